This design comes from an exercise in tuning for small area and a short achievable clock period on the open sky130 flow, not from production work. In this exercise RTL edits were held to simulation tests only and were not proved equivalent to the original. Runs are listed by start time; runs that overlapped did not see each other's results, and the first one shown may already differ from the original design. Some runs may be left out. An edit can pass the tests and still lose a function that they never use.

$ cat flow/run.sh
#!/bin/bash
# synth_recipe.tcl (not shown) runs the flow's synth.tcl, then flattens the netlist and writes it again
# the make line also repeats each setting of config.mk as NAME=value (left out here)
make -C /OpenROAD-flow-scripts/flow DESIGN_CONFIG=/design/flow/config.mk WORK_HOME=/design/flow/orfs CLKGATE_MAP_FILE= SYNTH_SCRIPT=/design/flow/synth_recipe.tcl finish
$ cat flow/design.v
module signed_vector_division(in_vector_1, in_vector_2, clk, out_vector);
  parameter LEFT_SHIFT_RESOLUTION = 10;  
  input clk;
  input  [56:0] in_vector_1, in_vector_2;
  output [56:0] out_vector;
  reg [18:0] reg_x1, reg_x2;
  reg [18:0] reg_y1, reg_y2;   
  reg [18:0] reg_z1, reg_z2;
  reg [27:0] x1_left_shift, y1_left_shift, z1_left_shift;   
  reg x_sign_bit, y_sign_bit, z_sign_bit;
  reg [27:0] reg_x, reg_y, reg_z;      
  reg [56:0] reg_out_vector;           
  always @(posedge clk)
    begin : SIGNED_VECTOR_DIVISION
      reg_x1[18:0] = in_vector_1[56:38];             
      reg_x2[18:0] = in_vector_2[56:38];
      reg_y1[18:0] = in_vector_1[37:19];             
      reg_y2[18:0] = in_vector_2[37:19];
      reg_z1[18:0] = in_vector_1[18:0];              
      reg_z2[18:0] = in_vector_2[18:0];
      x1_left_shift[27:0] = reg_x1[17:0] << LEFT_SHIFT_RESOLUTION;  
      y1_left_shift[27:0] = reg_y1[17:0] << LEFT_SHIFT_RESOLUTION;   
      z1_left_shift[27:0] = reg_z1[17:0] << LEFT_SHIFT_RESOLUTION;  
      reg_x[27:0] <= x1_left_shift[27:0] / reg_x2[17:0]; 
      reg_y[27:0] <= y1_left_shift[27:0] / reg_y2[17:0];   
      reg_z[27:0] <= z1_left_shift[27:0] / reg_z2[17:0];
      x_sign_bit <= reg_x1[18] ^ reg_x2[18];
      y_sign_bit <= reg_y1[18] ^ reg_y2[18];
      z_sign_bit <= reg_z1[18] ^ reg_z2[18];
      reg_out_vector[56:0] <= { {x_sign_bit, reg_x[17:0]}, {y_sign_bit, reg_y[17:0]}, {z_sign_bit, reg_z[17:0]} };
    end
  assign out_vector[56:0] = reg_out_vector[56:0];
endmodule
$ cat flow/constraint.sdc
create_clock -name core_clock -period 80.0 [get_ports {clk}]
set_input_delay 16.0000 -clock core_clock [delete_from_list [all_inputs] [get_ports {clk}]]
set_output_delay 16.0000 -clock core_clock [all_outputs]
set_load 0.01 [all_outputs]
$ cat flow/config.mk
export PLATFORM = sky130hd
export DESIGN_NAME = signed_vector_division
export DESIGN_NICKNAME = signed_vector_division
export VERILOG_FILES = /design/flow/design.v
export SDC_FILE = /design/flow/constraint.sdc
export NUM_CORES = 4
export LEC_CHECK = 0
export CAP_MARGIN = 20
export CORE_MARGIN = 2
export CORE_UTILIZATION = 40
export SLEW_MARGIN = 20
==> results of run 1 <==
cell type report:
cell class | count | area (µm²)
clock buffer | 17 | 425
clock inverter | 15 | 146
fill | 15000 | 76800
inverter | 353 | 1360
multi-input combinational | 7864 | 60000
sequential | 114 | 2280
tap | 2030 | 2540
timing repair buffer | 976 | 8260
timing repair inverter | 3 | 17.5
through the flow:
step	instance area, µm²	hold WS [ps]	util (%)
2_1_floorplan	61500	310	-
3_3_place_gp	69200	310	45.6
3_5_place_dp	69200	312	45.6
4_1_cts	70100	317	46.2
5_1_grt	75100	333	49.4
6_report	75100	318	49.4
final timing paths:
path                                      start                  to  slack [ps]  cells past startpoint
worst min register to register        reg_y[17]  reg_out_vector[36]         320                      0
worst min-delay path                  reg_y[17]  reg_out_vector[36]         320                      0
worst max register to register        reg_x[14]  reg_out_vector[52]       79490                      0
worst max-delay path            in_vector_2[11]            reg_z[0]        2540                    312
timing repair:
action	4_1_cts	5_1_grt
resized for setup	56	707
buffers inserted	15	197
setup endpoints to repair	3	6
hold endpoints to repair	0	0
pin swaps	12	244
gates cloned	2	12
cell families (layout without fill, tap and decap cells):
logic type                 after synthesis  in the layout  synth area share, %
adders and majority gates             1029           1029                 21.1
DFF                                    114            114                 3.73
buffers and inverters                  588           1364                 3.71
xor gates and xnor gates               618            618                 8.86
muxes                                  383            383                 6.94
and+or+nand+nor                       2837           2838                 22.8
AOI/OAI and AO/OA                     2996           2996                 32.8
cell usage after synthesis, types with 123 or more instances:
cell type | number | area (µm²)
ha_1 | 1026 | 12800
nor2_1 | 790 | 2970
a21oi_1 | 706 | 3530
nand2_1 | 694 | 2610
o21ai_0 | 527 | 2640
xnor2_1 | 420 | 3680
a21o_1 | 417 | 3130
o21a_1 | 336 | 2520
inv_1 | 333 | 1250
nor3_1 | 314 | 1570
mux2_2 | 282 | 3180
xor2_1 | 198 | 1730
clkbuf_1 | 175 | 657
nand3_1 | 166 | 831
o31ai_1 | 123 | 923
registers in the layout, summed over array words and instances, names as in the netlist:
signal and count:
reg_z 18, y_sign_bit 1, reg_out_vector 57, reg_x 18
x_sign_bit 1, reg_y 18, z_sign_bit 1
per-layer routing:
metal	GRT usage [%]	up-vias
met5	0	-
met3	2.40	403
met4	8.53	0
met2	45.7	1777
met1	34.8	32300
li1	-	33900
==> impl_metrics.py, run 1 <==
metrics = {
    "clocking": {
        "cts_made_buffers": 17,
        "cts-root-buf": "clkbuf_16",
        "clockBufferDepth": 2,
        "clkSlewWorstSetupHoldPaths_ps": 80,
        "clock_latency_ps": 600,
        "cts_tree": "yes",
        "cts_hold_buf": 0,
        "clock-sinks": 114,
        "h-tree-depth": 4,
    },
    "worst_setup_path": {
        "path_buf_inv": 26,
        "worstSetupStartpointType": "input port",
        "critical_path_arrival_ps": 77930,
        "critPathTopFamily": "compound AO/OA/AOI/OAI gates",
        "cp_slowest_stage_delay_ps": 560,
        "crit_path_end_kind": "register",
        "crit_type": "input port to register",
        "worst_ep_required_time_ps": 80470,
        "critPathMaxFanout": 11,
        "cp_slowest_cell": "or4_4",
        "critPathMostFrequentCell": "o21a_1",
    },
    "timing": {
        "timing.final.crit_share_pct": 96.8,
        "max_slew_margin_pct": 29.9,
        "setup_viol_count_final": 0,
        "worstMarginPinSlew_ps": 1050,
        "drv_slew": 0,
        "min_period_ps": 77460,
        "fin_setup_tns_ps": 0,
        "hold_viol": 0,
        "skew_ps": 24.3,
        "fin_ws_ps": 2540,
        "max_freq_mhz": 12.9,
    },
    "yosys": {
        "syn_avg_cell_area_um2": 7.14,
        "yosys_register_bits": 114,
        "syn_area_um2": 61100,
        "ys_seq_area_share_pct": 3.73,
        "synth_fp_nets": 9709,
        "async_flop_share_pct": 0,
        "synthCells": 8565,
        "yosys_warnings": 1,
        "ys_types": 123,
        "synth_edf_count": 0,
        "ys.flop_type": "dfxtp_1",
    },
    "floorplan": {
        "ios": 172,
        "rows": 143,
        "initial_core_util_pct": 40.2,
        "die_area_um2": 156000,
        "core_area_um2": 152000,
        "fp.dieH_um": 395,
        "die_x_um": 395,
    },
    "global_routing": {
        "grt_pass1_vias": 63600,
        "grt_antenna_before_repair": 4,
        "grt_first_pass_wirelength_um": 340000,
        "gr-total-overflow": 0,
        "grt_use_total_pct": 26.6,
        "grt_start_max_net_pins": 36,
    },
    "place": {
        "post-place-ws_ps": -2020,
        "port_buffers": 171,
        "place_inst": 11100,
        "dp.final_hpwl_um": 171000,
        "gp_congestion": 0.956,
    },
    "routing": {
        "final_antenna_net_count": 0,
        "drt-initial-drc-count": 4274,
        "highest_layer": "met4",
        "wl_met3_um": 9860,
        "drcViolationCount": 0,
        "wl_met2_um": 105000,
        "wl_um": 222000,
        "routed_via_density": 6.01,
        "vias": 68400,
        "routedWlPerCell_um": 19.6,
        "met1_length_um": 101000,
        "firstDrtPassIters": 6,
    },
    "cells_and_area": {
        "final_common_cell": "ha_1",
        "final_nets": 10500,
        "final_cell_mix": "ha_1 (960), nor2_1 (760), buf_4 (744), nand2_1 (683), a21oi_1 (610)",
        "fin_cells": 11400,
        "drive_above_1_share_pct": 19.7,
        "area_growth_pct": 22.8,
        "n_antenna_cell": 0,
    },
    "job": {
        "maxCapViolations": 0,
    },
    "min_path": {
        "hp-class": "register to register",
    },
    "run_status": {
        "status": "complete, no violations",
    },
}
Power of run 1 is left out: the tool's default activity adds up to more than one toggle a clock period on the data nets, which glitch-free logic cannot reach.
==> inputs of run 2 (changes only) <==
==> flow/design.v (replaced) <==
module vd_front (
  input  [17:0] m1,
  input  [17:0] m2,
  output [16:0] dn,      
  output [17:0] r0,      
  output [7:0]  feed     
);
  wire [9:0] a = m1[17:8];
  wire [9:0] r [0:10];
  assign r[0] = 10'd0;
  genvar j;
  generate
    for (j = 1; j <= 10; j = j + 1) begin : rs
      wire [j-1:0] t;
      if (j == 1) begin : t1
        assign t = a[9];
      end else begin : tn
        assign t = {r[j-1][j-2:0], a[10-j]};
      end
      wire hi_zero = ~|m2[17:j];
      wire ge = hi_zero & (t >= m2[j-1:0]);
      wire [j-1:0] d = t - m2[j-1:0];
      wire [j-1:0] n = ge ? d : t;
      if (j < 10) begin : pad
        assign r[j] = {{(10-j){1'b0}}, n};
      end else begin : nopad
        assign r[j] = n;
      end
    end
  endgenerate
  wire c4 = ~|m2[17:2];
  wire [17:0] u1 = c4 ? {m2[1:0], 16'd0} : m2;
  wire c3 = ~|u1[17:10];
  wire [17:0] u2 = c3 ? {u1[9:0], 8'd0} : u1;
  wire c2 = ~|u2[17:14];
  wire [17:0] u3 = c2 ? {u2[13:0], 4'd0} : u2;
  wire c1 = ~|u3[17:16];
  wire [17:0] u4 = c1 ? {u3[15:0], 2'd0} : u3;
  wire c0 = ~u4[17];
  wire [17:0] u5 = c0 ? {u4[16:0], 1'b0} : u4;
  assign dn = u5[16:0];
  wire [34:0] y0 = {17'd0, r[10], m1[7:0]};
  wire [34:0] y1 = c4 ? {y0[18:0], 16'd0} : y0;
  wire [34:0] y2 = c3 ? {y1[26:0], 8'd0} : y1;
  wire [34:0] y3 = c2 ? {y2[30:0], 4'd0} : y2;
  wire [34:0] y4 = c1 ? {y3[32:0], 2'd0} : y3;
  wire [34:0] y5 = c0 ? {y4[33:0], 1'b0} : y4;
  assign r0 = y5[25:8];
  assign feed = y5[7:0];
endmodule
module vd_back (
  input  [16:0] dn,
  input  [17:0] r0,
  input  [7:0]  feed,
  output [17:0] q
);
  wire [19:0] dp = {3'b001, dn};     
  wire [19:0] ws [0:18];
  wire [19:0] wc [0:18];
  wire [17:0] pd, nd;
  assign ws[0] = {2'b00, r0};
  assign wc[0] = 20'd0;
  genvar k;
  generate
    for (k = 0; k < 18; k = k + 1) begin : st
      wire b = (k < 8) ? feed[7-k] : 1'b0;
      wire [19:0] vs = {ws[k][18:0], b};
      wire [19:0] vc = {wc[k][18:0], 1'b0};
      wire [3:0] est = ws[k][19:16] + wc[k][19:16];
      wire pos = ~est[3];
      wire zer = &est;
      wire neg = est[3] & ~zer;
      wire [19:0] op = ({20{pos}} & ~dp) | ({20{neg}} & dp);
      wire [19:0] sm = vs ^ vc ^ op;
      wire [19:0] cy = (vs & vc) | (vs & op) | (vc & op);
      assign ws[k+1] = sm;
      assign wc[k+1] = {cy[18:0], pos};
      assign pd[17-k] = pos;
      assign nd[17-k] = neg;
    end
  endgenerate
  wire [19:0] rf = ws[18] + wc[18];
  assign q = pd - nd - {17'd0, rf[19]};
endmodule
module signed_vector_division(in_vector_1, in_vector_2, clk, out_vector);
  input clk;
  input  [56:0] in_vector_1, in_vector_2;
  output [56:0] out_vector;
  reg [2:0]  s_r;
  reg [16:0] dn_r [0:2];
  reg [17:0] r0_r [0:2];
  reg [7:0]  fd_r [0:2];
  reg [56:0] out_r;
  wire [16:0] dn [0:2];
  wire [17:0] r0 [0:2];
  wire [7:0]  fd [0:2];
  wire [17:0] q  [0:2];
  genvar i;
  generate
    for (i = 0; i < 3; i = i + 1) begin : c
      vd_front f (.m1(in_vector_1[19*i+17:19*i]), .m2(in_vector_2[19*i+17:19*i]),
                  .dn(dn[i]), .r0(r0[i]), .feed(fd[i]));
      vd_back b (.dn(dn_r[i]), .r0(r0_r[i]), .feed(fd_r[i]), .q(q[i]));
      always @(posedge clk) begin
        s_r[i]  <= in_vector_1[19*i+18] ^ in_vector_2[19*i+18];
        dn_r[i] <= dn[i];
        r0_r[i] <= r0[i];
        fd_r[i] <= fd[i];
        out_r[19*i+18:19*i] <= {s_r[i], q[i]};
      end
    end
  endgenerate
  assign out_vector = out_r;
endmodule
==> run 2 against run 1 <==
Net effect: count of clock-buffer cells in the layout unchanged; worst setup slack improved by 22000 ps; die area decreased by 1.9%; non-clock buffer count decreased by 669; synthesized cell count decreased by 12%; clock skew decreased by 4.1 ps; critical path depth decreased by 103; utilization decreased by 6.4 points; global-route usage decreased by 1.4 points; worst hold slack improved by 17 ps; sequential cell count increased by 75; final cell count decreased by 17%.
==> impl_metrics.py, run 2 <==
metrics = {
    "worst_setup_path": {
        "critPathMaxFanout": 24,
        "crit_path_end_kind": "register",
        "worst_ep_required_time_ps": 80480,
        "r2r-start": "dn_r[1][16]",
        "critPathMostFrequentCell": "a21oi_1",
        "crit_type": "register to register",
        "critical_path_arrival_ps": 56340,
        "worstSetupStartpointType": "register",
        "cp_slowest_cell": "nor2_1",
        "cp_slowest_stage_delay_ps": 870,
        "critPathTopFamily": "adder cells",
        "startpoint": "dn_r[1][16]",
        "path_buf_inv": 44,
    },
    "timing": {
        "fin_setup_tns_ps": 0,
        "hold_viol": 0,
        "worstMarginPinSlew_ps": 1140,
        "max_slew_margin_pct": 24.0,
        "min_period_ps": 55860,
        "timing.final.crit_share_pct": 69.8,
        "drv_slew": 0,
        "max_freq_mhz": 17.9,
        "rsz0062_at_grt": "false",
        "skew_ps": 20.2,
        "setup_viol_count_final": 0,
    },
    "global_routing": {
        "grt_pass1_vias": 53000,
        "grt_antenna_before_repair": 4,
        "gr-total-overflow": 0,
        "grt_use_total_pct": 25.1,
        "grt_start_max_net_pins": 57,
        "grt_first_pass_wirelength_um": 304000,
    },
    "yosys": {
        "synthCells": 7572,
        "syn_area_um2": 60000,
        "ys_types": 101,
        "syn_avg_cell_area_um2": 7.92,
        "yosys_warnings": 9,
        "synth.area.top_cells": "fa_1 (32%), ha_1 (11%), dfxtp_1 (6.3%)",
        "async_flop_share_pct": 0,
        "synth_common_cells": "fa_1 (944), inv_1 (933), nand2_1 (836)",
        "yosys_register_bits": 189,
        "yosysTopAreaCellShare_pct": 31.5,
        "ys.flop_type": "dfxtp_1",
        "ys_seq_area_share_pct": 6.31,
        "yosys.cell_count.top_type": "fa_1",
        "synth_edf_count": 0,
        "synth_area_leader_cell": "fa_1",
        "synth_fp_nets": 9144,
    },
    "clocking": {
        "cts_made_buffers": 17,
        "clock-sinks": 189,
        "h-tree-depth": 4,
        "cts_hold_buf": 0,
        "cts_resized": 0,
        "cts_tree": "yes",
        "clock_latency_ps": 560,
        "cts-root-buf": "clkbuf_16",
        "postCtsSetupBuffers": 0,
        "clockBufferDepth": 2,
        "clkSlewWorstSetupHoldPaths_ps": 90,
    },
    "cells_and_area": {
        "final_common_cell": "fa_1",
        "largest_reg_flops": 57,
        "top_register": "out_r",
        "area_growth_pct": 7.13,
        "final_cell_mix": "fa_1 (944), inv_1 (933), nand2_1 (836), o21ai_0 (704), a21oi_1 (690)",
        "final_nets": 9024,
        "drive_above_1_share_pct": 3.79,
        "reg_top3": "out_r x57, r0_r x54, dn_r x51",
        "n_fill_cell": 15000,
    },
    "min_path": {
        "hold_path_startpoint": "s_r[0]",
        "hp-class": "register to register",
    },
    "floorplan": {
        "initial_core_util_pct": 40.1,
        "die_area_um2": 153000,
        "ios": 172,
        "rows": 142,
        "core_area_um2": 149000,
        "die_x_um": 391,
        "fp.dieH_um": 391,
    },
    "job": {
        "maxCapViolations": 0,
    },
    "place": {
        "gp_congestion": 0.944,
        "dp.final_hpwl_um": 154000,
        "port_buffers": 171,
    },
    "routing": {
        "routedWlPerCell_um": 20.1,
        "drt-initial-drc-count": 4101,
        "vias": 52600,
        "routed_via_density": 5.54,
        "firstDrtPassIters": 6,
        "drcViolationCount": 0,
        "final_antenna_net_count": 0,
        "wl_um": 191000,
    },
    "run_status": {
        "status": "complete, no violations",
    },
}
==> run 2: final cells by class <==
cell class | instances | area [µm²] | area share (%)
Multi-Input combinational cell | 5978 | 50900 | 79.3
Clock inverter | 15 | 220 | 0.343
Sequential cell | 189 | 3790 | 5.89
Timing Repair Buffer | 307 | 2750 | 4.29
Tap cell | 2016 | 2520 | 3.93
Antenna cell | 1 | 2.50 | 0.00390
Inverter | 959 | 3600 | 5.61
Clock buffer | 17 | 425 | 0.662
==> run 2: metrics by stage <==
stage | worst slack, ps | std cells | util [%] | hold WS (ps) | instance area (µm²)
2_1_floorplan | 29960 | 7572 | - | 310 | 60000
3_3_place_gp | 23890 | 9447 | 42.5 | 310 | 63500
3_5_place_dp | 23900 | 9447 | 42.5 | 312 | 63500
4_1_cts | 23780 | 9479 | 43.0 | 335 | 64200
5_1_grt | 19220 | 9481 | 43.0 | 351 | 64200
6_report | 24140 | 9482 | 43.0 | 334 | 64200
==> run 2: cell families (layout without fill, tap and decap cells) <==
group,count (synthesis),count (layout),synth area share (%)
fa+ha+maj,1457,1457,42.2
other cells,0,1,0
xor+xnor,365,365,5.95
mux,115,115,2.13
simple gates,1999,1999,14.5
buf+inv,1405,1298,8.88
compound gates,2042,2042,20.0
flops,189,189,6.31
==> run 2: worst paths after layout <==
check	slack [ps]	cells past startpoint	to
setup / recovery	24140	209	out_r[36]
hold / removal	330	0	out_r[18]
setup reg to reg	24140	209	out_r[36]
hold reg to reg	330	0	out_r[18]
==> run 2: per-layer routing <==
metal	vias to the layer above	GRT usage [%]	part of all wire, %	wire (µm)
met5	-	0	0.013	24
met4	4	7.02	2.7	5180
met3	276	3.06	6.5	12400
met2	1787	42.2	47	90200
met1	25600	34.0	44	83100
li1	24900	-	-	-
Power of run 2 is left out for the same reason.
==> inputs of run 3 (changes only) <==
==> flow/design.v (replaced) <==
module vd_step1 (
  input  [0:0] t,
  input  [17:0] m2,
  output [0:0] r,
  output        ge
);
  wire [0:0] m = m2[0:0];
  wire hz = ~|m2[17:1];
  wire [0:0] p = ~(t ^ m);
  wire [0:0] g = t & ~m;
  wire G_0_0 = t[0] | ~m[0];
  wire [1:0] c = {G_0_0, 1'b1};
  wire [0:0] d = p ^ c[0:0];
  assign ge = hz & c[1];
  assign r = ge ? d : t;
endmodule
module vd_step2 (
  input  [1:0] t,
  input  [17:0] m2,
  output [1:0] r,
  output        ge
);
  wire [1:0] m = m2[1:0];
  wire hz = ~|m2[17:2];
  wire [1:0] p = ~(t ^ m);
  wire [1:0] g = t & ~m;
  wire G_0_0 = t[0] | ~m[0];
  wire G_1_1 = g[1];
  wire P_1_1 = p[1];
  wire G_1_0 = G_1_1 | (P_1_1 & G_0_0);
  wire [2:0] c = {G_1_0, G_0_0, 1'b1};
  wire [1:0] d = p ^ c[1:0];
  assign ge = hz & c[2];
  assign r = ge ? d : t;
endmodule
module vd_step3 (
  input  [2:0] t,
  input  [17:0] m2,
  output [2:0] r,
  output        ge
);
  wire [2:0] m = m2[2:0];
  wire hz = ~|m2[17:3];
  wire [2:0] p = ~(t ^ m);
  wire [2:0] g = t & ~m;
  wire G_0_0 = t[0] | ~m[0];
  wire G_1_1 = g[1];
  wire P_1_1 = p[1];
  wire G_2_2 = g[2];
  wire P_2_2 = p[2];
  wire G_1_0 = G_1_1 | (P_1_1 & G_0_0);
  wire G_2_0 = G_2_2 | (P_2_2 & G_1_0);
  wire [3:0] c = {G_2_0, G_1_0, G_0_0, 1'b1};
  wire [2:0] d = p ^ c[2:0];
  assign ge = hz & c[3];
  assign r = ge ? d : t;
endmodule
module vd_step4 (
  input  [3:0] t,
  input  [17:0] m2,
  output [3:0] r,
  output        ge
);
  wire [3:0] m = m2[3:0];
  wire hz = ~|m2[17:4];
  wire [3:0] p = ~(t ^ m);
  wire [3:0] g = t & ~m;
  wire G_0_0 = t[0] | ~m[0];
  wire G_1_1 = g[1];
  wire P_1_1 = p[1];
  wire G_2_2 = g[2];
  wire P_2_2 = p[2];
  wire G_3_3 = g[3];
  wire P_3_3 = p[3];
  wire G_1_0 = G_1_1 | (P_1_1 & G_0_0);
  wire G_3_2 = G_3_3 | (P_3_3 & G_2_2);
  wire P_3_2 = P_3_3 & P_2_2;
  wire G_2_0 = G_2_2 | (P_2_2 & G_1_0);
  wire G_3_0 = G_3_2 | (P_3_2 & G_1_0);
  wire [4:0] c = {G_3_0, G_2_0, G_1_0, G_0_0, 1'b1};
  wire [3:0] d = p ^ c[3:0];
  assign ge = hz & c[4];
  assign r = ge ? d : t;
endmodule
module vd_step5 (
  input  [4:0] t,
  input  [17:0] m2,
  output [4:0] r,
  output        ge
);
  wire [4:0] m = m2[4:0];
  wire hz = ~|m2[17:5];
  wire [4:0] p = ~(t ^ m);
  wire [4:0] g = t & ~m;
  wire G_0_0 = t[0] | ~m[0];
  wire G_1_1 = g[1];
  wire P_1_1 = p[1];
  wire G_2_2 = g[2];
  wire P_2_2 = p[2];
  wire G_3_3 = g[3];
  wire P_3_3 = p[3];
  wire G_4_4 = g[4];
  wire P_4_4 = p[4];
  wire G_1_0 = G_1_1 | (P_1_1 & G_0_0);
  wire G_2_0 = G_2_2 | (P_2_2 & G_1_0);
  wire G_4_3 = G_4_4 | (P_4_4 & G_3_3);
  wire P_4_3 = P_4_4 & P_3_3;
  wire G_3_0 = G_3_3 | (P_3_3 & G_2_0);
  wire G_4_0 = G_4_3 | (P_4_3 & G_2_0);
  wire [5:0] c = {G_4_0, G_3_0, G_2_0, G_1_0, G_0_0, 1'b1};
  wire [4:0] d = p ^ c[4:0];
  assign ge = hz & c[5];
  assign r = ge ? d : t;
endmodule
module vd_step6 (
  input  [5:0] t,
  input  [17:0] m2,
  output [5:0] r,
  output        ge
);
  wire [5:0] m = m2[5:0];
  wire hz = ~|m2[17:6];
  wire [5:0] p = ~(t ^ m);
  wire [5:0] g = t & ~m;
  wire G_0_0 = t[0] | ~m[0];
  wire G_1_1 = g[1];
  wire P_1_1 = p[1];
  wire G_2_2 = g[2];
  wire P_2_2 = p[2];
  wire G_3_3 = g[3];
  wire P_3_3 = p[3];
  wire G_4_4 = g[4];
  wire P_4_4 = p[4];
  wire G_5_5 = g[5];
  wire P_5_5 = p[5];
  wire G_1_0 = G_1_1 | (P_1_1 & G_0_0);
  wire G_2_0 = G_2_2 | (P_2_2 & G_1_0);
  wire G_4_3 = G_4_4 | (P_4_4 & G_3_3);
  wire P_4_3 = P_4_4 & P_3_3;
  wire G_5_3 = G_5_5 | (P_5_5 & G_4_3);
  wire P_5_3 = P_5_5 & P_4_3;
  wire G_3_0 = G_3_3 | (P_3_3 & G_2_0);
  wire G_4_0 = G_4_3 | (P_4_3 & G_2_0);
  wire G_5_0 = G_5_3 | (P_5_3 & G_2_0);
  wire [6:0] c = {G_5_0, G_4_0, G_3_0, G_2_0, G_1_0, G_0_0, 1'b1};
  wire [5:0] d = p ^ c[5:0];
  assign ge = hz & c[6];
  assign r = ge ? d : t;
endmodule
module vd_step7 (
  input  [6:0] t,
  input  [17:0] m2,
  output [6:0] r,
  output        ge
);
  wire [6:0] m = m2[6:0];
  wire hz = ~|m2[17:7];
  wire [6:0] p = ~(t ^ m);
  wire [6:0] g = t & ~m;
  wire G_0_0 = t[0] | ~m[0];
  wire G_1_1 = g[1];
  wire P_1_1 = p[1];
  wire G_2_2 = g[2];
  wire P_2_2 = p[2];
  wire G_3_3 = g[3];
  wire P_3_3 = p[3];
  wire G_4_4 = g[4];
  wire P_4_4 = p[4];
  wire G_5_5 = g[5];
  wire P_5_5 = p[5];
  wire G_6_6 = g[6];
  wire P_6_6 = p[6];
  wire G_1_0 = G_1_1 | (P_1_1 & G_0_0);
  wire G_3_2 = G_3_3 | (P_3_3 & G_2_2);
  wire P_3_2 = P_3_3 & P_2_2;
  wire G_2_0 = G_2_2 | (P_2_2 & G_1_0);
  wire G_3_0 = G_3_2 | (P_3_2 & G_1_0);
  wire G_5_4 = G_5_5 | (P_5_5 & G_4_4);
  wire P_5_4 = P_5_5 & P_4_4;
  wire G_6_4 = G_6_6 | (P_6_6 & G_5_4);
  wire P_6_4 = P_6_6 & P_5_4;
  wire G_4_0 = G_4_4 | (P_4_4 & G_3_0);
  wire G_5_0 = G_5_4 | (P_5_4 & G_3_0);
  wire G_6_0 = G_6_4 | (P_6_4 & G_3_0);
  wire [7:0] c = {G_6_0, G_5_0, G_4_0, G_3_0, G_2_0, G_1_0, G_0_0, 1'b1};
  wire [6:0] d = p ^ c[6:0];
  assign ge = hz & c[7];
  assign r = ge ? d : t;
endmodule
module vd_step8 (
  input  [7:0] t,
  input  [17:0] m2,
  output [7:0] r,
  output        ge
);
  wire [7:0] m = m2[7:0];
  wire hz = ~|m2[17:8];
  wire [7:0] p = ~(t ^ m);
  wire [7:0] g = t & ~m;
  wire G_0_0 = t[0] | ~m[0];
  wire G_1_1 = g[1];
  wire P_1_1 = p[1];
  wire G_2_2 = g[2];
  wire P_2_2 = p[2];
  wire G_3_3 = g[3];
  wire P_3_3 = p[3];
  wire G_4_4 = g[4];
  wire P_4_4 = p[4];
  wire G_5_5 = g[5];
  wire P_5_5 = p[5];
  wire G_6_6 = g[6];
  wire P_6_6 = p[6];
  wire G_7_7 = g[7];
  wire P_7_7 = p[7];
  wire G_1_0 = G_1_1 | (P_1_1 & G_0_0);
  wire G_3_2 = G_3_3 | (P_3_3 & G_2_2);
  wire P_3_2 = P_3_3 & P_2_2;
  wire G_2_0 = G_2_2 | (P_2_2 & G_1_0);
  wire G_3_0 = G_3_2 | (P_3_2 & G_1_0);
  wire G_5_4 = G_5_5 | (P_5_5 & G_4_4);
  wire P_5_4 = P_5_5 & P_4_4;
  wire G_7_6 = G_7_7 | (P_7_7 & G_6_6);
  wire P_7_6 = P_7_7 & P_6_6;
  wire G_6_4 = G_6_6 | (P_6_6 & G_5_4);
  wire P_6_4 = P_6_6 & P_5_4;
  wire G_7_4 = G_7_6 | (P_7_6 & G_5_4);
  wire P_7_4 = P_7_6 & P_5_4;
  wire G_4_0 = G_4_4 | (P_4_4 & G_3_0);
  wire G_5_0 = G_5_4 | (P_5_4 & G_3_0);
  wire G_6_0 = G_6_4 | (P_6_4 & G_3_0);
  wire G_7_0 = G_7_4 | (P_7_4 & G_3_0);
  wire [8:0] c = {G_7_0, G_6_0, G_5_0, G_4_0, G_3_0, G_2_0, G_1_0, G_0_0, 1'b1};
  wire [7:0] d = p ^ c[7:0];
  assign ge = hz & c[8];
  assign r = ge ? d : t;
endmodule
module vd_step9 (
  input  [8:0] t,
  input  [17:0] m2,
  output [8:0] r,
  output        ge
);
  wire [8:0] m = m2[8:0];
  wire hz = ~|m2[17:9];
  wire [8:0] p = ~(t ^ m);
  wire [8:0] g = t & ~m;
  wire G_0_0 = t[0] | ~m[0];
  wire G_1_1 = g[1];
  wire P_1_1 = p[1];
  wire G_2_2 = g[2];
  wire P_2_2 = p[2];
  wire G_3_3 = g[3];
  wire P_3_3 = p[3];
  wire G_4_4 = g[4];
  wire P_4_4 = p[4];
  wire G_5_5 = g[5];
  wire P_5_5 = p[5];
  wire G_6_6 = g[6];
  wire P_6_6 = p[6];
  wire G_7_7 = g[7];
  wire P_7_7 = p[7];
  wire G_8_8 = g[8];
  wire P_8_8 = p[8];
  wire G_1_0 = G_1_1 | (P_1_1 & G_0_0);
  wire G_2_0 = G_2_2 | (P_2_2 & G_1_0);
  wire G_4_3 = G_4_4 | (P_4_4 & G_3_3);
  wire P_4_3 = P_4_4 & P_3_3;
  wire G_3_0 = G_3_3 | (P_3_3 & G_2_0);
  wire G_4_0 = G_4_3 | (P_4_3 & G_2_0);
  wire G_6_5 = G_6_6 | (P_6_6 & G_5_5);
  wire P_6_5 = P_6_6 & P_5_5;
  wire G_8_7 = G_8_8 | (P_8_8 & G_7_7);
  wire P_8_7 = P_8_8 & P_7_7;
  wire G_7_5 = G_7_7 | (P_7_7 & G_6_5);
  wire P_7_5 = P_7_7 & P_6_5;
  wire G_8_5 = G_8_7 | (P_8_7 & G_6_5);
  wire P_8_5 = P_8_7 & P_6_5;
  wire G_5_0 = G_5_5 | (P_5_5 & G_4_0);
  wire G_6_0 = G_6_5 | (P_6_5 & G_4_0);
  wire G_7_0 = G_7_5 | (P_7_5 & G_4_0);
  wire G_8_0 = G_8_5 | (P_8_5 & G_4_0);
  wire [9:0] c = {G_8_0, G_7_0, G_6_0, G_5_0, G_4_0, G_3_0, G_2_0, G_1_0, G_0_0, 1'b1};
  wire [8:0] d = p ^ c[8:0];
  assign ge = hz & c[9];
  assign r = ge ? d : t;
endmodule
module vd_step10 (
  input  [9:0] t,
  input  [17:0] m2,
  output [9:0] r,
  output        ge
);
  wire [9:0] m = m2[9:0];
  wire hz = ~|m2[17:10];
  wire [9:0] p = ~(t ^ m);
  wire [9:0] g = t & ~m;
  wire G_0_0 = t[0] | ~m[0];
  wire G_1_1 = g[1];
  wire P_1_1 = p[1];
  wire G_2_2 = g[2];
  wire P_2_2 = p[2];
  wire G_3_3 = g[3];
  wire P_3_3 = p[3];
  wire G_4_4 = g[4];
  wire P_4_4 = p[4];
  wire G_5_5 = g[5];
  wire P_5_5 = p[5];
  wire G_6_6 = g[6];
  wire P_6_6 = p[6];
  wire G_7_7 = g[7];
  wire P_7_7 = p[7];
  wire G_8_8 = g[8];
  wire P_8_8 = p[8];
  wire G_9_9 = g[9];
  wire P_9_9 = p[9];
  wire G_1_0 = G_1_1 | (P_1_1 & G_0_0);
  wire G_2_0 = G_2_2 | (P_2_2 & G_1_0);
  wire G_4_3 = G_4_4 | (P_4_4 & G_3_3);
  wire P_4_3 = P_4_4 & P_3_3;
  wire G_3_0 = G_3_3 | (P_3_3 & G_2_0);
  wire G_4_0 = G_4_3 | (P_4_3 & G_2_0);
  wire G_6_5 = G_6_6 | (P_6_6 & G_5_5);
  wire P_6_5 = P_6_6 & P_5_5;
  wire G_7_5 = G_7_7 | (P_7_7 & G_6_5);
  wire P_7_5 = P_7_7 & P_6_5;
  wire G_9_8 = G_9_9 | (P_9_9 & G_8_8);
  wire P_9_8 = P_9_9 & P_8_8;
  wire G_8_5 = G_8_8 | (P_8_8 & G_7_5);
  wire P_8_5 = P_8_8 & P_7_5;
  wire G_9_5 = G_9_8 | (P_9_8 & G_7_5);
  wire P_9_5 = P_9_8 & P_7_5;
  wire G_5_0 = G_5_5 | (P_5_5 & G_4_0);
  wire G_6_0 = G_6_5 | (P_6_5 & G_4_0);
  wire G_7_0 = G_7_5 | (P_7_5 & G_4_0);
  wire G_8_0 = G_8_5 | (P_8_5 & G_4_0);
  wire G_9_0 = G_9_5 | (P_9_5 & G_4_0);
  wire [10:0] c = {G_9_0, G_8_0, G_7_0, G_6_0, G_5_0, G_4_0, G_3_0, G_2_0, G_1_0, G_0_0, 1'b1};
  wire [9:0] d = p ^ c[9:0];
  assign ge = hz & c[10];
  assign r = ge ? d : t;
endmodule
module vd_step11 (
  input  [10:0] t,
  input  [17:0] m2,
  output [10:0] r,
  output        ge
);
  wire [10:0] m = m2[10:0];
  wire hz = ~|m2[17:11];
  wire [10:0] p = ~(t ^ m);
  wire [10:0] g = t & ~m;
  wire G_0_0 = t[0] | ~m[0];
  wire G_1_1 = g[1];
  wire P_1_1 = p[1];
  wire G_2_2 = g[2];
  wire P_2_2 = p[2];
  wire G_3_3 = g[3];
  wire P_3_3 = p[3];
  wire G_4_4 = g[4];
  wire P_4_4 = p[4];
  wire G_5_5 = g[5];
  wire P_5_5 = p[5];
  wire G_6_6 = g[6];
  wire P_6_6 = p[6];
  wire G_7_7 = g[7];
  wire P_7_7 = p[7];
  wire G_8_8 = g[8];
  wire P_8_8 = p[8];
  wire G_9_9 = g[9];
  wire P_9_9 = p[9];
  wire G_10_10 = g[10];
  wire P_10_10 = p[10];
  wire G_1_0 = G_1_1 | (P_1_1 & G_0_0);
  wire G_2_0 = G_2_2 | (P_2_2 & G_1_0);
  wire G_4_3 = G_4_4 | (P_4_4 & G_3_3);
  wire P_4_3 = P_4_4 & P_3_3;
  wire G_5_3 = G_5_5 | (P_5_5 & G_4_3);
  wire P_5_3 = P_5_5 & P_4_3;
  wire G_3_0 = G_3_3 | (P_3_3 & G_2_0);
  wire G_4_0 = G_4_3 | (P_4_3 & G_2_0);
  wire G_5_0 = G_5_3 | (P_5_3 & G_2_0);
  wire G_7_6 = G_7_7 | (P_7_7 & G_6_6);
  wire P_7_6 = P_7_7 & P_6_6;
  wire G_8_6 = G_8_8 | (P_8_8 & G_7_6);
  wire P_8_6 = P_8_8 & P_7_6;
  wire G_10_9 = G_10_10 | (P_10_10 & G_9_9);
  wire P_10_9 = P_10_10 & P_9_9;
  wire G_9_6 = G_9_9 | (P_9_9 & G_8_6);
  wire P_9_6 = P_9_9 & P_8_6;
  wire G_10_6 = G_10_9 | (P_10_9 & G_8_6);
  wire P_10_6 = P_10_9 & P_8_6;
  wire G_6_0 = G_6_6 | (P_6_6 & G_5_0);
  wire G_7_0 = G_7_6 | (P_7_6 & G_5_0);
  wire G_8_0 = G_8_6 | (P_8_6 & G_5_0);
  wire G_9_0 = G_9_6 | (P_9_6 & G_5_0);
  wire G_10_0 = G_10_6 | (P_10_6 & G_5_0);
  wire [11:0] c = {G_10_0, G_9_0, G_8_0, G_7_0, G_6_0, G_5_0, G_4_0, G_3_0, G_2_0, G_1_0, G_0_0, 1'b1};
  wire [10:0] d = p ^ c[10:0];
  assign ge = hz & c[11];
  assign r = ge ? d : t;
endmodule
module vd_step12 (
  input  [11:0] t,
  input  [17:0] m2,
  output [11:0] r,
  output        ge
);
  wire [11:0] m = m2[11:0];
  wire hz = ~|m2[17:12];
  wire [11:0] p = ~(t ^ m);
  wire [11:0] g = t & ~m;
  wire G_0_0 = t[0] | ~m[0];
  wire G_1_1 = g[1];
  wire P_1_1 = p[1];
  wire G_2_2 = g[2];
  wire P_2_2 = p[2];
  wire G_3_3 = g[3];
  wire P_3_3 = p[3];
  wire G_4_4 = g[4];
  wire P_4_4 = p[4];
  wire G_5_5 = g[5];
  wire P_5_5 = p[5];
  wire G_6_6 = g[6];
  wire P_6_6 = p[6];
  wire G_7_7 = g[7];
  wire P_7_7 = p[7];
  wire G_8_8 = g[8];
  wire P_8_8 = p[8];
  wire G_9_9 = g[9];
  wire P_9_9 = p[9];
  wire G_10_10 = g[10];
  wire P_10_10 = p[10];
  wire G_11_11 = g[11];
  wire P_11_11 = p[11];
  wire G_1_0 = G_1_1 | (P_1_1 & G_0_0);
  wire G_2_0 = G_2_2 | (P_2_2 & G_1_0);
  wire G_4_3 = G_4_4 | (P_4_4 & G_3_3);
  wire P_4_3 = P_4_4 & P_3_3;
  wire G_5_3 = G_5_5 | (P_5_5 & G_4_3);
  wire P_5_3 = P_5_5 & P_4_3;
  wire G_3_0 = G_3_3 | (P_3_3 & G_2_0);
  wire G_4_0 = G_4_3 | (P_4_3 & G_2_0);
  wire G_5_0 = G_5_3 | (P_5_3 & G_2_0);
  wire G_7_6 = G_7_7 | (P_7_7 & G_6_6);
  wire P_7_6 = P_7_7 & P_6_6;
  wire G_8_6 = G_8_8 | (P_8_8 & G_7_6);
  wire P_8_6 = P_8_8 & P_7_6;
  wire G_10_9 = G_10_10 | (P_10_10 & G_9_9);
  wire P_10_9 = P_10_10 & P_9_9;
  wire G_11_9 = G_11_11 | (P_11_11 & G_10_9);
  wire P_11_9 = P_11_11 & P_10_9;
  wire G_9_6 = G_9_9 | (P_9_9 & G_8_6);
  wire P_9_6 = P_9_9 & P_8_6;
  wire G_10_6 = G_10_9 | (P_10_9 & G_8_6);
  wire P_10_6 = P_10_9 & P_8_6;
  wire G_11_6 = G_11_9 | (P_11_9 & G_8_6);
  wire P_11_6 = P_11_9 & P_8_6;
  wire G_6_0 = G_6_6 | (P_6_6 & G_5_0);
  wire G_7_0 = G_7_6 | (P_7_6 & G_5_0);
  wire G_8_0 = G_8_6 | (P_8_6 & G_5_0);
  wire G_9_0 = G_9_6 | (P_9_6 & G_5_0);
  wire G_10_0 = G_10_6 | (P_10_6 & G_5_0);
  wire G_11_0 = G_11_6 | (P_11_6 & G_5_0);
  wire [12:0] c = {G_11_0, G_10_0, G_9_0, G_8_0, G_7_0, G_6_0, G_5_0, G_4_0, G_3_0, G_2_0, G_1_0, G_0_0, 1'b1};
  wire [11:0] d = p ^ c[11:0];
  assign ge = hz & c[12];
  assign r = ge ? d : t;
endmodule
module vd_step13 (
  input  [12:0] t,
  input  [17:0] m2,
  output [12:0] r,
  output        ge
);
  wire [12:0] m = m2[12:0];
  wire hz = ~|m2[17:13];
  wire [12:0] p = ~(t ^ m);
  wire [12:0] g = t & ~m;
  wire G_0_0 = t[0] | ~m[0];
  wire G_1_1 = g[1];
  wire P_1_1 = p[1];
  wire G_2_2 = g[2];
  wire P_2_2 = p[2];
  wire G_3_3 = g[3];
  wire P_3_3 = p[3];
  wire G_4_4 = g[4];
  wire P_4_4 = p[4];
  wire G_5_5 = g[5];
  wire P_5_5 = p[5];
  wire G_6_6 = g[6];
  wire P_6_6 = p[6];
  wire G_7_7 = g[7];
  wire P_7_7 = p[7];
  wire G_8_8 = g[8];
  wire P_8_8 = p[8];
  wire G_9_9 = g[9];
  wire P_9_9 = p[9];
  wire G_10_10 = g[10];
  wire P_10_10 = p[10];
  wire G_11_11 = g[11];
  wire P_11_11 = p[11];
  wire G_12_12 = g[12];
  wire P_12_12 = p[12];
  wire G_1_0 = G_1_1 | (P_1_1 & G_0_0);
  wire G_3_2 = G_3_3 | (P_3_3 & G_2_2);
  wire P_3_2 = P_3_3 & P_2_2;
  wire G_2_0 = G_2_2 | (P_2_2 & G_1_0);
  wire G_3_0 = G_3_2 | (P_3_2 & G_1_0);
  wire G_5_4 = G_5_5 | (P_5_5 & G_4_4);
  wire P_5_4 = P_5_5 & P_4_4;
  wire G_6_4 = G_6_6 | (P_6_6 & G_5_4);
  wire P_6_4 = P_6_6 & P_5_4;
  wire G_4_0 = G_4_4 | (P_4_4 & G_3_0);
  wire G_5_0 = G_5_4 | (P_5_4 & G_3_0);
  wire G_6_0 = G_6_4 | (P_6_4 & G_3_0);
  wire G_8_7 = G_8_8 | (P_8_8 & G_7_7);
  wire P_8_7 = P_8_8 & P_7_7;
  wire G_9_7 = G_9_9 | (P_9_9 & G_8_7);
  wire P_9_7 = P_9_9 & P_8_7;
  wire G_11_10 = G_11_11 | (P_11_11 & G_10_10);
  wire P_11_10 = P_11_11 & P_10_10;
  wire G_12_10 = G_12_12 | (P_12_12 & G_11_10);
  wire P_12_10 = P_12_12 & P_11_10;
  wire G_10_7 = G_10_10 | (P_10_10 & G_9_7);
  wire P_10_7 = P_10_10 & P_9_7;
  wire G_11_7 = G_11_10 | (P_11_10 & G_9_7);
  wire P_11_7 = P_11_10 & P_9_7;
  wire G_12_7 = G_12_10 | (P_12_10 & G_9_7);
  wire P_12_7 = P_12_10 & P_9_7;
  wire G_7_0 = G_7_7 | (P_7_7 & G_6_0);
  wire G_8_0 = G_8_7 | (P_8_7 & G_6_0);
  wire G_9_0 = G_9_7 | (P_9_7 & G_6_0);
  wire G_10_0 = G_10_7 | (P_10_7 & G_6_0);
  wire G_11_0 = G_11_7 | (P_11_7 & G_6_0);
  wire G_12_0 = G_12_7 | (P_12_7 & G_6_0);
  wire [13:0] c = {G_12_0, G_11_0, G_10_0, G_9_0, G_8_0, G_7_0, G_6_0, G_5_0, G_4_0, G_3_0, G_2_0, G_1_0, G_0_0, 1'b1};
  wire [12:0] d = p ^ c[12:0];
  assign ge = hz & c[13];
  assign r = ge ? d : t;
endmodule
module vd_step14 (
  input  [13:0] t,
  input  [17:0] m2,
  output [13:0] r,
  output        ge
);
  wire [13:0] m = m2[13:0];
  wire hz = ~|m2[17:14];
  wire [13:0] p = ~(t ^ m);
  wire [13:0] g = t & ~m;
  wire G_0_0 = t[0] | ~m[0];
  wire G_1_1 = g[1];
  wire P_1_1 = p[1];
  wire G_2_2 = g[2];
  wire P_2_2 = p[2];
  wire G_3_3 = g[3];
  wire P_3_3 = p[3];
  wire G_4_4 = g[4];
  wire P_4_4 = p[4];
  wire G_5_5 = g[5];
  wire P_5_5 = p[5];
  wire G_6_6 = g[6];
  wire P_6_6 = p[6];
  wire G_7_7 = g[7];
  wire P_7_7 = p[7];
  wire G_8_8 = g[8];
  wire P_8_8 = p[8];
  wire G_9_9 = g[9];
  wire P_9_9 = p[9];
  wire G_10_10 = g[10];
  wire P_10_10 = p[10];
  wire G_11_11 = g[11];
  wire P_11_11 = p[11];
  wire G_12_12 = g[12];
  wire P_12_12 = p[12];
  wire G_13_13 = g[13];
  wire P_13_13 = p[13];
  wire G_1_0 = G_1_1 | (P_1_1 & G_0_0);
  wire G_3_2 = G_3_3 | (P_3_3 & G_2_2);
  wire P_3_2 = P_3_3 & P_2_2;
  wire G_2_0 = G_2_2 | (P_2_2 & G_1_0);
  wire G_3_0 = G_3_2 | (P_3_2 & G_1_0);
  wire G_5_4 = G_5_5 | (P_5_5 & G_4_4);
  wire P_5_4 = P_5_5 & P_4_4;
  wire G_6_4 = G_6_6 | (P_6_6 & G_5_4);
  wire P_6_4 = P_6_6 & P_5_4;
  wire G_4_0 = G_4_4 | (P_4_4 & G_3_0);
  wire G_5_0 = G_5_4 | (P_5_4 & G_3_0);
  wire G_6_0 = G_6_4 | (P_6_4 & G_3_0);
  wire G_8_7 = G_8_8 | (P_8_8 & G_7_7);
  wire P_8_7 = P_8_8 & P_7_7;
  wire G_10_9 = G_10_10 | (P_10_10 & G_9_9);
  wire P_10_9 = P_10_10 & P_9_9;
  wire G_9_7 = G_9_9 | (P_9_9 & G_8_7);
  wire P_9_7 = P_9_9 & P_8_7;
  wire G_10_7 = G_10_9 | (P_10_9 & G_8_7);
  wire P_10_7 = P_10_9 & P_8_7;
  wire G_12_11 = G_12_12 | (P_12_12 & G_11_11);
  wire P_12_11 = P_12_12 & P_11_11;
  wire G_13_11 = G_13_13 | (P_13_13 & G_12_11);
  wire P_13_11 = P_13_13 & P_12_11;
  wire G_11_7 = G_11_11 | (P_11_11 & G_10_7);
  wire P_11_7 = P_11_11 & P_10_7;
  wire G_12_7 = G_12_11 | (P_12_11 & G_10_7);
  wire P_12_7 = P_12_11 & P_10_7;
  wire G_13_7 = G_13_11 | (P_13_11 & G_10_7);
  wire P_13_7 = P_13_11 & P_10_7;
  wire G_7_0 = G_7_7 | (P_7_7 & G_6_0);
  wire G_8_0 = G_8_7 | (P_8_7 & G_6_0);
  wire G_9_0 = G_9_7 | (P_9_7 & G_6_0);
  wire G_10_0 = G_10_7 | (P_10_7 & G_6_0);
  wire G_11_0 = G_11_7 | (P_11_7 & G_6_0);
  wire G_12_0 = G_12_7 | (P_12_7 & G_6_0);
  wire G_13_0 = G_13_7 | (P_13_7 & G_6_0);
  wire [14:0] c = {G_13_0, G_12_0, G_11_0, G_10_0, G_9_0, G_8_0, G_7_0, G_6_0, G_5_0, G_4_0, G_3_0, G_2_0, G_1_0, G_0_0, 1'b1};
  wire [13:0] d = p ^ c[13:0];
  assign ge = hz & c[14];
  assign r = ge ? d : t;
endmodule
module vd_step15 (
  input  [14:0] t,
  input  [17:0] m2,
  output [14:0] r,
  output        ge
);
  wire [14:0] m = m2[14:0];
  wire hz = ~|m2[17:15];
  wire [14:0] p = ~(t ^ m);
  wire [14:0] g = t & ~m;
  wire G_0_0 = t[0] | ~m[0];
  wire G_1_1 = g[1];
  wire P_1_1 = p[1];
  wire G_2_2 = g[2];
  wire P_2_2 = p[2];
  wire G_3_3 = g[3];
  wire P_3_3 = p[3];
  wire G_4_4 = g[4];
  wire P_4_4 = p[4];
  wire G_5_5 = g[5];
  wire P_5_5 = p[5];
  wire G_6_6 = g[6];
  wire P_6_6 = p[6];
  wire G_7_7 = g[7];
  wire P_7_7 = p[7];
  wire G_8_8 = g[8];
  wire P_8_8 = p[8];
  wire G_9_9 = g[9];
  wire P_9_9 = p[9];
  wire G_10_10 = g[10];
  wire P_10_10 = p[10];
  wire G_11_11 = g[11];
  wire P_11_11 = p[11];
  wire G_12_12 = g[12];
  wire P_12_12 = p[12];
  wire G_13_13 = g[13];
  wire P_13_13 = p[13];
  wire G_14_14 = g[14];
  wire P_14_14 = p[14];
  wire G_1_0 = G_1_1 | (P_1_1 & G_0_0);
  wire G_3_2 = G_3_3 | (P_3_3 & G_2_2);
  wire P_3_2 = P_3_3 & P_2_2;
  wire G_2_0 = G_2_2 | (P_2_2 & G_1_0);
  wire G_3_0 = G_3_2 | (P_3_2 & G_1_0);
  wire G_5_4 = G_5_5 | (P_5_5 & G_4_4);
  wire P_5_4 = P_5_5 & P_4_4;
  wire G_7_6 = G_7_7 | (P_7_7 & G_6_6);
  wire P_7_6 = P_7_7 & P_6_6;
  wire G_6_4 = G_6_6 | (P_6_6 & G_5_4);
  wire P_6_4 = P_6_6 & P_5_4;
  wire G_7_4 = G_7_6 | (P_7_6 & G_5_4);
  wire P_7_4 = P_7_6 & P_5_4;
  wire G_4_0 = G_4_4 | (P_4_4 & G_3_0);
  wire G_5_0 = G_5_4 | (P_5_4 & G_3_0);
  wire G_6_0 = G_6_4 | (P_6_4 & G_3_0);
  wire G_7_0 = G_7_4 | (P_7_4 & G_3_0);
  wire G_9_8 = G_9_9 | (P_9_9 & G_8_8);
  wire P_9_8 = P_9_9 & P_8_8;
  wire G_11_10 = G_11_11 | (P_11_11 & G_10_10);
  wire P_11_10 = P_11_11 & P_10_10;
  wire G_10_8 = G_10_10 | (P_10_10 & G_9_8);
  wire P_10_8 = P_10_10 & P_9_8;
  wire G_11_8 = G_11_10 | (P_11_10 & G_9_8);
  wire P_11_8 = P_11_10 & P_9_8;
  wire G_13_12 = G_13_13 | (P_13_13 & G_12_12);
  wire P_13_12 = P_13_13 & P_12_12;
  wire G_14_12 = G_14_14 | (P_14_14 & G_13_12);
  wire P_14_12 = P_14_14 & P_13_12;
  wire G_12_8 = G_12_12 | (P_12_12 & G_11_8);
  wire P_12_8 = P_12_12 & P_11_8;
  wire G_13_8 = G_13_12 | (P_13_12 & G_11_8);
  wire P_13_8 = P_13_12 & P_11_8;
  wire G_14_8 = G_14_12 | (P_14_12 & G_11_8);
  wire P_14_8 = P_14_12 & P_11_8;
  wire G_8_0 = G_8_8 | (P_8_8 & G_7_0);
  wire G_9_0 = G_9_8 | (P_9_8 & G_7_0);
  wire G_10_0 = G_10_8 | (P_10_8 & G_7_0);
  wire G_11_0 = G_11_8 | (P_11_8 & G_7_0);
  wire G_12_0 = G_12_8 | (P_12_8 & G_7_0);
  wire G_13_0 = G_13_8 | (P_13_8 & G_7_0);
  wire G_14_0 = G_14_8 | (P_14_8 & G_7_0);
  wire [15:0] c = {G_14_0, G_13_0, G_12_0, G_11_0, G_10_0, G_9_0, G_8_0, G_7_0, G_6_0, G_5_0, G_4_0, G_3_0, G_2_0, G_1_0, G_0_0, 1'b1};
  wire [14:0] d = p ^ c[14:0];
  assign ge = hz & c[15];
  assign r = ge ? d : t;
endmodule
module vd_step16 (
  input  [15:0] t,
  input  [17:0] m2,
  output [15:0] r,
  output        ge
);
  wire [15:0] m = m2[15:0];
  wire hz = ~|m2[17:16];
  wire [15:0] p = ~(t ^ m);
  wire [15:0] g = t & ~m;
  wire G_0_0 = t[0] | ~m[0];
  wire G_1_1 = g[1];
  wire P_1_1 = p[1];
  wire G_2_2 = g[2];
  wire P_2_2 = p[2];
  wire G_3_3 = g[3];
  wire P_3_3 = p[3];
  wire G_4_4 = g[4];
  wire P_4_4 = p[4];
  wire G_5_5 = g[5];
  wire P_5_5 = p[5];
  wire G_6_6 = g[6];
  wire P_6_6 = p[6];
  wire G_7_7 = g[7];
  wire P_7_7 = p[7];
  wire G_8_8 = g[8];
  wire P_8_8 = p[8];
  wire G_9_9 = g[9];
  wire P_9_9 = p[9];
  wire G_10_10 = g[10];
  wire P_10_10 = p[10];
  wire G_11_11 = g[11];
  wire P_11_11 = p[11];
  wire G_12_12 = g[12];
  wire P_12_12 = p[12];
  wire G_13_13 = g[13];
  wire P_13_13 = p[13];
  wire G_14_14 = g[14];
  wire P_14_14 = p[14];
  wire G_15_15 = g[15];
  wire P_15_15 = p[15];
  wire G_1_0 = G_1_1 | (P_1_1 & G_0_0);
  wire G_3_2 = G_3_3 | (P_3_3 & G_2_2);
  wire P_3_2 = P_3_3 & P_2_2;
  wire G_2_0 = G_2_2 | (P_2_2 & G_1_0);
  wire G_3_0 = G_3_2 | (P_3_2 & G_1_0);
  wire G_5_4 = G_5_5 | (P_5_5 & G_4_4);
  wire P_5_4 = P_5_5 & P_4_4;
  wire G_7_6 = G_7_7 | (P_7_7 & G_6_6);
  wire P_7_6 = P_7_7 & P_6_6;
  wire G_6_4 = G_6_6 | (P_6_6 & G_5_4);
  wire P_6_4 = P_6_6 & P_5_4;
  wire G_7_4 = G_7_6 | (P_7_6 & G_5_4);
  wire P_7_4 = P_7_6 & P_5_4;
  wire G_4_0 = G_4_4 | (P_4_4 & G_3_0);
  wire G_5_0 = G_5_4 | (P_5_4 & G_3_0);
  wire G_6_0 = G_6_4 | (P_6_4 & G_3_0);
  wire G_7_0 = G_7_4 | (P_7_4 & G_3_0);
  wire G_9_8 = G_9_9 | (P_9_9 & G_8_8);
  wire P_9_8 = P_9_9 & P_8_8;
  wire G_11_10 = G_11_11 | (P_11_11 & G_10_10);
  wire P_11_10 = P_11_11 & P_10_10;
  wire G_10_8 = G_10_10 | (P_10_10 & G_9_8);
  wire P_10_8 = P_10_10 & P_9_8;
  wire G_11_8 = G_11_10 | (P_11_10 & G_9_8);
  wire P_11_8 = P_11_10 & P_9_8;
  wire G_13_12 = G_13_13 | (P_13_13 & G_12_12);
  wire P_13_12 = P_13_13 & P_12_12;
  wire G_15_14 = G_15_15 | (P_15_15 & G_14_14);
  wire P_15_14 = P_15_15 & P_14_14;
  wire G_14_12 = G_14_14 | (P_14_14 & G_13_12);
  wire P_14_12 = P_14_14 & P_13_12;
  wire G_15_12 = G_15_14 | (P_15_14 & G_13_12);
  wire P_15_12 = P_15_14 & P_13_12;
  wire G_12_8 = G_12_12 | (P_12_12 & G_11_8);
  wire P_12_8 = P_12_12 & P_11_8;
  wire G_13_8 = G_13_12 | (P_13_12 & G_11_8);
  wire P_13_8 = P_13_12 & P_11_8;
  wire G_14_8 = G_14_12 | (P_14_12 & G_11_8);
  wire P_14_8 = P_14_12 & P_11_8;
  wire G_15_8 = G_15_12 | (P_15_12 & G_11_8);
  wire P_15_8 = P_15_12 & P_11_8;
  wire G_8_0 = G_8_8 | (P_8_8 & G_7_0);
  wire G_9_0 = G_9_8 | (P_9_8 & G_7_0);
  wire G_10_0 = G_10_8 | (P_10_8 & G_7_0);
  wire G_11_0 = G_11_8 | (P_11_8 & G_7_0);
  wire G_12_0 = G_12_8 | (P_12_8 & G_7_0);
  wire G_13_0 = G_13_8 | (P_13_8 & G_7_0);
  wire G_14_0 = G_14_8 | (P_14_8 & G_7_0);
  wire G_15_0 = G_15_8 | (P_15_8 & G_7_0);
  wire [16:0] c = {G_15_0, G_14_0, G_13_0, G_12_0, G_11_0, G_10_0, G_9_0, G_8_0, G_7_0, G_6_0, G_5_0, G_4_0, G_3_0, G_2_0, G_1_0, G_0_0, 1'b1};
  wire [15:0] d = p ^ c[15:0];
  assign ge = hz & c[16];
  assign r = ge ? d : t;
endmodule
module vd_step17 (
  input  [16:0] t,
  input  [17:0] m2,
  output [16:0] r,
  output        ge
);
  wire [16:0] m = m2[16:0];
  wire hz = ~|m2[17:17];
  wire [16:0] p = ~(t ^ m);
  wire [16:0] g = t & ~m;
  wire G_0_0 = t[0] | ~m[0];
  wire G_1_1 = g[1];
  wire P_1_1 = p[1];
  wire G_2_2 = g[2];
  wire P_2_2 = p[2];
  wire G_3_3 = g[3];
  wire P_3_3 = p[3];
  wire G_4_4 = g[4];
  wire P_4_4 = p[4];
  wire G_5_5 = g[5];
  wire P_5_5 = p[5];
  wire G_6_6 = g[6];
  wire P_6_6 = p[6];
  wire G_7_7 = g[7];
  wire P_7_7 = p[7];
  wire G_8_8 = g[8];
  wire P_8_8 = p[8];
  wire G_9_9 = g[9];
  wire P_9_9 = p[9];
  wire G_10_10 = g[10];
  wire P_10_10 = p[10];
  wire G_11_11 = g[11];
  wire P_11_11 = p[11];
  wire G_12_12 = g[12];
  wire P_12_12 = p[12];
  wire G_13_13 = g[13];
  wire P_13_13 = p[13];
  wire G_14_14 = g[14];
  wire P_14_14 = p[14];
  wire G_15_15 = g[15];
  wire P_15_15 = p[15];
  wire G_16_16 = g[16];
  wire P_16_16 = p[16];
  wire G_1_0 = G_1_1 | (P_1_1 & G_0_0);
  wire G_2_0 = G_2_2 | (P_2_2 & G_1_0);
  wire G_4_3 = G_4_4 | (P_4_4 & G_3_3);
  wire P_4_3 = P_4_4 & P_3_3;
  wire G_3_0 = G_3_3 | (P_3_3 & G_2_0);
  wire G_4_0 = G_4_3 | (P_4_3 & G_2_0);
  wire G_6_5 = G_6_6 | (P_6_6 & G_5_5);
  wire P_6_5 = P_6_6 & P_5_5;
  wire G_8_7 = G_8_8 | (P_8_8 & G_7_7);
  wire P_8_7 = P_8_8 & P_7_7;
  wire G_7_5 = G_7_7 | (P_7_7 & G_6_5);
  wire P_7_5 = P_7_7 & P_6_5;
  wire G_8_5 = G_8_7 | (P_8_7 & G_6_5);
  wire P_8_5 = P_8_7 & P_6_5;
  wire G_5_0 = G_5_5 | (P_5_5 & G_4_0);
  wire G_6_0 = G_6_5 | (P_6_5 & G_4_0);
  wire G_7_0 = G_7_5 | (P_7_5 & G_4_0);
  wire G_8_0 = G_8_5 | (P_8_5 & G_4_0);
  wire G_10_9 = G_10_10 | (P_10_10 & G_9_9);
  wire P_10_9 = P_10_10 & P_9_9;
  wire G_12_11 = G_12_12 | (P_12_12 & G_11_11);
  wire P_12_11 = P_12_12 & P_11_11;
  wire G_11_9 = G_11_11 | (P_11_11 & G_10_9);
  wire P_11_9 = P_11_11 & P_10_9;
  wire G_12_9 = G_12_11 | (P_12_11 & G_10_9);
  wire P_12_9 = P_12_11 & P_10_9;
  wire G_14_13 = G_14_14 | (P_14_14 & G_13_13);
  wire P_14_13 = P_14_14 & P_13_13;
  wire G_16_15 = G_16_16 | (P_16_16 & G_15_15);
  wire P_16_15 = P_16_16 & P_15_15;
  wire G_15_13 = G_15_15 | (P_15_15 & G_14_13);
  wire P_15_13 = P_15_15 & P_14_13;
  wire G_16_13 = G_16_15 | (P_16_15 & G_14_13);
  wire P_16_13 = P_16_15 & P_14_13;
  wire G_13_9 = G_13_13 | (P_13_13 & G_12_9);
  wire P_13_9 = P_13_13 & P_12_9;
  wire G_14_9 = G_14_13 | (P_14_13 & G_12_9);
  wire P_14_9 = P_14_13 & P_12_9;
  wire G_15_9 = G_15_13 | (P_15_13 & G_12_9);
  wire P_15_9 = P_15_13 & P_12_9;
  wire G_16_9 = G_16_13 | (P_16_13 & G_12_9);
  wire P_16_9 = P_16_13 & P_12_9;
  wire G_9_0 = G_9_9 | (P_9_9 & G_8_0);
  wire G_10_0 = G_10_9 | (P_10_9 & G_8_0);
  wire G_11_0 = G_11_9 | (P_11_9 & G_8_0);
  wire G_12_0 = G_12_9 | (P_12_9 & G_8_0);
  wire G_13_0 = G_13_9 | (P_13_9 & G_8_0);
  wire G_14_0 = G_14_9 | (P_14_9 & G_8_0);
  wire G_15_0 = G_15_9 | (P_15_9 & G_8_0);
  wire G_16_0 = G_16_9 | (P_16_9 & G_8_0);
  wire [17:0] c = {G_16_0, G_15_0, G_14_0, G_13_0, G_12_0, G_11_0, G_10_0, G_9_0, G_8_0, G_7_0, G_6_0, G_5_0, G_4_0, G_3_0, G_2_0, G_1_0, G_0_0, 1'b1};
  wire [16:0] d = p ^ c[16:0];
  assign ge = hz & c[17];
  assign r = ge ? d : t;
endmodule
module vd_step18 (
  input  [17:0] t,
  input  [17:0] m2,
  output [17:0] r,
  output        ge
);
  wire [17:0] m = m2;
  wire hz = 1'b1;
  wire [17:0] p = ~(t ^ m);
  wire [17:0] g = t & ~m;
  wire G_0_0 = t[0] | ~m[0];
  wire G_1_1 = g[1];
  wire P_1_1 = p[1];
  wire G_2_2 = g[2];
  wire P_2_2 = p[2];
  wire G_3_3 = g[3];
  wire P_3_3 = p[3];
  wire G_4_4 = g[4];
  wire P_4_4 = p[4];
  wire G_5_5 = g[5];
  wire P_5_5 = p[5];
  wire G_6_6 = g[6];
  wire P_6_6 = p[6];
  wire G_7_7 = g[7];
  wire P_7_7 = p[7];
  wire G_8_8 = g[8];
  wire P_8_8 = p[8];
  wire G_9_9 = g[9];
  wire P_9_9 = p[9];
  wire G_10_10 = g[10];
  wire P_10_10 = p[10];
  wire G_11_11 = g[11];
  wire P_11_11 = p[11];
  wire G_12_12 = g[12];
  wire P_12_12 = p[12];
  wire G_13_13 = g[13];
  wire P_13_13 = p[13];
  wire G_14_14 = g[14];
  wire P_14_14 = p[14];
  wire G_15_15 = g[15];
  wire P_15_15 = p[15];
  wire G_16_16 = g[16];
  wire P_16_16 = p[16];
  wire G_17_17 = g[17];
  wire P_17_17 = p[17];
  wire G_1_0 = G_1_1 | (P_1_1 & G_0_0);
  wire G_2_0 = G_2_2 | (P_2_2 & G_1_0);
  wire G_4_3 = G_4_4 | (P_4_4 & G_3_3);
  wire P_4_3 = P_4_4 & P_3_3;
  wire G_3_0 = G_3_3 | (P_3_3 & G_2_0);
  wire G_4_0 = G_4_3 | (P_4_3 & G_2_0);
  wire G_6_5 = G_6_6 | (P_6_6 & G_5_5);
  wire P_6_5 = P_6_6 & P_5_5;
  wire G_8_7 = G_8_8 | (P_8_8 & G_7_7);
  wire P_8_7 = P_8_8 & P_7_7;
  wire G_7_5 = G_7_7 | (P_7_7 & G_6_5);
  wire P_7_5 = P_7_7 & P_6_5;
  wire G_8_5 = G_8_7 | (P_8_7 & G_6_5);
  wire P_8_5 = P_8_7 & P_6_5;
  wire G_5_0 = G_5_5 | (P_5_5 & G_4_0);
  wire G_6_0 = G_6_5 | (P_6_5 & G_4_0);
  wire G_7_0 = G_7_5 | (P_7_5 & G_4_0);
  wire G_8_0 = G_8_5 | (P_8_5 & G_4_0);
  wire G_10_9 = G_10_10 | (P_10_10 & G_9_9);
  wire P_10_9 = P_10_10 & P_9_9;
  wire G_11_9 = G_11_11 | (P_11_11 & G_10_9);
  wire P_11_9 = P_11_11 & P_10_9;
  wire G_13_12 = G_13_13 | (P_13_13 & G_12_12);
  wire P_13_12 = P_13_13 & P_12_12;
  wire G_12_9 = G_12_12 | (P_12_12 & G_11_9);
  wire P_12_9 = P_12_12 & P_11_9;
  wire G_13_9 = G_13_12 | (P_13_12 & G_11_9);
  wire P_13_9 = P_13_12 & P_11_9;
  wire G_15_14 = G_15_15 | (P_15_15 & G_14_14);
  wire P_15_14 = P_15_15 & P_14_14;
  wire G_17_16 = G_17_17 | (P_17_17 & G_16_16);
  wire P_17_16 = P_17_17 & P_16_16;
  wire G_16_14 = G_16_16 | (P_16_16 & G_15_14);
  wire P_16_14 = P_16_16 & P_15_14;
  wire G_17_14 = G_17_16 | (P_17_16 & G_15_14);
  wire P_17_14 = P_17_16 & P_15_14;
  wire G_14_9 = G_14_14 | (P_14_14 & G_13_9);
  wire P_14_9 = P_14_14 & P_13_9;
  wire G_15_9 = G_15_14 | (P_15_14 & G_13_9);
  wire P_15_9 = P_15_14 & P_13_9;
  wire G_16_9 = G_16_14 | (P_16_14 & G_13_9);
  wire P_16_9 = P_16_14 & P_13_9;
  wire G_17_9 = G_17_14 | (P_17_14 & G_13_9);
  wire P_17_9 = P_17_14 & P_13_9;
  wire G_9_0 = G_9_9 | (P_9_9 & G_8_0);
  wire G_10_0 = G_10_9 | (P_10_9 & G_8_0);
  wire G_11_0 = G_11_9 | (P_11_9 & G_8_0);
  wire G_12_0 = G_12_9 | (P_12_9 & G_8_0);
  wire G_13_0 = G_13_9 | (P_13_9 & G_8_0);
  wire G_14_0 = G_14_9 | (P_14_9 & G_8_0);
  wire G_15_0 = G_15_9 | (P_15_9 & G_8_0);
  wire G_16_0 = G_16_9 | (P_16_9 & G_8_0);
  wire G_17_0 = G_17_9 | (P_17_9 & G_8_0);
  wire [18:0] c = {G_17_0, G_16_0, G_15_0, G_14_0, G_13_0, G_12_0, G_11_0, G_10_0, G_9_0, G_8_0, G_7_0, G_6_0, G_5_0, G_4_0, G_3_0, G_2_0, G_1_0, G_0_0, 1'b1};
  wire [17:0] d = p ^ c[17:0];
  assign ge = hz & c[18];
  assign r = ge ? d : t;
endmodule
module vd_step19 (
  input  [18:0] t,
  input  [17:0] m2,
  output [18:0] r,
  output        ge
);
  wire [18:0] m = {1'b0, m2};
  wire hz = 1'b1;
  wire [18:0] p = ~(t ^ m);
  wire [18:0] g = t & ~m;
  wire G_0_0 = t[0] | ~m[0];
  wire G_1_1 = g[1];
  wire P_1_1 = p[1];
  wire G_2_2 = g[2];
  wire P_2_2 = p[2];
  wire G_3_3 = g[3];
  wire P_3_3 = p[3];
  wire G_4_4 = g[4];
  wire P_4_4 = p[4];
  wire G_5_5 = g[5];
  wire P_5_5 = p[5];
  wire G_6_6 = g[6];
  wire P_6_6 = p[6];
  wire G_7_7 = g[7];
  wire P_7_7 = p[7];
  wire G_8_8 = g[8];
  wire P_8_8 = p[8];
  wire G_9_9 = g[9];
  wire P_9_9 = p[9];
  wire G_10_10 = g[10];
  wire P_10_10 = p[10];
  wire G_11_11 = g[11];
  wire P_11_11 = p[11];
  wire G_12_12 = g[12];
  wire P_12_12 = p[12];
  wire G_13_13 = g[13];
  wire P_13_13 = p[13];
  wire G_14_14 = g[14];
  wire P_14_14 = p[14];
  wire G_15_15 = g[15];
  wire P_15_15 = p[15];
  wire G_16_16 = g[16];
  wire P_16_16 = p[16];
  wire G_17_17 = g[17];
  wire P_17_17 = p[17];
  wire G_18_18 = g[18];
  wire P_18_18 = p[18];
  wire G_1_0 = G_1_1 | (P_1_1 & G_0_0);
  wire G_2_0 = G_2_2 | (P_2_2 & G_1_0);
  wire G_4_3 = G_4_4 | (P_4_4 & G_3_3);
  wire P_4_3 = P_4_4 & P_3_3;
  wire G_3_0 = G_3_3 | (P_3_3 & G_2_0);
  wire G_4_0 = G_4_3 | (P_4_3 & G_2_0);
  wire G_6_5 = G_6_6 | (P_6_6 & G_5_5);
  wire P_6_5 = P_6_6 & P_5_5;
  wire G_7_5 = G_7_7 | (P_7_7 & G_6_5);
  wire P_7_5 = P_7_7 & P_6_5;
  wire G_9_8 = G_9_9 | (P_9_9 & G_8_8);
  wire P_9_8 = P_9_9 & P_8_8;
  wire G_8_5 = G_8_8 | (P_8_8 & G_7_5);
  wire P_8_5 = P_8_8 & P_7_5;
  wire G_9_5 = G_9_8 | (P_9_8 & G_7_5);
  wire P_9_5 = P_9_8 & P_7_5;
  wire G_5_0 = G_5_5 | (P_5_5 & G_4_0);
  wire G_6_0 = G_6_5 | (P_6_5 & G_4_0);
  wire G_7_0 = G_7_5 | (P_7_5 & G_4_0);
  wire G_8_0 = G_8_5 | (P_8_5 & G_4_0);
  wire G_9_0 = G_9_5 | (P_9_5 & G_4_0);
  wire G_11_10 = G_11_11 | (P_11_11 & G_10_10);
  wire P_11_10 = P_11_11 & P_10_10;
  wire G_12_10 = G_12_12 | (P_12_12 & G_11_10);
  wire P_12_10 = P_12_12 & P_11_10;
  wire G_14_13 = G_14_14 | (P_14_14 & G_13_13);
  wire P_14_13 = P_14_14 & P_13_13;
  wire G_13_10 = G_13_13 | (P_13_13 & G_12_10);
  wire P_13_10 = P_13_13 & P_12_10;
  wire G_14_10 = G_14_13 | (P_14_13 & G_12_10);
  wire P_14_10 = P_14_13 & P_12_10;
  wire G_16_15 = G_16_16 | (P_16_16 & G_15_15);
  wire P_16_15 = P_16_16 & P_15_15;
  wire G_18_17 = G_18_18 | (P_18_18 & G_17_17);
  wire P_18_17 = P_18_18 & P_17_17;
  wire G_17_15 = G_17_17 | (P_17_17 & G_16_15);
  wire P_17_15 = P_17_17 & P_16_15;
  wire G_18_15 = G_18_17 | (P_18_17 & G_16_15);
  wire P_18_15 = P_18_17 & P_16_15;
  wire G_15_10 = G_15_15 | (P_15_15 & G_14_10);
  wire P_15_10 = P_15_15 & P_14_10;
  wire G_16_10 = G_16_15 | (P_16_15 & G_14_10);
  wire P_16_10 = P_16_15 & P_14_10;
  wire G_17_10 = G_17_15 | (P_17_15 & G_14_10);
  wire P_17_10 = P_17_15 & P_14_10;
  wire G_18_10 = G_18_15 | (P_18_15 & G_14_10);
  wire P_18_10 = P_18_15 & P_14_10;
  wire G_10_0 = G_10_10 | (P_10_10 & G_9_0);
  wire G_11_0 = G_11_10 | (P_11_10 & G_9_0);
  wire G_12_0 = G_12_10 | (P_12_10 & G_9_0);
  wire G_13_0 = G_13_10 | (P_13_10 & G_9_0);
  wire G_14_0 = G_14_10 | (P_14_10 & G_9_0);
  wire G_15_0 = G_15_10 | (P_15_10 & G_9_0);
  wire G_16_0 = G_16_10 | (P_16_10 & G_9_0);
  wire G_17_0 = G_17_10 | (P_17_10 & G_9_0);
  wire G_18_0 = G_18_10 | (P_18_10 & G_9_0);
  wire [19:0] c = {G_18_0, G_17_0, G_16_0, G_15_0, G_14_0, G_13_0, G_12_0, G_11_0, G_10_0, G_9_0, G_8_0, G_7_0, G_6_0, G_5_0, G_4_0, G_3_0, G_2_0, G_1_0, G_0_0, 1'b1};
  wire [18:0] d = p ^ c[18:0];
  assign ge = hz & c[19];
  assign r = ge ? d : t;
endmodule
module vd_s1 (
  input  [17:0] din,
  input  [17:0] m2,
  output [9:0] rout,
  output [7:0] dout
);
  wire [0:0] r1; wire g1;
  vd_step1 s1 (.t(din[17]), .m2(m2), .r(r1), .ge(g1));
  wire [1:0] r2; wire g2;
  vd_step2 s2 (.t({r1, din[16]}), .m2(m2), .r(r2), .ge(g2));
  wire [2:0] r3; wire g3;
  vd_step3 s3 (.t({r2, din[15]}), .m2(m2), .r(r3), .ge(g3));
  wire [3:0] r4; wire g4;
  vd_step4 s4 (.t({r3, din[14]}), .m2(m2), .r(r4), .ge(g4));
  wire [4:0] r5; wire g5;
  vd_step5 s5 (.t({r4, din[13]}), .m2(m2), .r(r5), .ge(g5));
  wire [5:0] r6; wire g6;
  vd_step6 s6 (.t({r5, din[12]}), .m2(m2), .r(r6), .ge(g6));
  wire [6:0] r7; wire g7;
  vd_step7 s7 (.t({r6, din[11]}), .m2(m2), .r(r7), .ge(g7));
  wire [7:0] r8; wire g8;
  vd_step8 s8 (.t({r7, din[10]}), .m2(m2), .r(r8), .ge(g8));
  wire [8:0] r9; wire g9;
  vd_step9 s9 (.t({r8, din[9]}), .m2(m2), .r(r9), .ge(g9));
  wire [9:0] r10; wire g10;
  vd_step10 s10 (.t({r9, din[8]}), .m2(m2), .r(r10), .ge(g10));
  assign rout = r10;
  assign dout = din[7:0];
endmodule
module vd_s2 (
  input  [9:0] rin,
  input  [7:0] din,
  input  [17:0] m2,
  output [17:0] rout,
  output [11:0] qout
);
  wire [10:0] r11; wire g11;
  vd_step11 s11 (.t({rin, din[7]}), .m2(m2), .r(r11), .ge(g11));
  wire [11:0] r12; wire g12;
  vd_step12 s12 (.t({r11, din[6]}), .m2(m2), .r(r12), .ge(g12));
  wire [12:0] r13; wire g13;
  vd_step13 s13 (.t({r12, din[5]}), .m2(m2), .r(r13), .ge(g13));
  wire [13:0] r14; wire g14;
  vd_step14 s14 (.t({r13, din[4]}), .m2(m2), .r(r14), .ge(g14));
  wire [14:0] r15; wire g15;
  vd_step15 s15 (.t({r14, din[3]}), .m2(m2), .r(r15), .ge(g15));
  wire [15:0] r16; wire g16;
  vd_step16 s16 (.t({r15, din[2]}), .m2(m2), .r(r16), .ge(g16));
  wire [16:0] r17; wire g17;
  vd_step17 s17 (.t({r16, din[1]}), .m2(m2), .r(r17), .ge(g17));
  wire [17:0] r18; wire g18;
  vd_step18 s18 (.t({r17, din[0]}), .m2(m2), .r(r18), .ge(g18));
  wire [17:0] r19; wire g19;
  wire [18:0] x19;
  vd_step19 s19 (.t({r18, 1'b0}), .m2(m2), .r(x19), .ge(g19));
  assign r19 = x19[17:0];
  wire [17:0] r20; wire g20;
  wire [18:0] x20;
  vd_step19 s20 (.t({r19, 1'b0}), .m2(m2), .r(x20), .ge(g20));
  assign r20 = x20[17:0];
  wire [17:0] r21; wire g21;
  wire [18:0] x21;
  vd_step19 s21 (.t({r20, 1'b0}), .m2(m2), .r(x21), .ge(g21));
  assign r21 = x21[17:0];
  wire [17:0] r22; wire g22;
  wire [18:0] x22;
  vd_step19 s22 (.t({r21, 1'b0}), .m2(m2), .r(x22), .ge(g22));
  assign r22 = x22[17:0];
  assign rout = r22;
  assign qout = {g11, g12, g13, g14, g15, g16, g17, g18, g19, g20, g21, g22};
endmodule
module vd_s3 (
  input  [17:0] rin,
  input  [11:0] qin,
  input  [17:0] m2,
  output [17:0] rout,
  output [17:0] qout
);
  wire [17:0] r23; wire g23;
  wire [18:0] x23;
  vd_step19 s23 (.t({rin, 1'b0}), .m2(m2), .r(x23), .ge(g23));
  assign r23 = x23[17:0];
  wire [17:0] r24; wire g24;
  wire [18:0] x24;
  vd_step19 s24 (.t({r23, 1'b0}), .m2(m2), .r(x24), .ge(g24));
  assign r24 = x24[17:0];
  wire [17:0] r25; wire g25;
  wire [18:0] x25;
  vd_step19 s25 (.t({r24, 1'b0}), .m2(m2), .r(x25), .ge(g25));
  assign r25 = x25[17:0];
  wire [17:0] r26; wire g26;
  wire [18:0] x26;
  vd_step19 s26 (.t({r25, 1'b0}), .m2(m2), .r(x26), .ge(g26));
  assign r26 = x26[17:0];
  wire [17:0] r27; wire g27;
  wire [18:0] x27;
  vd_step19 s27 (.t({r26, 1'b0}), .m2(m2), .r(x27), .ge(g27));
  assign r27 = x27[17:0];
  wire [17:0] r28; wire g28;
  wire [18:0] x28;
  vd_step19 s28 (.t({r27, 1'b0}), .m2(m2), .r(x28), .ge(g28));
  assign r28 = x28[17:0];
  assign rout = r28;
  assign qout = {qin, g23, g24, g25, g26, g27, g28};
endmodule
module signed_vector_division(in_vector_1, in_vector_2, clk, out_vector);
  input clk;
  input  [56:0] in_vector_1, in_vector_2;
  output [56:0] out_vector;
  genvar i;
  generate
    for (i = 0; i < 3; i = i + 1) begin : c
      wire [17:0] m1 = in_vector_1[19*i+17:19*i];
      wire [17:0] m2 = in_vector_2[19*i+17:19*i];
      reg s_a, s_b;
      reg [17:0] m2_a, m2_b;
      reg [9:0] r_a;
      reg [7:0] d_a;
      wire [9:0] r_an;
      wire [7:0] d_an;
      reg [17:0] r_b;
      reg [11:0] q_b;
      wire [17:0] r_bn;
      wire [11:0] q_bn;
      vd_s1 u1 (.din(m1), .m2(m2), .rout(r_an), .dout(d_an));
      vd_s2 u2 (.rin(r_a), .din(d_a), .m2(m2_a), .rout(r_bn), .qout(q_bn));
      wire [17:0] r_o; wire [17:0] q_o;
      vd_s3 u3 (.rin(r_b), .qin(q_b), .m2(m2_b), .rout(r_o), .qout(q_o));
      always @(posedge clk) begin
        s_a <= in_vector_1[19*i+18] ^ in_vector_2[19*i+18];
        s_b <= s_a;
        m2_a <= m2;
        m2_b <= m2_a;
        r_a <= r_an;
        r_b <= r_bn;
        d_a <= d_an;
        q_b <= q_bn;
      end
      assign out_vector[19*i+18:19*i] = {s_b, q_o};
    end
  endgenerate
endmodule
==> run 3 against run 2 <==
Net effect: clock skew grew 17 ps; critical path depth shrank 74; worst setup slack gained 17000 ps; via count shrank 10%; utilization grew 1.3 points; cell area shrank 7.8%; register-to-register slack gained 17000 ps; count of clock-buffer cells in the layout grew 33; synthesized area shrank 9.9%; sequential cell count grew 69; synthesized cell count shrank 14%; critical path type unchanged.
==> impl_metrics.py, run 3 <==
metrics = {
    "run_status": {
        "status": "complete, no violations",
    },
    "yosys": {
        "yosys_register_bits": 258,
        "yosys.cell_count.top_type": "ha_1",
        "synth_area_leader_cell": "ha_1",
        "yosys_warnings": 1,
        "ys_seq_area_share_pct": 9.56,
        "ys.flop_type": "dfxtp_1",
        "synth_fp_nets": 7792,
        "synth.area.top_cells": "ha_1 (21%), fa_1 (11%), dfxtp_1 (9.6%)",
        "synthCells": 6477,
        "ys_types": 109,
        "syn_avg_cell_area_um2": 8.35,
        "async_flop_share_pct": 0,
        "yosysTopAreaCellShare_pct": 21.0,
        "synth_common_cells": "ha_1 (909), inv_1 (541), nor2_1 (536)",
        "syn_area_um2": 54100,
        "synth_edf_count": 0,
    },
    "timing": {
        "drv_slew": 0,
        "skew_ps": 37.3,
        "setup_viol_count_final": 0,
        "max_slew_margin_pct": 30.6,
        "hold_viol": 0,
        "fin_setup_tns_ps": 0,
        "worstMarginPinSlew_ps": 1030,
        "rsz0062_at_grt": "false",
        "max_freq_mhz": 25.8,
        "timing.final.crit_share_pct": 48.4,
        "min_period_ps": 38760,
    },
    "floorplan": {
        "die_x_um": 372,
        "rows": 134,
        "die_area_um2": 138000,
        "ios": 172,
        "core_area_um2": 134000,
        "initial_core_util_pct": 40.4,
        "fp.dieH_um": 372,
    },
    "worst_setup_path": {
        "critical_path_arrival_ps": 39220,
        "reg2reg_slack_ps": 41250,
        "r2r_end": "c[1].r_b[16]",
        "cp_slowest_stage_delay_ps": 830,
        "critPathMostFrequentCell": "a21oi_1",
        "worst_ep_required_time_ps": 80460,
        "ff2ff_path_depth": 135,
        "critPathMaxFanout": 24,
        "r2r-start": "c[1].m2_a[1]",
        "worstSetupStartpointType": "register",
        "crit_path_end_kind": "register",
        "cp_slowest_cell": "dfxtp_1",
        "crit_type": "register to register",
    },
    "global_routing": {
        "gr-total-overflow": 0,
        "grt_antenna_before_repair": 8,
        "grt_start_max_net_pins": 31,
        "grt_pass1_vias": 46500,
        "grt_first_pass_wirelength_um": 247000,
        "grt_use_total_pct": 22.0,
    },
    "cells_and_area": {
        "utilization_pct": 44.2,
        "final_common_cell": "ha_1",
        "reg_top3": "c.m2_a x54, c.m2_b x54, c.r_b x54",
        "final_nets": 7927,
        "n_fill_cell": 13200,
        "area_growth_pct": 9.51,
        "drive_above_1_share_pct": 8.69,
        "final_cell_mix": "ha_1 (909), inv_1 (541), nor2_1 (536), a21oi_1 (457), nand2_1 (360)",
    },
    "routing": {
        "routed_via_density": 5.62,
        "final_antenna_net_count": 0,
        "vias": 47200,
        "drt-initial-drc-count": 2464,
        "wl_um": 153000,
        "routedWlPerCell_um": 18.2,
        "firstDrtPassIters": 5,
        "drcViolationCount": 0,
    },
    "min_path": {
        "hold_path_startpoint": "c[0].s_a",
        "hp-class": "register to register",
        "whs_endpoint": "c[0].s_b",
        "holdPathStages": 0,
    },
    "place": {
        "dp.final_hpwl_um": 126000,
        "port_buffers": 171,
        "gp_congestion": 0.906,
    },
    "job": {
        "maxCapViolations": 0,
    },
    "clocking": {
        "postCtsSetupBuffers": 0,
        "h-tree-depth": 2,
        "cts-root-buf": "clkbuf_16",
        "clock_latency_ps": 610,
        "cts_tree": "yes",
        "clock-sinks": 258,
        "clockBufferDepth": 3,
        "cts_made_buffers": 38,
        "cts_hold_buf": 0,
        "clkSlewWorstSetupHoldPaths_ps": 60,
        "cts_resized": 0,
    },
}
run 3: cell count changes in the layout (fill, tap and decap cells not counted), sizes merged, moves of 123 or more:
| cell | delta |
|---|---|
| fa | -653 |
| nand2 | -475 |
| o21ai | -407 |
| inv | -400 |
| ha | +396 |
| mux2 | +311 |
| a21oi | -232 |
| nor2 | -123 |
run 3: worst max path at each step:
stage,from,slack [ps],to
after floorplan,in_vector_2[10],46650,c[0].r_a[8]
after global placement,c[1].m2_a[1],41660,c[1].r_b[16]
after detailed placement,c[1].m2_a[1],41390,c[1].r_b[16]
after CTS,c[1].m2_a[1],41230,c[1].r_b[16]
after global routing,c[1].m2_a[1],38300,c[1].r_b[16]
final,c[1].m2_a[1],41250,c[1].r_b[16]
run 3: area by class of cell:
cell class / instances / area [µm²] / share of cell area (%)
Multi-Input combinational cell: 5515 / 46200 / 78.0
Clock inverter: 17 / 225 / 0.380
Tap cell: 1768 / 2210 / 3.74
Sequential cell: 258 / 5160 / 8.73
Antenna cell: 2 / 5.00 / 0.00846
Timing Repair Buffer: 244 / 2260 / 3.82
Inverter: 555 / 2080 / 3.52
Clock buffer: 50 / 1080 / 1.82
run 3: logic make-up (layout without fill, tap and decap cells):
family	Yosys count	in the layout	share of synthesized area, %
and+or+nand+nor	1643	1643	14.8
other	0	2	0
AOI/OAI and AO/OA	1698	1698	20.9
buffers and inverters	704	866	5.12
DFF	258	258	9.56
xor gates and xnor gates	471	471	7.63
adders and majority gates	1200	1200	31.8
muxes	503	503	10.1
run 3: worst max-delay path, delay by kind of cell (launching register included):
family,cells,cell delay (ps)
flip-flops,1,830
buffers and inverters,17,4070
adder cells (fa/ha/maj),17,6220
multiplexers,3,1280
AND/OR/NAND/NOR,26,7090
AO/OA/AOI/OAI,72,18990
run 3: metrics by stage:
| step | setup slack (ps) | cell area, µm² | hold WS [ps] | instances |
|---|---|---|---|---|
| final | 41250 | 59200 | 326 | 8409 |
| after global routing | 38300 | 59200 | 334 | 8407 |
| after CTS | 41230 | 59200 | 329 | 8407 |
| after detailed placement | 41390 | 57900 | 315 | 8340 |
| after global placement | 41660 | 57900 | 315 | 8340 |
| after floorplan | 46650 | 54100 | 310 | 6477 |
run 3: per-layer routing:
metal  up-vias  share of wire [%]  GRT usage [%]
li1      23700                  -              -
met1     22600                 47           29.6
met2       789                 47           37.6
met3       177                4.0           2.25
met4         4                2.1           5.08
met5         -              0.011              0
Power of run 3 is left out for the same reason.
==> inputs of run 4 (changes only) <==
--- a/flow/design.v
+++ b/flow/design.v
@@ -1111,6 +1111,6 @@
   input  [17:0] din,
   input  [17:0] m2,
-  output [9:0] rout,
-  output [7:0] dout
+  output [8:0] rout,
+  output [8:0] dout
 );
   wire [0:0] r1; wire g1;
@@ -1132,18 +1132,18 @@
   wire [8:0] r9; wire g9;
   vd_step9 s9 (.t({r8, din[9]}), .m2(m2), .r(r9), .ge(g9));
-  wire [9:0] r10; wire g10;
-  vd_step10 s10 (.t({r9, din[8]}), .m2(m2), .r(r10), .ge(g10));
-  assign rout = r10;
-  assign dout = din[7:0];
+  assign rout = r9;
+  assign dout = din[8:0];
 endmodule
 module vd_s2 (
-  input  [9:0] rin,
-  input  [7:0] din,
+  input  [8:0] rin,
+  input  [8:0] din,
   input  [17:0] m2,
   output [17:0] rout,
   output [11:0] qout
 );
+  wire [9:0] r10; wire g10;
+  vd_step10 s10 (.t({rin, din[8]}), .m2(m2), .r(r10), .ge(g10));
   wire [10:0] r11; wire g11;
-  vd_step11 s11 (.t({rin, din[7]}), .m2(m2), .r(r11), .ge(g11));
+  vd_step11 s11 (.t({r10, din[7]}), .m2(m2), .r(r11), .ge(g11));
   wire [11:0] r12; wire g12;
   vd_step12 s12 (.t({r11, din[6]}), .m2(m2), .r(r12), .ge(g12));
@@ -1224,8 +1224,8 @@
       reg s_a, s_b;
       reg [17:0] m2_a, m2_b;
-      reg [9:0] r_a;
-      reg [7:0] d_a;
-      wire [9:0] r_an;
-      wire [7:0] d_an;
+      reg [8:0] r_a;
+      reg [8:0] d_a;
+      wire [8:0] r_an;
+      wire [8:0] d_an;
       reg [17:0] r_b;
       reg [11:0] q_b;
--- a/flow/config.mk
+++ b/flow/config.mk
@@ -6,6 +6,7 @@
 export NUM_CORES = 4
 export LEC_CHECK = 0
+export ABC_AREA = 1
 export CAP_MARGIN = 20
 export CORE_MARGIN = 2
-export CORE_UTILIZATION = 40
+export CORE_UTILIZATION = 55
 export SLEW_MARGIN = 20
==> run 4 against run 3 <==
Net effect: still clean on timing, DRC and antenna; clock skew is essentially flat; sequential cell count is the same; worst setup slack gained 4800 ps; routed wire length shrank 4.4%; die area shrank 25%; critical path depth shrank 54; utilization grew 15 points; cell area is essentially flat; global-route usage grew 6.5 points.
==> impl_metrics.py, run 4 <==
metrics = {
    "timing": {
        "rsz0062_at_grt": "false",
        "fin_setup_tns_ps": 0,
        "setup_viol_count_final": 0,
        "hold_viol": 0,
        "worstMarginPinSlew_ps": 980,
        "min_period_ps": 33920,
        "timing.final.crit_share_pct": 42.4,
        "max_slew_margin_pct": 33.8,
        "drv_slew": 0,
        "max_freq_mhz": 29.5,
        "skew_ps": 36.9,
    },
    "cells_and_area": {
        "final_nets": 9613,
        "reg_top3": "c.m2_a x54, c.m2_b x54, c.r_b x54",
        "final_common_cell": "nand2_1",
        "drive_above_1_share_pct": 4.54,
        "area_growth_pct": 7.19,
        "final_cell_mix": "nand2_1 (2,365), inv_1 (1,097), ha_1 (909), nand3_1 (887), a21oi_1 (367)",
    },
    "yosys": {
        "ys.flop_type": "dfxtp_1",
        "synth_area_leader_cell": "ha_1",
        "synthCells": 8230,
        "synth.area.top_cells": "ha_1 (21%), nand2_1 (16%), fa_1 (11%)",
        "synth_common_cells": "nand2_1 (2,365), inv_1 (1,097), ha_1 (909)",
        "ys_types": 60,
        "synth_fp_nets": 9545,
        "syn_area_um2": 55200,
        "yosys_warnings": 1,
        "synth_edf_count": 0,
        "yosysTopAreaCellShare_pct": 20.6,
        "yosys_register_bits": 258,
        "ys_seq_area_share_pct": 9.36,
        "syn_avg_cell_area_um2": 6.71,
        "async_flop_share_pct": 0,
        "yosys.cell_count.top_type": "nand2_1",
    },
    "run_status": {
        "status": "complete, no violations",
    },
    "routing": {
        "drcViolationCount": 0,
        "wl_um": 146000,
        "drt-initial-drc-count": 2991,
        "firstDrtPassIters": 8,
        "routed_via_density": 5.36,
        "vias": 51600,
        "final_antenna_net_count": 0,
        "routedWlPerCell_um": 15.2,
    },
    "worst_setup_path": {
        "cp_slowest_stage_delay_ps": 840,
        "crit_type": "register to output pin",
        "crit_path_end_kind": "output pin",
        "critPathMaxFanout": 31,
        "cp_slowest_cell": "o311ai_0",
        "critPathMostFrequentCell": "nand2_1",
        "critical_path_arrival_ps": 17920,
        "worst_ep_required_time_ps": 64000,
        "worstSetupStartpointType": "register",
    },
    "clocking": {
        "cts_resized": 0,
        "clkSlewWorstSetupHoldPaths_ps": 70,
        "h-tree-depth": 2,
        "clock-sinks": 258,
        "cts-root-buf": "clkbuf_16",
        "cts_hold_buf": 0,
        "clock_latency_ps": 610,
        "clockBufferDepth": 3,
        "postCtsSetupBuffers": 0,
        "cts_made_buffers": 36,
        "cts_tree": "yes",
    },
    "job": {
        "maxCapViolations": 0,
    },
    "place": {
        "gp_congestion": 0.935,
        "port_buffers": 171,
        "dp.final_hpwl_um": 122000,
    },
    "floorplan": {
        "rows": 116,
        "ios": 172,
        "core_area_um2": 99900,
        "initial_core_util_pct": 55.3,
        "die_x_um": 321,
        "fp.dieH_um": 321,
        "die_area_um2": 103000,
    },
    "global_routing": {
        "grt_first_pass_wirelength_um": 242000,
        "grt_pass1_vias": 48600,
        "gr-total-overflow": 0,
        "grt_antenna_before_repair": 6,
        "grt_use_total_pct": 28.4,
        "grt_start_max_net_pins": 32,
    },
    "min_path": {
        "hp-class": "register to register",
    },
}
==> run 4: cell types whose count changed in the layout (fill, tap and decap cells not counted), sizes merged, moves of 89 or more <==
cell    delta
nand2b    -89
nand3    +855
o21a     -152
mux2i    -162
mux2     -325
a21o     -147
nor2b    -117
nand2   +2046
inv      +570
nor2     -241
nor3     -104
or2       +97
==> run 4: final cells by class <==
| class | instances | area [µm²] |
|---|---|---|
| Clock buffer | 41 | 982 |
| Clock inverter | 25 | 350 |
| Inverter | 1117 | 4190 |
| Timing Repair Buffer | 200 | 1930 |
| Tap cell | 1298 | 1620 |
| Antenna cell | 1 | 2.50 |
| Fill cell | 9710 | 40700 |
| Multi-Input combinational cell | 6685 | 44900 |
| Sequential cell | 258 | 5160 |
==> run 4: worst paths after layout <==
| path | start | to | slack (ps) | cells past startpoint |
|---|---|---|---|---|
| max | c[1].m2_b[0] | out_vector[19] | 46080 | 81 |
| min | c[2].s_a | c[2].s_b | 310 | 0 |
| max reg2reg | c[1].m2_a[0] | c[1].r_b[6] | 46150 | 186 |
| min reg2reg | c[2].s_a | c[2].s_b | 310 | 0 |
==> run 4: critical path, delay by kind of cell, from the launching register on <==
| family | cells | cell delay, ps |
|---|---|---|
| flops | 1 | 650 |
| compound gates | 21 | 5330 |
| simple gates | 42 | 5160 |
| buf+inv | 10 | 3220 |
| fa+ha+maj | 8 | 2950 |
==> run 4: through the flow <==
step	area, µm²	util, %	worst slack [ps]	hold slack (ps)	instances
3_5_place_dp	57800	57.9	46210	313	9558
4_1_cts	59200	59.3	46100	310	9624
6_report	59200	59.3	46080	312	9625
3_3_place_gp	57800	57.9	46300	311	9558
2_1_floorplan	55200	-	51090	310	8230
5_1_grt	59200	59.3	42130	314	9624
==> run 4: kinds of logic (layout without fill, tap and decap cells) <==
group                    after synthesis  in the layout  share of synthesized area [%]
AO/OA/AOI/OAI                       1016           1016                           10.7
multiplexers                          16             16                          0.301
AND/OR/NAND/NOR                     3983           3983                           31.8
other                                  0              1                              0
flip-flops                           258            258                           9.36
XOR/XNOR                             470            470                           7.46
adder cells (fa/ha/maj)             1200           1200                           31.2
buffers and inverters               1287           1383                           9.27
==> run 4: metal layers <==
metal | part of all wire (%) | track usage, % | vias to the layer above
li1 | - | - | 26900
met1 | 47 | 38.7 | 23500
met2 | 45 | 47.6 | 918
met3 | 4.7 | 3.02 | 191
met4 | 2.8 | 8.35 | 10
met5 | 0.039 | 0 | -
Power of run 4 is left out for the same reason.
==> inputs of run 5 (changes only) <==
--- a/flow/config.mk
+++ b/flow/config.mk
@@ -9,4 +9,4 @@
 export CAP_MARGIN = 20
 export CORE_MARGIN = 2
-export CORE_UTILIZATION = 55
-export SLEW_MARGIN = 20
+export CORE_UTILIZATION = 60
+export SLEW_MARGIN = 80
==> run 5 against run 4 <==
Net effect: still clean; utilization rose by 7.4 points; critical path depth grew 115; synthesized area unchanged; worst hold slack better by 14 ps; clock skew fell by 4.3 ps; highest routed layer unchanged.
==> impl_metrics.py, run 5 <==
metrics = {
    "routing": {
        "routedWlPerCell_um": 14.9,
        "drcViolationCount": 0,
        "wl_um": 143000,
        "routed_via_density": 5.46,
        "drt-initial-drc-count": 2836,
        "final_antenna_net_count": 0,
        "vias": 52400,
        "firstDrtPassIters": 6,
    },
    "worst_setup_path": {
        "crit_path_end_kind": "register",
        "r2r_end": "c[1].r_b[2]",
        "ff2ff_path_depth": 196,
        "path_buf_inv": 32,
        "reg2reg_slack_ps": 48710,
        "worst-path-stages": 196,
        "worst_ep_required_time_ps": 80540,
        "cp_slowest_stage_delay_ps": 500,
        "cp_slowest_cell": "clkdlybuf4s50_1",
        "worstSetupStartpointType": "register",
        "r2r-start": "c[1].m2_a[0]",
        "critPathMostFrequentCell": "nand2_1",
        "critPathTopFamily": "simple AND/OR/NAND/NOR gates",
        "critPathMaxFanout": 19,
        "crit_type": "register to register",
        "critical_path_arrival_ps": 31830,
    },
    "cells_and_area": {
        "final_common_cell": "nand2_1",
        "utilization_pct": 66.7,
        "final_nets": 9691,
        "area_growth_pct": 10.4,
        "drive_above_1_share_pct": 9.14,
        "reg_top3": "c.m2_a x54, c.m2_b x54, c.r_b x54",
        "final_cell_mix": "nand2_1 (2,339), inv_1 (997), ha_1 (909), nand3_1 (880), a21oi_1 (340)",
    },
    "floorplan": {
        "fp.dieH_um": 307,
        "initial_core_util_pct": 60.4,
        "rows": 111,
        "ios": 172,
        "die_x_um": 307,
        "die_area_um2": 94500,
        "core_area_um2": 91400,
    },
    "clocking": {
        "cts_made_buffers": 36,
        "cts_tree": "yes",
        "cts-root-buf": "clkbuf_16",
        "clkSlewWorstSetupHoldPaths_ps": 60,
        "clock_latency_ps": 600,
        "h-tree-depth": 2,
        "postCtsSetupBuffers": 0,
        "cts_hold_buf": 0,
        "clock-sinks": 258,
        "cts_resized": 0,
        "clockBufferDepth": 3,
    },
    "global_routing": {
        "grt_first_pass_wirelength_um": 240000,
        "grt_start_max_net_pins": 32,
        "grt_antenna_before_repair": 7,
        "grt_pass1_vias": 49900,
        "gr-total-overflow": 0,
        "grt_use_total_pct": 30.3,
    },
    "min_path": {
        "holdPathStages": 0,
        "whs_endpoint": "c[2].s_b",
        "hold_path_startpoint": "c[2].s_a",
        "hp-class": "register to register",
    },
    "yosys": {
        "ys_seq_area_share_pct": 9.36,
        "synth_common_cells": "nand2_1 (2,365), inv_1 (1,097), ha_1 (909)",
        "yosysTopAreaCellShare_pct": 20.6,
        "ys_types": 60,
        "async_flop_share_pct": 0,
        "synth_area_leader_cell": "ha_1",
        "synth.area.top_cells": "ha_1 (21%), nand2_1 (16%), fa_1 (11%)",
        "yosys_register_bits": 258,
        "synth_edf_count": 0,
        "ys.flop_type": "dfxtp_1",
        "syn_area_um2": 55200,
        "yosys_warnings": 1,
        "synth_fp_nets": 9545,
        "synthCells": 8230,
        "syn_avg_cell_area_um2": 6.71,
        "yosys.cell_count.top_type": "nand2_1",
    },
    "timing": {
        "hold_viol": 0,
        "drv_slew": 0,
        "setup_viol_count_final": 0,
        "max_freq_mhz": 32.0,
        "rsz0062_at_grt": "false",
        "fin_setup_tns_ps": 0,
        "worstMarginPinSlew_ps": 300,
        "skew_ps": 32.6,
        "timing.final.crit_share_pct": 39.1,
        "max_slew_margin_pct": 79.8,
        "min_period_ps": 31290,
    },
    "place": {
        "gp_congestion": 0.922,
        "dp.final_hpwl_um": 119000,
        "port_buffers": 171,
    },
    "job": {
        "maxCapViolations": 0,
    },
    "run_status": {
        "status": "complete, no violations",
    },
}
==> run 5: cell types whose count changed in the layout (fill, tap and decap cells not counted), sizes merged <==
cell,before,now
inv,1120,1109
buf,29,103
bufinv,6,2
clkinv,12,19
clkinvlp,4,3
clkdlybuf4s25,0,4
clkbuf,41,56
clkdlybuf4s50,171,162
clkdlybuf4s15,0,3
diode,1,2
==> run 5: worst max-delay path by stage <==
stage            startpoint        endpoint  slack (ps)
2_1_floorplan  c[1].m2_b[0]  out_vector[19]       51090
3_3_place_gp   c[1].m2_a[1]    c[1].r_b[11]       46270
3_5_place_dp   c[2].m2_a[0]     c[2].r_b[2]       49130
4_1_cts        c[2].m2_a[0]     c[2].r_b[6]       48960
5_1_grt         c[2].d_a[8]     c[2].r_b[6]       45870
6_report       c[1].m2_a[0]     c[1].r_b[2]       48710
==> run 5: worst register-to-register path: cells and delay by family (launching register included) <==
family / cells / cell delay [ps]
flip-flops: 1 / 320
buffers and inverters: 32 / 4750
AND/OR/NAND/NOR: 101 / 11480
AO/OA/AOI/OAI: 40 / 6110
adder cells (fa/ha/maj): 23 / 8600
==> run 5: layout make-up <==
class / count / area (µm²)
multi-input combinational: 6685 / 46100
timing repair buffer: 278 / 2460
fill: 8323 / 30400
sequential: 258 / 5260
antenna: 2 / 5.00
clock buffer: 50 / 1100
inverter: 1117 / 4310
tap: 1186 / 1480
clock inverter: 16 / 186
==> run 5: metal layers <==
metal | global-route usage [%] | part of all wire, % | up-vias
met5 | 0 | 0.046 | -
met4 | 8.16 | 2.7 | 10
met3 | 3.76 | 4.7 | 234
met2 | 52.5 | 47 | 985
met1 | 39.7 | 46 | 24000
li1 | - | - | 27100
==> run 5: through the flow <==
step	area [µm²]	instances	worst slack [ps]	hold slack (ps)
after floorplan	55200	8230	51090	310
after global placement	57700	9443	46270	309
after detailed placement	59000	9500	49130	313
after CTS	60300	9566	48960	327
after global routing	60900	9591	45870	335
final	60900	9592	48710	326
==> run 5: logic make-up after synthesis <==
| family | Yosys count | share of synthesized area (%) |
|---|---|---|
| AND/OR/NAND/NOR | 3983 | 31.8 |
| buffers and inverters | 1287 | 9.27 |
| adder cells (fa/ha/maj) | 1200 | 31.2 |
| AO/OA/AOI/OAI | 1016 | 10.7 |
| XOR/XNOR | 470 | 7.46 |
| flip-flops | 258 | 9.36 |
| multiplexers | 16 | 0.301 |
Power of run 5 is left out for the same reason.
==> inputs of run 6 (changes only) <==
--- a/flow/design.v
+++ b/flow/design.v
@@ -1111,6 +1111,6 @@
   input  [17:0] din,
   input  [17:0] m2,
-  output [8:0] rout,
-  output [8:0] dout
+  output [9:0] rout,
+  output [7:0] dout
 );
   wire [0:0] r1; wire g1;
@@ -1132,18 +1132,18 @@
   wire [8:0] r9; wire g9;
   vd_step9 s9 (.t({r8, din[9]}), .m2(m2), .r(r9), .ge(g9));
-  assign rout = r9;
-  assign dout = din[8:0];
+  wire [9:0] r10; wire g10;
+  vd_step10 s10 (.t({r9, din[8]}), .m2(m2), .r(r10), .ge(g10));
+  assign rout = r10;
+  assign dout = din[7:0];
 endmodule
 module vd_s2 (
-  input  [8:0] rin,
-  input  [8:0] din,
+  input  [9:0] rin,
+  input  [7:0] din,
   input  [17:0] m2,
   output [17:0] rout,
   output [11:0] qout
 );
-  wire [9:0] r10; wire g10;
-  vd_step10 s10 (.t({rin, din[8]}), .m2(m2), .r(r10), .ge(g10));
   wire [10:0] r11; wire g11;
-  vd_step11 s11 (.t({r10, din[7]}), .m2(m2), .r(r11), .ge(g11));
+  vd_step11 s11 (.t({rin, din[7]}), .m2(m2), .r(r11), .ge(g11));
   wire [11:0] r12; wire g12;
   vd_step12 s12 (.t({r11, din[6]}), .m2(m2), .r(r12), .ge(g12));
@@ -1224,8 +1224,8 @@
       reg s_a, s_b;
       reg [17:0] m2_a, m2_b;
-      reg [8:0] r_a;
-      reg [8:0] d_a;
-      wire [8:0] r_an;
-      wire [8:0] d_an;
+      reg [9:0] r_a;
+      reg [7:0] d_a;
+      wire [9:0] r_an;
+      wire [7:0] d_an;
       reg [17:0] r_b;
       reg [11:0] q_b;
==> run 6 against run 5 <==
Net effect: still clean; maximum frequency up 1.5%; cell area up 0.68%; worst hold slack better by 0.82 ps; via count up 0.37%; count of clock-buffer cells in the layout down 6; sequential cell count unchanged; first-iteration DRC count up 11%; utilization down 0.052 points; register-to-register slack better by 3100 ps; critical endpoint is now c[1].r_a[5].
==> impl_metrics.py, run 6 <==
metrics = {
    "run_status": {
        "status": "complete, no violations",
    },
    "yosys": {
        "ys.flop_type": "dfxtp_1",
        "yosys_register_bits": 258,
        "yosys.cell_count.top_type": "nand2_1",
        "synth_edf_count": 0,
        "synth.area.top_cells": "ha_1 (20%), nand2_1 (15%), fa_1 (10%)",
        "yosys_warnings": 1,
        "yosysTopAreaCellShare_pct": 20.3,
        "ys_seq_area_share_pct": 9.23,
        "synthCells": 8301,
        "synth_area_leader_cell": "ha_1",
        "syn_avg_cell_area_um2": 6.74,
        "synth_fp_nets": 9616,
        "async_flop_share_pct": 0,
        "syn_area_um2": 55900,
        "synth_common_cells": "nand2_1 (2,303), inv_1 (1,135), ha_1 (909)",
        "ys_types": 65,
    },
    "worst_setup_path": {
        "crit_type": "input port to register",
        "worst_ep_required_time_ps": 80490,
        "ff2ff_path_depth": 177,
        "critical_path_arrival_ps": 31310,
        "r2r_end": "c[0].r_b[3]",
        "critPathMaxFanout": 18,
        "worstSetupStartpointType": "input port",
        "path_buf_inv": 10,
        "r2r-start": "c[0].m2_a[1]",
        "crit_path_end_kind": "register",
        "cp_slowest_cell": "fa_1",
        "critPathTopFamily": "simple AND/OR/NAND/NOR gates",
        "reg2reg_slack_ps": 51770,
        "worst-path-stages": 90,
        "startpoint": "in_vector_2[29]",
        "critPathMostFrequentCell": "nand2_1",
        "cp_slowest_stage_delay_ps": 470,
    },
    "timing": {
        "timing.final.crit_share_pct": 38.5,
        "worstMarginPinSlew_ps": 303,
        "max_freq_mhz": 32.4,
        "skew_ps": 20.0,
        "setup_viol_count_final": 0,
        "rsz0062_at_grt": "false",
        "drv_slew": 0,
        "min_period_ps": 30820,
        "hold_viol": 0,
        "fin_setup_tns_ps": 0,
        "max_slew_margin_pct": 79.8,
    },
    "floorplan": {
        "ios": 172,
        "fp.dieH_um": 309,
        "die_x_um": 309,
        "die_area_um2": 95700,
        "core_area_um2": 92100,
        "initial_core_util_pct": 60.8,
        "rows": 111,
    },
    "global_routing": {
        "grt_first_pass_wirelength_um": 245000,
        "grt_pass1_vias": 49800,
        "grt_use_total_pct": 30.9,
        "grt_antenna_before_repair": 0,
        "grt_start_max_net_pins": 32,
        "gr-total-overflow": 0,
    },
    "clocking": {
        "cts_tree": "yes",
        "h-tree-depth": 2,
        "clockBufferDepth": 3,
        "clock_latency_ps": 610,
        "clock-sinks": 258,
        "clkSlewWorstSetupHoldPaths_ps": 60,
        "postCtsSetupBuffers": 0,
        "cts-root-buf": "clkbuf_16",
        "cts_hold_buf": 0,
        "cts_resized": 0,
        "cts_made_buffers": 35,
    },
    "min_path": {
        "hp-class": "register to register",
        "whs_endpoint": "c[2].s_b",
        "holdPathStages": 0,
        "hold_path_startpoint": "c[2].s_a",
    },
    "routing": {
        "drcViolationCount": 0,
        "final_antenna_net_count": 0,
        "routed_via_density": 5.43,
        "vias": 52600,
        "firstDrtPassIters": 6,
        "routedWlPerCell_um": 15.2,
        "wl_um": 148000,
        "drt-initial-drc-count": 3144,
    },
    "cells_and_area": {
        "final_cell_mix": "nand2_1 (2,283), inv_1 (1,019), ha_1 (909), nand3_1 (852), a21oi_1 (337)",
        "reg_top3": "c.m2_a x54, c.m2_b x54, c.r_b x54",
        "n_fill_cell": 8457,
        "area_growth_pct": 9.68,
        "final_common_cell": "nand2_1",
        "final_nets": 9739,
        "drive_above_1_share_pct": 9.87,
    },
    "place": {
        "port_buffers": 171,
        "dp.final_hpwl_um": 123000,
        "gp_congestion": 0.914,
    },
    "job": {
        "maxCapViolations": 0,
    },
}
run 6: metrics by stage:
step | hold slack, ps | cell area (µm²) | utilization [%] | std cells | setup slack [ps]
after floorplan | 310 | 55900 | - | 8301 | 50100
after global placement | 310 | 58400 | 63.4 | 9562 | 47360
after detailed placement | 313 | 59600 | 64.8 | 9615 | 48300
after CTS | 327 | 60800 | 66.0 | 9678 | 48800
after global routing | 328 | 61400 | 66.6 | 9693 | 47570
final | 327 | 61400 | 66.6 | 9695 | 49180
run 6: final cells by class:
type / instances / area [µm²] / share of cell area [%]
Clock inverter: 19 / 189 / 0.308
Timing Repair Buffer: 261 / 2330 / 3.81
Tap cell: 1243 / 1560 / 2.53
Multi-Input combinational cell: 6700 / 46500 / 75.8
Inverter: 1168 / 4540 / 7.40
Antenna cell: 2 / 5.00 / 0.00816
Clock buffer: 44 / 940 / 1.53
Sequential cell: 258 / 5280 / 8.60
run 6: how the worst max path moves through the flow:
stage / to
after global placement: c[1].r_a[5]
after floorplan: c[1].r_a[0]
after CTS: c[1].r_a[5]
after detailed placement: c[1].r_a[5]
final: c[1].r_a[5]
after global routing: c[1].r_a[5]
run 6: worst register-to-register path: cells and delay by family, from the launching register on:
family,cells,cell delay (ps)
AO/OA/AOI/OAI,39,6040
adder cells (fa/ha/maj),19,7310
AND/OR/NAND/NOR,88,9680
flip-flops,1,410
buffers and inverters,31,4730
run 6: cell families after synthesis:
logic type | synth area share (%)
flip-flops | 9.23
buffers and inverters | 9.57
multiplexers | 0.179
AND/OR/NAND/NOR | 31.7
XOR/XNOR | 7.45
AO/OA/AOI/OAI | 11.1
adder cells (fa/ha/maj) | 30.7
run 6: per-layer routing:
layer / GRT usage (%) / part of all wire (%)
met1: 41.6 / 47
met2: 53.5 / 47
met3: 2.68 / 4.1
met4: 7.23 / 2.0
met5: 0 / 0
Power of run 6 is left out for the same reason.
==> inputs of run 7 (changes only) <==
--- a/flow/design.v
+++ b/flow/design.v
@@ -1111,6 +1111,6 @@
   input  [17:0] din,
   input  [17:0] m2,
-  output [9:0] rout,
-  output [7:0] dout
+  output [8:0] rout,
+  output [8:0] dout
 );
   wire [0:0] r1; wire g1;
@@ -1132,18 +1132,18 @@
   wire [8:0] r9; wire g9;
   vd_step9 s9 (.t({r8, din[9]}), .m2(m2), .r(r9), .ge(g9));
-  wire [9:0] r10; wire g10;
-  vd_step10 s10 (.t({r9, din[8]}), .m2(m2), .r(r10), .ge(g10));
-  assign rout = r10;
-  assign dout = din[7:0];
+  assign rout = r9;
+  assign dout = din[8:0];
 endmodule
 module vd_s2 (
-  input  [9:0] rin,
-  input  [7:0] din,
+  input  [8:0] rin,
+  input  [8:0] din,
   input  [17:0] m2,
   output [17:0] rout,
   output [11:0] qout
 );
+  wire [9:0] r10; wire g10;
+  vd_step10 s10 (.t({rin, din[8]}), .m2(m2), .r(r10), .ge(g10));
   wire [10:0] r11; wire g11;
-  vd_step11 s11 (.t({rin, din[7]}), .m2(m2), .r(r11), .ge(g11));
+  vd_step11 s11 (.t({r10, din[7]}), .m2(m2), .r(r11), .ge(g11));
   wire [11:0] r12; wire g12;
   vd_step12 s12 (.t({r11, din[6]}), .m2(m2), .r(r12), .ge(g12));
@@ -1224,8 +1224,8 @@
       reg s_a, s_b;
       reg [17:0] m2_a, m2_b;
-      reg [9:0] r_a;
-      reg [7:0] d_a;
-      wire [9:0] r_an;
-      wire [7:0] d_an;
+      reg [8:0] r_a;
+      reg [8:0] d_a;
+      wire [8:0] r_an;
+      wire [8:0] d_an;
       reg [17:0] r_b;
       reg [11:0] q_b;
--- a/flow/config.mk
+++ b/flow/config.mk
@@ -9,4 +9,4 @@
 export CAP_MARGIN = 20
 export CORE_MARGIN = 2
-export CORE_UTILIZATION = 60
+export CORE_UTILIZATION = 70
 export SLEW_MARGIN = 80
==> run 7 against run 6 <==
Net effect: still clean; die area shrank 15%; first-iteration DRC count up 2.1%; worst setup slack got worse by 1100 ps; count of clock-buffer cells in the layout increased by 5; critical path depth rose by 108; register-to-register slack worse by 3700 ps; synthesized area shrank 1.3%.
==> impl_metrics.py, run 7 <==
metrics = {
    "run_status": {
        "status": "complete, no violations",
    },
    "global_routing": {
        "grt_first_pass_wirelength_um": 243000,
        "met2_usage_pct": 60.0,
        "grtUsageMet3_pct": 4.57,
        "grt_start_max_net_pins": 32,
        "grt_util_met1_pct": 46.0,
        "grt.busiest_layer": "met2",
        "grt_antenna_before_repair": 3,
        "grt_use_total_pct": 35.6,
        "grt_pass1_vias": 51600,
        "gr-total-overflow": 0,
    },
    "yosys": {
        "synth_fp_nets": 9545,
        "ys.flop_type": "dfxtp_1",
        "ys_types": 60,
        "yosys_warnings": 1,
        "syn_area_um2": 55200,
        "async_flop_share_pct": 0,
        "yosys.cell_count.top_type": "nand2_1",
        "ys_seq_area_share_pct": 9.36,
        "synth.area.top_cells": "ha_1 (21%), nand2_1 (16%), fa_1 (11%)",
        "yosys_register_bits": 258,
        "synth_common_cells": "nand2_1 (2,365), inv_1 (1,097), ha_1 (909)",
        "synth_area_leader_cell": "ha_1",
        "syn_avg_cell_area_um2": 6.71,
        "yosysTopAreaCellShare_pct": 20.6,
        "synth_edf_count": 0,
        "synthCells": 8230,
    },
    "timing": {
        "max_slew_margin_pct": 78.3,
        "setup_viol_count_final": 0,
        "fin_ws_ps": 48040,
        "hold_viol": 0,
        "worstMarginPinSlew_ps": 325,
        "timing.final.crit_share_pct": 40.0,
        "max_freq_mhz": 31.3,
        "drv_slew": 0,
        "min_period_ps": 31960,
        "skew_ps": 36.0,
        "fin_setup_tns_ps": 0,
        "rsz0062_at_grt": "false",
    },
    "place": {
        "dp.final_hpwl_um": 121000,
        "gp_congestion": 0.954,
        "port_buffers": 171,
        "place_inst": 9363,
        "post-place-ws_ps": 48630,
        "place_area_um2": 58700,
    },
    "worst_setup_path": {
        "worst_ep_required_time_ps": 80520,
        "critPathTopFamily": "simple AND/OR/NAND/NOR gates",
        "critPathMostFrequentCell": "nand2_1",
        "crit_type": "register to register",
        "critPathMaxFanout": 19,
        "worstSetupStartpointType": "register",
        "reg2reg_slack_ps": 48040,
        "critical_path_arrival_ps": 32480,
        "path_buf_inv": 34,
        "cp_slowest_cell": "clkdlybuf4s50_1",
        "cp_slowest_stage_delay_ps": 500,
        "crit_path_end_kind": "register",
    },
    "clocking": {
        "cts_made_buffers": 35,
        "cts_hold_buf": 0,
        "cts_resized": 0,
        "h-tree-depth": 2,
        "postCtsSetupBuffers": 0,
        "cts_tree": "yes",
        "clockBufferDepth": 3,
        "clock-sinks": 258,
        "clkSlewWorstSetupHoldPaths_ps": 60,
        "cts-root-buf": "clkbuf_16",
        "clock_latency_ps": 580,
    },
    "floorplan": {
        "die_area_um2": 81100,
        "rows": 102,
        "core_area_um2": 77700,
        "fp.dieH_um": 285,
        "initial_core_util_pct": 71.0,
        "ios": 172,
        "die_x_um": 285,
    },
    "routing": {
        "drt-initial-drc-count": 3209,
        "firstDrtPassIters": 7,
        "vias": 54100,
        "final_antenna_net_count": 0,
        "routedWlPerCell_um": 15.5,
        "routed_via_density": 5.72,
        "wl_um": 147000,
        "drcViolationCount": 0,
    },
    "min_path": {
        "hp-class": "register to register",
    },
    "cells_and_area": {
        "area_growth_pct": 9.77,
        "reg_top3": "c.m2_a x54, c.m2_b x54, c.r_b x54",
        "fin_area_um2": 60600,
        "drive_above_1_share_pct": 8.88,
        "final_common_cell": "nand2_1",
        "fin_cells": 9446,
        "final_nets": 9694,
        "final_cell_mix": "nand2_1 (2,340), inv_1 (1,011), ha_1 (909), nand3_1 (880), a21oi_1 (339)",
    },
    "job": {
        "maxCapViolations": 0,
    },
}
run 7: cell types whose count changed in the layout (fill, tap and decap cells not counted), moves of 10 or more:
cell,before,now
inv_2,86,71
nand2_2,55,36
nand3_1,852,880
nand3b_1,58,42
nand2_1,2283,2340
a21o_1,62,52
buf_4,27,40
inv_4,45,17
o21ai_2,50,31
and2_1,106,92
nor3_1,38,25
o21ai_0,117,130
dfxtp_1,204,219
run 7: kinds of logic after synthesis:
logic type | share of synthesized area (%)
flip-flops | 9.36
buffers and inverters | 9.27
XOR/XNOR | 7.46
AO/OA/AOI/OAI | 10.7
adder cells (fa/ha/maj) | 31.2
multiplexers | 0.301
AND/OR/NAND/NOR | 31.8
run 7: final timing paths:
path / startpoint / to / cells past startpoint
max: c[1].m2_a[0] / c[1].r_b[3] / 198
min: c[1].s_a / c[1].s_b / 0
max reg2reg: c[1].m2_a[0] / c[1].r_b[3] / 198
min reg2reg: c[1].s_a / c[1].s_b / 0
run 7: metrics by stage:
stage	hold WS [ps]	utilization, %
6_report	326	78.0
4_1_cts	328	77.1
5_1_grt	332	78.0
2_1_floorplan	310	-
3_5_place_dp	314	75.6
3_3_place_gp	309	74.1
run 7: metal layers:
layer | up-vias | wire length, µm | share of wire (%)
met5 | - | 11 | 0.0075
met4 | 2 | 5830 | 4.0
met3 | 365 | 9760 | 6.6
met2 | 1651 | 67800 | 46
met1 | 24900 | 63400 | 43
li1 | 27100 | - | -
run 7: worst reg2reg max path: cells and delay by family (launching register included):
kind                       cells  cell delay, ps
buffers and inverters         34            5530
adders and majority gates     22            8270
DFF                            1             310
and+or+nand+nor              100           11250
AOI/OAI and AO/OA             42            6580
run 7: cell type report:
type                            instances  area [µm²]
Multi-Input combinational cell       6685       46100
Sequential cell                       258        5240
Inverter                             1117        4270
Timing Repair Buffer                  282        2490
Fill cell                            6114       17100
Clock buffer                           49        1040
Tap cell                             1040        1300
Antenna cell                            1        2.50
Clock inverter                         14         156
Power of run 7 is left out for the same reason.
==> inputs of run 8 (changes only) <==
--- a/flow/design.v
+++ b/flow/design.v
@@ -1111,6 +1111,6 @@
   input  [17:0] din,
   input  [17:0] m2,
-  output [8:0] rout,
-  output [8:0] dout
+  output [9:0] rout,
+  output [7:0] dout
 );
   wire [0:0] r1; wire g1;
@@ -1132,18 +1132,18 @@
   wire [8:0] r9; wire g9;
   vd_step9 s9 (.t({r8, din[9]}), .m2(m2), .r(r9), .ge(g9));
-  assign rout = r9;
-  assign dout = din[8:0];
+  wire [9:0] r10; wire g10;
+  vd_step10 s10 (.t({r9, din[8]}), .m2(m2), .r(r10), .ge(g10));
+  assign rout = r10;
+  assign dout = din[7:0];
 endmodule
 module vd_s2 (
-  input  [8:0] rin,
-  input  [8:0] din,
+  input  [9:0] rin,
+  input  [7:0] din,
   input  [17:0] m2,
   output [17:0] rout,
   output [11:0] qout
 );
-  wire [9:0] r10; wire g10;
-  vd_step10 s10 (.t({rin, din[8]}), .m2(m2), .r(r10), .ge(g10));
   wire [10:0] r11; wire g11;
-  vd_step11 s11 (.t({r10, din[7]}), .m2(m2), .r(r11), .ge(g11));
+  vd_step11 s11 (.t({rin, din[7]}), .m2(m2), .r(r11), .ge(g11));
   wire [11:0] r12; wire g12;
   vd_step12 s12 (.t({r11, din[6]}), .m2(m2), .r(r12), .ge(g12));
@@ -1224,8 +1224,8 @@
       reg s_a, s_b;
       reg [17:0] m2_a, m2_b;
-      reg [8:0] r_a;
-      reg [8:0] d_a;
-      wire [8:0] r_an;
-      wire [8:0] d_an;
+      reg [9:0] r_a;
+      reg [7:0] d_a;
+      wire [9:0] r_an;
+      wire [7:0] d_an;
       reg [17:0] r_b;
       reg [11:0] q_b;
==> flow/flow/run.sh (new file) <==
#!/bin/bash
# The standard layout (standard.sh: standard synthesis, floorplan,
# placement, CTS, routing, finish) with only one change: ORFS's timing
# repair is asked to keep 50 ns of setup slack instead of 0, so that it sizes
# up the critical cells of the divider array.  Synthesis, constraints, clock
# period and every other setting are the standard flow's.
set -e
export SETUP_SLACK_MARGIN=50
bash standard.sh > standard.log 2>&1
==> flow/standard.sh (new file) <==
#!/bin/bash
# synth_recipe.tcl (not shown) runs the flow's synth.tcl, then flattens the netlist and writes it again
# the make line also repeats each setting of config.mk as NAME=value (left out here)
make -C /OpenROAD-flow-scripts/flow DESIGN_CONFIG=/design/flow/config.mk WORK_HOME=/design/flow/orfs CLKGATE_MAP_FILE= SYNTH_SCRIPT=/design/flow/synth_recipe.tcl "${@:-finish}"
--- a/flow/config.mk
+++ b/flow/config.mk
@@ -9,4 +9,4 @@
 export CAP_MARGIN = 20
 export CORE_MARGIN = 2
-export CORE_UTILIZATION = 70
-export SLEW_MARGIN = 80
+export CORE_UTILIZATION = 60
+export SLEW_MARGIN = 20
removed: flow/run.sh
==> run 8 against run 7 <==
Net effect: global-route usage fell by 4.5 points; worst hold slack improved by 2.0 ps; first-iteration DRC count fell by 1.7%; register-to-register slack improved by 4200 ps; count of clock-buffer cells in the layout fell by 6; via count fell by 0.23%.
==> impl_metrics.py, run 8 <==
metrics = {
    "clocking": {
        "cts_hold_buf": 0,
        "h-tree-depth": 2,
        "clock_latency_ps": 610,
        "clock-sinks": 258,
        "cts-root-buf": "clkbuf_16",
        "cts_tree": "yes",
        "clkSlewWorstSetupHoldPaths_ps": 60,
        "clockBufferDepth": 3,
        "cts_made_buffers": 35,
    },
    "cells_and_area": {
        "area_growth_pct": 12.8,
        "final_common_cell": "nand2_1",
        "final_nets": 9926,
        "n_fill_cell": 8298,
        "reg_top3": "c.m2_a x54, c.m2_b x54, c.r_b x54",
        "drive_above_1_share_pct": 11.3,
        "final_cell_mix": "nand2_1 (2,261), inv_1 (1,081), ha_1 (903), nand3_1 (838), a21oi_1 (328)",
    },
    "yosys": {
        "yosys.cell_count.top_type": "nand2_1",
        "yosysTopAreaCellShare_pct": 20.3,
        "synthCells": 8301,
        "synth.area.top_cells": "ha_1 (20%), nand2_1 (15%), fa_1 (10%)",
        "synth_area_leader_cell": "ha_1",
        "syn_area_um2": 55900,
        "async_flop_share_pct": 0,
        "synth_common_cells": "nand2_1 (2,303), inv_1 (1,135), ha_1 (909)",
        "yosys_register_bits": 258,
        "ys_types": 65,
        "ys.flop_type": "dfxtp_1",
        "synth_edf_count": 0,
        "ys_seq_area_share_pct": 9.23,
        "synth_fp_nets": 9616,
        "syn_avg_cell_area_um2": 6.74,
        "yosys_warnings": 1,
    },
    "place": {
        "dp.final_hpwl_um": 122000,
        "port_buffers": 171,
        "gp_congestion": 0.914,
    },
    "floorplan": {
        "die_area_um2": 95700,
        "core_area_um2": 92100,
        "fp.dieH_um": 309,
        "die_x_um": 309,
        "rows": 111,
        "initial_core_util_pct": 60.8,
        "ios": 172,
    },
    "global_routing": {
        "met2_usage_pct": 54.5,
        "grt_first_pass_wirelength_um": 245000,
        "grt_util_met1_pct": 41.3,
        "grtUsageMet3_pct": 2.46,
        "grt_antenna_before_repair": 1,
        "grt_use_total_pct": 31.0,
        "grt_start_max_net_pins": 29,
        "grt_pass1_vias": 49800,
        "grt.busiest_layer": "met2",
        "gr-total-overflow": 0,
    },
    "routing": {
        "firstDrtPassIters": 6,
        "wl_um": 154000,
        "vias": 54000,
        "final_antenna_net_count": 0,
        "drcViolationCount": 0,
        "routed_via_density": 5.46,
        "routedWlPerCell_um": 15.6,
        "drt-initial-drc-count": 3156,
    },
    "timing": {
        "max_freq_mhz": 34.2,
        "max_slew_margin_pct": 42.2,
        "drv_slew": 0,
        "fin_setup_tns_ps": 0,
        "hold_viol": 0,
        "worstMarginPinSlew_ps": 866,
        "skew_ps": 14.8,
        "rsz0062_at_grt": "false",
        "setup_viol_count_final": 0,
        "timing.final.crit_share_pct": 36.5,
        "min_period_ps": 29200,
    },
    "worst_setup_path": {
        "worstSetupStartpointType": "register",
        "crit_type": "register to output pin",
        "cp_slowest_stage_delay_ps": 520,
        "worst_ep_required_time_ps": 64000,
        "crit_path_end_kind": "output pin",
        "critPathMaxFanout": 22,
        "critPathMostFrequentCell": "nand2_1",
        "cp_slowest_cell": "clkdlybuf4s50_1",
        "critical_path_arrival_ps": 13200,
    },
    "job": {
        "maxCapViolations": 0,
    },
    "run_status": {
        "status": "complete, no violations",
    },
    "min_path": {
        "hp-class": "register to register",
    },
}
==> run 8: changes by cell type in the layout (fill, tap and decap cells not counted), sizes merged, moves of 12 or more <==
cell      previous run  this run
buf                112       246
clkinvlp             3        58
nand2             2407      2377
inv               1107      1134
nand3b              42        64
nand3              933       913
and2                92       106
clkbuf              56        44
==> run 8: layout make-up <==
type                       count  area [µm²]  area share [%]
antenna                        1        2.50         0.00396
clock buffer                  43         956            1.51
clock inverter                20         255           0.404
inverter                    1168        4580            7.25
multi-input combinational   6715       46800            74.1
sequential                   258        5220            8.27
tap                         1243        1560            2.46
timing repair buffer         418        3700            5.85
timing repair inverter        15        93.8           0.149
==> run 8: final timing paths <==
kind / slack [ps] / start / cells past startpoint / endpoint
min reg2reg: 330 / c[2].s_a / 0 / c[2].s_b
max: 50800 / c[0].m2_b[0] / 84 / out_vector[0]
max reg2reg: 52210 / c[2].m2_a[8] / 173 / c[2].r_b[16]
min: 330 / c[2].s_a / 0 / c[2].s_b
==> run 8: stage by stage <==
step	area, µm²	instances	hold WS, ps	setup slack (ps)	util, %
after floorplan	55900	8301	310	50100	-
after global placement	58400	9562	310	47360	63.4
after detailed placement	58400	9562	316	47010	63.4
after CTS	60500	9680	329	49810	65.7
after global routing	63100	9880	330	49830	68.6
final	63100	9881	328	50800	68.6
==> run 8: cell families (layout without fill, tap and decap cells) <==
kind of cell	after synthesis	count (layout)	synth area share (%)
buf+inv	1343	1664	9.57
fa+ha+maj	1200	1200	30.7
xor+xnor	476	476	7.45
other cells	0	1	0
compound gates	1047	1048	11.1
mux	10	10	0.179
simple gates	3967	3981	31.7
flops	258	258	9.23
==> run 8: layer usage <==
layer | up-vias | wire [µm]
li1 | 27700 | -
met1 | 25000 | 69700
met2 | 1104 | 73700
met3 | 218 | 7190
met4 | 0 | 3580
met5 | - | 0
==> run 8: critical path, delay by kind of cell (launching register included) <==
family	cells	cell delay, ps
fa+ha+maj	9	3020
simple gates	46	4340
buf+inv	14	2230
mux	1	180
compound gates	14	2370
flops	1	410
==> run 8: what timing repair did <==
| action | in CTS | in global routing |
|---|---|---|
| pin swaps | 15 | 107 |
| cloned | 13 | 17 |
| gates resized for setup | 169 | 323 |
| setup endpoints to repair | 91 | 91 |
| buffers inserted | 42 | 183 |
| hold endpoints to repair | 0 | 0 |
Power of run 8 is left out for the same reason.

-- re-timing with driven ports --
No port has a modelled driver above. Below, the same layouts with a new extraction and two added sets of constraints. Step 1, drivers: a clkbuf_16 drives clk and a buf_2 each remaining input, both assumed. Step 2 adds t to the input delays and takes it off the output delays; t is the mean of the earliest and latest rising clock arrival at the registers after step 1. Input paths then give back, and output paths get back, about the clock's delay inside the block. Three values: ideal, step 1, step 2; two values: the first two.
| run | t, ns | setup WS [ns] | worst setup path after step 2 |
|---|---|---|---|
| run 1 | 0.672 | 2.543 / 2.604 / 1.932 | input to register |
| run 2 | 0.628 | 24.139 / 24.139 / 24.139 | register to register |
| run 3 | 0.668 | 41.245 / 41.245 / 41.245 | register to register |
| run 4 | 0.670 | 46.079 / 46.004 / 46.147 | register to register |
| run 5 | 0.665 | 48.710 / 48.710 / 48.710 | register to register |
| run 6 | 0.669 | 49.177 / 49.229 / 48.560 | input to register |
| run 7 | 0.628 | 48.038 / 48.038 / 48.038 | register to register |
| run 8 | 0.667 | 50.798 / 50.732 / 50.263 | input to register |
After both steps every run listed still meets setup and hold. The setup slack of run 6, which loses most, moves by +0.052 ns with the drivers and by -0.617 ns with both steps.
